This is an optimization exercise on Yosys and OpenROAD, whose aim is small area, not a production implementation.
Function was checked by simulation only, so behaviour that the tests miss may differ from the original.
The runs stand in the order in which they began. Some may have run side by side, so a run need not build on the results above it, and the first need not be the original design.
Not every run is shown, and edits may drop behaviour that the tests do not exercise.
The clock port is modelled as an ideal driver; clocking choices that lean on that would not hold on a real chip.
Power figures rest on the tool's default switching activity, not on a simulated workload.

--- flow/config.mk ---
export PLATFORM = sky130hd
export DESIGN_NAME = cpu
export DESIGN_NICKNAME = cpu
export VERILOG_FILES = /design/flow/design.v
export SDC_FILE = /design/flow/constraint.sdc
export NUM_CORES = 4
export LEC_CHECK = 0
export CAP_MARGIN = 20
export CORE_MARGIN = 2
export CORE_UTILIZATION = 40
export SLEW_MARGIN = 20
--- flow/constraint.sdc ---
create_clock -name core_clock -period 10.0 [get_ports {clk}]
set_input_delay 2.0000 -clock core_clock [delete_from_list [all_inputs] [get_ports {clk}]]
set_output_delay 2.0000 -clock core_clock [all_outputs]
set_load 0.01 [all_outputs]
--- flow/design.v ---
module cpu(clk, reset, read_data, mem_addr, mem_cmd, out, N, V, Z, w);
    input clk, reset;
    input [15:0] read_data;
    output [8:0] mem_addr;
    output [1:0] mem_cmd;
    output [15:0] out;
    output N, V, Z, w;
    reg [127:0] rf;          
    reg [15:0] ob;           
    reg [8:0] pc;            
    reg [8:0] nx;            
    reg [2:0] cnt;           
    reg fn, fv, fz;          
    reg ac;                  
    reg pcr;                 
    reg mp;                  
    reg ph2;                 
    reg ld;                  
    reg hlt;
    wire [15:0] ir = read_data;
    wire [2:0] opc = ir[15:13];
    wire [1:0] op = ir[12:11];
    wire [2:0] rn = ir[10:8];
    wire [2:0] rd = ir[7:5];
    wire [2:0] rm = ir[2:0];
    wire [1:0] sh = ir[4:3];
    wire c0 = (cnt == 3'd0);
    wire c6 = (cnt == 3'd6);
    wire c7 = (cnt == 3'd7);
    wire f1 = ~ph2 & ~ld & ~hlt;
    wire i_movi = (opc == 3'b110) & (op == 2'b10);
    wire i_movr = (opc == 3'b110) & (op == 2'b00);
    wire i_alu  = (opc == 3'b101);
    wire i_cmp  = i_alu & (op == 2'b01);
    wire i_and  = i_alu & (op == 2'b10);
    wire i_mvn  = i_alu & (op == 2'b11);
    wire i_ldr  = (opc == 3'b011) & (op == 2'b00);
    wire i_str  = (opc == 3'b100) & (op == 2'b00);
    wire i_b    = (opc == 3'b001) & (op == 2'b00);
    wire i_bl   = (opc == 3'b010) & (op == 2'b11) & (rn == 3'b111);
    wire i_blx  = (opc == 3'b010) & (op == 2'b10) & (rn == 3'b111);
    wire i_bx   = (opc == 3'b010) & (op == 2'b00) & (rn == 3'b000);
    wire i_halt = ~(i_movi | i_movr | i_alu | i_ldr | i_str | i_b | i_bl | i_blx | i_bx);
    wire [2:0] bs = (i_str | i_bx | i_blx) ? rd : rm;
    wire [1:0] ndig = rf[{rn, 4'd0} +: 2];
    wire [1:0] bdig = rf[{bs, 4'd0} +: 2];
    wire bla = rf[{bs, 4'd2}];
    reg [1:0] pdig;
    always @(*)
        case (cnt)
            3'd0: pdig = pc[1:0];
            3'd1: pdig = pc[3:2];
            3'd2: pdig = pc[5:4];
            3'd3: pdig = pc[7:6];
            3'd4: pdig = {1'b0, pc[8]};
            default: pdig = 2'b00;
        endcase
    wire pci = c0 | pcr;
    wire pcm = pdig[0] & pci;
    wire [1:0] pinc = {(pdig[1] ^ pcm) & ~cnt[2], pdig[0] ^ pci};
    reg [1:0] im8d;
    always @(*)
        case (cnt)
            3'd0: im8d = ir[1:0];
            3'd1: im8d = ir[3:2];
            3'd2: im8d = ir[5:4];
            3'd3: im8d = ir[7:6];
            default: im8d = {2{ir[7]}};
        endcase
    wire [1:0] im5d = (cnt == 3'd0) ? ir[1:0] : (cnt == 3'd1) ? ir[3:2] : {2{ir[4]}};
    reg [1:0] shd;
    always @(*)
        case (sh)
            2'b00: shd = bdig;
            2'b01: shd = {bdig[0], mp & ~c0};
            2'b10: shd = {bla & ~c7, bdig[1]};
            default: shd = {c7 ? bdig[1] : bla, bdig[1]};
        endcase
    wire [1:0] bop = (i_movi | i_b | i_bl) ? im8d :
                     (i_ldr | i_str) ? im5d :
                     (i_bx | i_blx) ? bdig : shd;
    wire [1:0] aop = (i_b | i_bl) ? pdig :
                     (i_alu & ~i_mvn) | i_ldr | i_str ? ndig : 2'b00;
    wire invb = i_cmp | i_mvn;
    wire cin0 = i_cmp | i_b | i_bl;
    wire ci = c0 ? cin0 : ac;
    wire [1:0] bb = bop ^ {2{invb}};
    wire s0 = aop[0] ^ bb[0] ^ ci;
    wire c1 = (aop[0] & bb[0]) | (ci & (aop[0] ^ bb[0]));
    wire s1 = aop[1] ^ bb[1] ^ c1;
    wire co = (aop[1] & bb[1]) | (c1 & (aop[1] ^ bb[1]));
    wire [1:0] res = i_and ? (aop & bop) : {s1, s0};
    reg taken;
    always @(*)
        case (rn)
            3'd0: taken = 1'b1;
            3'd1: taken = ~fv & ~fn & fz;
            3'd2: taken = ~fz;
            3'd3: taken = (fv ^ fn) & ~fz;
            3'd4: taken = ((fv ^ fn) & ~fz) | (~fv & ~fn & fz);
            default: taken = 1'b0;
        endcase
    wire use_alu = (i_b & taken) | i_bl | i_ldr | i_str | i_bx | (i_blx & (rd != 3'd7));
    wire [1:0] sdig = (f1 & use_alu) ? res : pinc;
    wire wen = (f1 & (i_movi | i_movr | (i_alu & ~i_cmp) | i_bl | i_blx)) | ld & ph2;
    wire [2:0] wdst = (f1 & i_movi) ? rn : (f1 & (i_bl | i_blx)) ? 3'd7 : rd;
    wire [1:0] wdat = ph2 ? ob[1:0] : (i_bl | i_blx) ? pinc : res;
    integer i;
    always @(posedge clk)
        for (i = 0; i < 8; i = i + 1)
            rf[16*i +: 16] <= {(wen && wdst == i) ? wdat : rf[16*i +: 2], rf[16*i+2 +: 14]};
    wire enter2 = ~ph2 & (ld | (f1 & i_str));
    wire memw = c0 & ph2 & ~ld;
    wire sel_nx = (c7 & ~(ld & ~ph2)) | (c6 & f1 & i_ldr) | memw;
    assign mem_addr = sel_nx ? nx : pc;
    assign mem_cmd = {~memw, memw};
    assign out = ob;
    assign N = fn;
    assign V = fv;
    assign Z = fz;
    assign w = hlt;
    always @(posedge clk) begin
        ob <= (ld & ~ph2 & c7) ? read_data : {bdig, ob[15:2]};
        mp <= bdig[1];
        ac <= co;
        pcr <= pdig[1] & pcm;
        if (f1 & i_cmp) begin
            fz <= (c0 | fz) & ~(s1 | s0);
            if (c7) begin
                fn <= s1;
                fv <= c1 ^ co;
            end
        end
        if (c7 & ~enter2)
            pc <= nx;
        if (reset) begin
            cnt <= 3'd7;
            ph2 <= 1'b1;
            ld <= 1'b0;
            hlt <= 1'b0;
            nx <= 9'd0;
        end else begin
            cnt <= cnt + 3'd1;
            if (c7)
                ph2 <= enter2;
            if (f1 & c6 & i_ldr)
                ld <= 1'b1;
            else if (ph2 & c7)
                ld <= 1'b0;
            hlt <= hlt | (f1 & i_halt);
            case (cnt)
                3'd0: nx[1:0] <= sdig;
                3'd1: nx[3:2] <= sdig;
                3'd2: nx[5:4] <= sdig;
                3'd3: nx[7:6] <= sdig;
                3'd4: nx[8] <= sdig[0];
                default: ;
            endcase
        end
    end
endmodule
--- flow/run.sh ---
#!/bin/bash
# synth_recipe.tcl (not shown) runs the flow's synth.tcl, then flattens the netlist and writes it again
# the make line also repeats each setting of config.mk as NAME=value (left out here)
make -C /OpenROAD-flow-scripts/flow DESIGN_CONFIG=/design/flow/config.mk WORK_HOME=/design/flow/orfs CLKGATE_MAP_FILE= SYNTH_SCRIPT=/design/flow/synth_recipe.tcl finish
==> results of run 1 <==
## critical path, delay by kind of cell
kind,cells,cell delay [ps]
simple gates,4,1160
buf+inv,2,1130
mux,1,390
## cells in the mapped netlist (all sizes together), types with 10 or more instances
library cell    n  area (um2)
a21oi          23       122.6
nand2b         19       118.9
inv            18       67.56
a2111oi        11       96.34
a32oi          14       122.6
edfxtp         12       360.4
nand2          67       251.5
dfxtp         162        3243
o21ai          13       65.06
clkbuf         20       75.07
mux2           36       405.4
nor2           46       180.2
a211oi         10       75.07
## layout make-up
| class | count | area [um2] | area share [%] |
|---|---|---|---|
| Inverter | 18 | 67.56 | 0.9051 |
| Timing Repair Buffer | 50 | 495.5 | 6.638 |
| Clock buffer | 19 | 442.9 | 5.934 |
| Clock inverter | 13 | 141.4 | 1.894 |
| Sequential cell | 174 | 3603 | 48.27 |
| Tap cell | 211 | 264.0 | 3.537 |
| Multi-Input combinational cell | 353 | 2450 | 32.82 |
## registers in the layout (all words and copies together), names as in the netlist
name  count
mp        1
ph2       1
ob       16
pc        9
pcr       1
hlt       1
fz        1
ac        1
rf      128
cnt       3
ld        1
nx        9
fn        1
fv        1
## stage by stage
stage	setup slack (ps)	instance area (um2)	hold slack, ps
after floorplan	4309	6261	309.6
after global placement	3078	6880	309.6
after detailed placement	2979	6880	312.1
after CTS	3330	7465	321.1
after global routing	3132	7465	327.3
final	3325	7465	321.1
## per-layer routing
metal | vias to the layer above | wire, um | global-route usage (%)
li1 | 2124 | - | -
met1 | 2124 | 6585 | 23.44
met2 | 133 | 7185 | 30.31
met3 | 30 | 663 | 5.120
met4 | 0 | 335 | 7.097
met5 | - | 0 | 0
## cells by family (layout without fill, tap and decap cells)
| group | count (synthesis) | in the layout | share of synthesized area, % |
|---|---|---|---|
| simple gates | 184 | 184 | 14.49 |
| flops | 174 | 174 | 57.55 |
| compound gates | 109 | 109 | 12.51 |
| buf+inv | 47 | 100 | 3.317 |
| mux | 45 | 45 | 9.113 |
| fa+ha+maj | 12 | 12 | 2.598 |
| xor+xnor | 3 | 3 | 0.4197 |
## final timing paths
path,slack (ps),cells after the start,endpoint
max,3330,7,mem_addr[3]
min,320,0,rf[4]
max reg2reg,5990,14,rf[127]
min reg2reg,320,0,rf[4]
## report_power, final
part / internal (mW) / leakage, nW / switching (mW)
clock network: 0.361 / 0.291 / 0.293
registers: 0.724 / 1.43 / 0.0160
logic: 0.0593 / 1.09 / 0.0705
total: 1.14 / 2.81 / 0.379
==> out/qor_table.md, run 1 <==
| Step | Quantity | This run |
|:---|:---|:---|
| sta | TNS Setup | 0 ps |
| sta | Number of max-slew violations in the final report | 0 |
| finish | Proportion of layout cells with a drive suffix above 1 | 14.35% |
| placement | Dpl cells | 806 |
| worst setup path | Critical Path Start Type | input port |
| worst hold path | Beginning of the worst hold path | rf[6] |
| clock tree | Clock latency of the later-clocked register in the worst-skew pair | 440 ps |
| route | Total via count after detailed routing | 4411 |
| logic synthesis | Number of synthesized flops with an enable pin | 12 |
| finish | Final instance count without filler cells | 838 |
| worst hold path | Type of the worst min-delay path | reg -> reg |
| power and ir drop | Leakage component of the power | 2.807 nW |
| grt | Global-route wire length before repair | 23240 um |
| finish | Nets@finish | 643 |
| finish | Most common cell after layout, fill and taps aside | sky130_fd_sc_hd__dfxtp_1 |
| worst setup path | WP data arrival | 4670 ps |
| logic synthesis | Library cells used by synthesis | 63 |
| logic synthesis | Sequential share of the synthesized area | 57.55% |
| logic synthesis | Number of cells produced by synthesis | 574 |
| worst setup path | Highest fanout seen on the critical path | 12 |
| finish | Number of filler instances in the final layout | 1391 |
| floorplan | Die Height | 129.1 um |
| route | Number of design rule violations left after detail routing | 0 |
| worst setup path | Cell with the most instances on the worst path | sky130_fd_sc_hd__clkdlybuf4s50_1 |
| sta | Count of final hold-check violations | 0 |
| logic synthesis | Fraction of registers with async set or reset after synthesis | 0% |
| grt | Vias in the first global route | 4314 |
| placement | Detailed placer's ending HPWL | 10610 um |
| worst setup path | Element type at the critical path end | output pin |
| flow run | Max cap viols | 0 |
| power and ir drop | Worst supply voltage drop on vdd | 0.1703 mV |
| clock tree | Hold bufs inserted after CTS | 0 |
| power and ir drop | PD cells | 204.0 nW/um2 |
| sta | Final period utilization | 66.75% |
| logic synthesis | Post-Synthesis Net Count | 603 |
| worst setup path | Largest stage delay on the critical path | 650 ps |
| floorplan | Site Rows | 45 |
| grt | Total grt overflow | 0 |
| floorplan | Initial standard-cell utilization of the core | 41.03% |
| logic synthesis | Avg Cell Area, Syn | 10.91 um2 |
| worst setup path | Launching element of the worst setup path | read_data[12] |
| worst setup path | Cell Chain, Critical Path | clkdlybuf4s50_1, nor3_2, and3_1, nand2_1, nand3_1, mux2_2, clkdlybuf4s50_1 |
| route | Number of routed nets with antenna violations | 0 |
| sta | Unrepaired setup endpoints after global routing | false |
| clock tree | Setup fix buffers added after clock tree synthesis | 0 |
| clock tree | TritonCTS clock tree | built |
| sta | Worst slew slack as a fraction of its limit | 39.33% |
| sta | Min Tclk post-route | 6675 ps |
| route | Detailed Routing Iterations Pass 1 | 5 |
| grt | Pin count of the biggest net entering global routing | 30 |
| power and ir drop | Power Total | 1.523 mW |
| sta | Fmax | 149.8 MHz |
| placement | Count of buffers from port buffering | 48 |
| floorplan | Die ar. | 16670 um2 |
| grt | Aggregate global-route resource usage | 18.54% |
| worst setup path | Category of the critical setup timing path | in -> out |
| finish | Final antenna diode count | 0 |
| logic synthesis | Flop and latch count out of synthesis | 174 |
| worst setup path | Worst r2r src | cnt[0] |
| finish | Most frequent cells in the layout | sky130_fd_sc_hd__dfxtp_1 (162), sky130_fd_sc_hd__nand2_1 (67), sky130_fd_sc_hd__clkdlybuf4s50_1 (48) |
| clock tree | CTS Buffer Depth | 2 |
| clock tree | H-tree depth reported by CTS | 4 |
| logic synthesis | Synthesized cell area | 6261 um2 |
| placement | Final weighted congestion of routability-driven global placement | 0.8894 |
| finish | Synthesis-to-layout area growth | 19.22% |
| logic synthesis | Total number of yosys warnings | 1 |
| worst setup path | Worst Path Required | 8000 ps |
| clock tree | Clock Tree Root | sky130_fd_sc_hd__clkbuf_16 |
| route | Vias/cell | 5.264 |
| status | Status | finished clean |
| sta | Worst Skew | 21.13 ps |
| route | DR WL/cell | 17.62 um |
| clock tree | Cts bufs inserted | 17 |
| floorplan | Die Span X | 129.1 um |
| route | Wirelength, routed | 14770 um |
| route | Number of DRC markers after the initial detailed-route iteration | 279 |
| finish | Util after Layout | 48.92% |
| clock tree | Clock edge transition at the registers on the reported setup and hold paths | 60 ps |
| sta | Final count of negative-setup-slack endpoints | 0 |
| logic synthesis | Synth Flop Type | sky130_fd_sc_hd__dfxtp_1 |
| sta | Least-Margin Pin Slew | 907.1 ps |
| grt | Number of antenna violations at the first check in global routing | 0 |
| worst setup path | Slowest stage cell, crit path | sky130_fd_sc_hd__clkdlybuf4s50_1 |
| clock tree | Post-cts sizing count | 0 |
| clock tree | Number of clock sinks | 174 |
| floorplan | Number of top-level pins | 49 |
| floorplan | Area of the placeable core | 15260 um2 |
==> run 2: changes to the inputs <==
--- a/flow/design.v
+++ b/flow/design.v
@@ -42,9 +42,30 @@
     wire i_bx   = (opc == 3'b010) & (op == 2'b00) & (rn == 3'b000);
     wire i_halt = ~(i_movi | i_movr | i_alu | i_ldr | i_str | i_b | i_bl | i_blx | i_bx);
     wire [2:0] bs = (i_str | i_bx | i_blx) ? rd : rm;
-    wire [1:0] ndig = rf[{rn, 4'd0} +: 2];
-    wire [1:0] bdig = rf[{bs, 4'd0} +: 2];
-    wire bla = rf[{bs, 4'd2}];
+    reg [1:0] ndig, bdig;
+    reg bla;
+    always @(*) begin
+        case (rn)
+            3'd0: ndig = rf[1:0];
+            3'd1: ndig = rf[17:16];
+            3'd2: ndig = rf[33:32];
+            3'd3: ndig = rf[49:48];
+            3'd4: ndig = rf[65:64];
+            3'd5: ndig = rf[81:80];
+            3'd6: ndig = rf[97:96];
+            default: ndig = rf[113:112];
+        endcase
+        case (bs)
+            3'd0: {bla, bdig} = rf[2:0];
+            3'd1: {bla, bdig} = rf[18:16];
+            3'd2: {bla, bdig} = rf[34:32];
+            3'd3: {bla, bdig} = rf[50:48];
+            3'd4: {bla, bdig} = rf[66:64];
+            3'd5: {bla, bdig} = rf[82:80];
+            3'd6: {bla, bdig} = rf[98:96];
+            default: {bla, bdig} = rf[114:112];
+        endcase
+    end
     reg [1:0] pdig;
     always @(*)
         case (cnt)
==> flow/flow/run.sh (new file) <==
#!/bin/bash
# Own layout flow: the standard ORFS flow (standard.sh) with three changes
#  - synthesis maps logic with an area-oriented ABC script (flow/abc.script) and
#    leaves adders to ABC instead of the fa/ha cells; the registers are mapped
#    exactly as in the standard synthesis (that step is untouched);
#  - port buffers are sky130_fd_sc_hd__buf_1 (every port still gets one);
#  - CTS uses clkbuf_8 and inserts no dummy loads.
# Each tool's output goes to a log file in the work folder.
set -euo pipefail
cd "$(dirname "$0")/.."
W=$PWD
rm -rf "$W/scripts_abc"
cp -r "$FLOW_HOME/scripts" "$W/scripts_abc"
cp "$W/flow/abc.script" "$W/scripts_abc/abc_area.script"
export SCRIPTS_DIR="$W/scripts_abc"
export ADDER_MAP_FILE=
export BUFFER_PORTS_ARGS="-buffer_cell sky130_fd_sc_hd__buf_1"
export CTS_ARGS="-sink_clustering_enable -repair_clock_nets -dont_use_dummy_load -buf_list sky130_fd_sc_hd__clkbuf_8"
bash standard.sh synth > "$W/synth.log" 2>&1
bash standard.sh > "$W/layout.log" 2>&1
==> flow/flow/abc.script (new file) <==
strash
&get -n
&fraig -x
&put
scorr
dc2
strash
dch -f
amap
topo
strash
dch -f
amap
==> flow/standard.sh (new file) <==
#!/bin/bash
# synth_recipe.tcl (not shown) runs the flow's synth.tcl, then flattens the netlist and writes it again
# the make line also repeats each setting of config.mk as NAME=value (left out here)
make -C /OpenROAD-flow-scripts/flow DESIGN_CONFIG=/design/flow/config.mk WORK_HOME=/design/flow/orfs CLKGATE_MAP_FILE= SYNTH_SCRIPT=/design/flow/synth_recipe.tcl "${@:-finish}"
--- a/flow/config.mk
+++ b/flow/config.mk
@@ -5,7 +5,8 @@
 export SDC_FILE = /design/flow/constraint.sdc
 export NUM_CORES = 4
 export LEC_CHECK = 0
+export ABC_AREA = 1
 export CAP_MARGIN = 20
 export CORE_MARGIN = 2
-export CORE_UTILIZATION = 40
+export CORE_UTILIZATION = 60
 export SLEW_MARGIN = 20
removed: flow/run.sh
==> out/qor_table.md, run 2 <==
| Step | Quantity | This run | Change |
|:---|:---|:---|:---|
| power and ir drop | Switching power as a share of total power | 25.49% | +0.59 points |
| sta | Least-Margin Pin Slew | 936.4 ps | +29.26 ps |
| logic synthesis | Top cells by instance count after synthesis | sky130_fd_sc_hd__dfxtp_1 (162), sky130_fd_sc_hd__clkinv_1 (82), sky130_fd_sc_hd__nor2_1 (82), sky130_fd_sc_hd__a21oi_1 (50), sky130_fd_sc_hd__o22ai_1 (28) |  |
| placement | Detailed placer's ending HPWL | 9363 um | -12% |
| worst hold path | Worst hold stages | 0 | unchanged |
| logic synthesis | Number of cells produced by synthesis | 545 | -5.1% |
| sta | Worst Skew | 42.82 ps | +21.69 ps |
| sta | Worst slew slack as a fraction of its limit | 37.42% | -1.9 points |
| sta | Final period utilization | 84.15% | +17 points |
| route | DR WL/cell | 18.13 um | +2.9% |
| grt | Total grt overflow | 0 | unchanged |
| status | Status | finished clean |  |
| floorplan | Die Span X | 99.05 um | -23% |
| route | Wirelength, routed | 13070 um | -11% |
| grt | Vias in the first global route | 4015 | -6.9% |
| clock tree | Number of clock sinks | 174 | unchanged |
| route | Number of design rule violations left after detail routing | 0 | unchanged |
| finish | Number of filler instances in the final layout | 681 | -51% |
| finish | Most common cell after layout, fill and taps aside | sky130_fd_sc_hd__dfxtp_1 |  |
| logic synthesis | Synthesized cell area | 5420 um2 | -13% |
| worst setup path | Category of the critical setup timing path | in -> reg |  |
| sta | TNS Setup | 0 ps | unchanged |
| placement | Worst slack at placement | 1118 ps | -1861 ps |
| grt | Global-route wire length before repair | 20510 um | -12% |
| worst hold path | Beginning of the worst hold path | rf[10] |  |
| sta | Number of max-slew violations in the final report | 0 | unchanged |
| floorplan | Die ar. | 9810 um2 | -41% |
| logic synthesis | Fraction of registers with async set or reset after synthesis | 0% | unchanged |
| sta | Final hold slack | 312.3 ps | -8.756 ps |
| floorplan | Initial standard-cell utilization of the core | 62.15% | +21 points |
| placement | Final weighted congestion of routability-driven global placement | 0.9720 | +9.3% |
| logic synthesis | Synth Flop Type | sky130_fd_sc_hd__dfxtp_1 |  |
| finish | Nets@finish | 633 | -1.6% |
| power and ir drop | Sequential fraction of design power | 60.5% | +12 points |
| power and ir drop | Leakage component of the power | 2.222 nW | -21% |
| power and ir drop | PD cells | 209.2 nW/um2 | +2.5% |
| sta | Final count of negative-setup-slack endpoints | 0 | unchanged |
| finish | Synthesis-to-layout area growth | 10.57% |  |
| clock tree | Hold bufs inserted after CTS | 0 | unchanged |
| finish | Flip-flop count of the largest register, all copies and words added | 128 | unchanged |
| logic synthesis | Largest cells by area after synthesis | sky130_fd_sc_hd__dfxtp_1 (60%), sky130_fd_sc_hd__edfxtp_1 (6.6%), sky130_fd_sc_hd__clkinv_1 (5.7%), sky130_fd_sc_hd__nor2_1 (5.7%), sky130_fd_sc_hd__a21oi_1 (4.6%) |  |
| finish | Largest registers | rf (128), ob (16) |  |
| grt | Number of antenna violations at the first check in global routing | 0 | unchanged |
| sta | Fmax | 118.8 MHz | -21% |
| worst setup path | Register-to-register setup slack | 5500 ps | -490 ps |
| logic synthesis | Post-Synthesis Net Count | 563 | -6.6% |
| finish | Most frequent cells in the layout | sky130_fd_sc_hd__dfxtp_1 (162), sky130_fd_sc_hd__clkinv_1 (82), sky130_fd_sc_hd__nor2_1 (82) |  |
| logic synthesis | Flop and latch count out of synthesis | 174 | unchanged |
| clock tree | CTS Buffer Depth | 2 | unchanged |
| logic synthesis | Sequential share of the synthesized area | 66.48% | +8.9 points |
| worst setup path | Highest fanout seen on the critical path | 8 | -4 |
| finish | Final antenna diode count | 0 | unchanged |
| placement | Count of buffers from port buffering | 48 | unchanged |
| clock tree | H-tree depth reported by CTS | 4 | unchanged |
| route | Number of routed nets with antenna violations | 0 | unchanged |
| sta | Unrepaired setup endpoints after global routing | false |  |
| logic synthesis | Share of the synthesized area in the top cell type | 59.83% | +8.0 points |
| floorplan | Number of top-level pins | 49 | unchanged |
| worst setup path | Worst Path Required | 10290 ps | +2290 ps |
| logic synthesis | Avg Cell Area, Syn | 9.945 um2 | -8.8% |
| logic synthesis | Most area-hungry cell type in the Yosys netlist | sky130_fd_sc_hd__dfxtp_1 |  |
| clock tree | TritonCTS clock tree | built |  |
| power and ir drop | Net switching power of the design | 319.7 uW | -16% |
| floorplan | Site Rows | 34 | -24% |
| flow run | Max cap viols | 0 | unchanged |
| logic synthesis | Total number of yosys warnings | 1 | unchanged |
| worst setup path | Worst r2r src | cnt[0] |  |
| power and ir drop | Worst supply voltage drop on vdd | 0.1896 mV | +11% |
| power and ir drop | P_int | 934.1 uW | -18% |
| route | Vias/cell | 5.741 | +9.1% |
| worst hold path | Sink of the worst hold path | rf[8] |  |
| logic synthesis | Most common cell in the synthesized netlist | sky130_fd_sc_hd__dfxtp_1 |  |
| worst setup path | Largest stage delay on the critical path | 860 ps | +210 ps |
| clock tree | Setup fix buffers added after clock tree synthesis | 0 | unchanged |
| route | Detailed Routing Iterations Pass 1 | 5 | unchanged |
| logic synthesis | Number of synthesized flops with an enable pin | 12 | unchanged |
| clock tree | Clock latency of the later-clocked register in the worst-skew pair | 450 ps | about the same |
| worst setup path | Cell with the most instances on the worst path | sky130_fd_sc_hd__nor2_1 |  |
| route | Total via count after detailed routing | 4139 | -6.2% |
| worst setup path | Critical Path Start Type | input port |  |
| floorplan | Die Height | 99.05 um | -23% |
| clock tree | Clock Tree Root | sky130_fd_sc_hd__clkbuf_8 |  |
| clock tree | Cts bufs inserted | 17 | unchanged |
| worst setup path | Slowest stage cell, crit path | sky130_fd_sc_hd__a2111oi_1 |  |
| sta | Count of final hold-check violations | 0 | unchanged |
| worst setup path | Cell count of the worst reg-to-reg path | 22 | +8 |
| power and ir drop | Power share of the combinational group | 10.7% | +2.2 points |
| worst hold path | Type of the worst min-delay path | reg -> reg |  |
| power and ir drop | Power Total | 1.254 mW | -18% |
| sta | Min Tclk post-route | 8415 ps | +1741 ps |
| logic synthesis | Library cells used by synthesis | 35 | -44% |
| grt | Aggregate global-route resource usage | 27.82% | +9.3 points |
| finish | Most flop-heavy register | rf |  |
| clock tree | Post-cts sizing count | 0 | unchanged |
| finish | Proportion of layout cells with a drive suffix above 1 | 3.426% | -11 points |
| worst setup path | Terminus of the critical flop-to-flop path | rf[127] |  |
| worst setup path | WP data arrival | 8700 ps | +4030 ps |
| grt | Pin count of the biggest net entering global routing | 27 | -10% |
| clock tree | Clock edge transition at the registers on the reported setup and hold paths | 110 ps | +50 ps |
| route | Number of DRC markers after the initial detailed-route iteration | 312 | +12% |
| floorplan | Area of the placeable core | 8721 um2 | -43% |
| power and ir drop | Clock Power Share | 28.8% | -14 points |
| sta | Worst setup margin | 1585 ps | -1741 ps |
| worst setup path | Element type at the critical path end | register |  |
-- run 2: area by class of cell --
| class | count | area [um2] | area share, % |
|---|---|---|---|
| Sequential cell | 174 | 3603 | 60.13 |
| Timing Repair Buffer | 52 | 210.2 | 3.507 |
| Multi-Input combinational cell | 288 | 1503 | 25.07 |
| Clock buffer | 17 | 234.0 | 3.904 |
| Tap cell | 108 | 135.1 | 2.255 |
| Inverter | 82 | 307.8 | 5.136 |
-- run 2: how the worst max path moves through the flow --
stage	startpoint	to	slack, ps
floorplan	read_data[9]	rf[79]	3050
global placement	read_data[9]	rf[79]	1470
detailed placement	read_data[9]	rf[15]	1120
CTS	read_data[9]	rf[111]	1570
global route	read_data[8]	rf[111]	860
finish	read_data[9]	rf[127]	1580
-- run 2: cell families (layout without fill, tap and decap cells) --
logic type	after synthesis	in the layout	synth area share (%)
flip-flops	174	174	66.48
AND/OR/NAND/NOR	145	145	11.36
AO/OA/AOI/OAI	143	143	16.34
buffers and inverters	83	151	5.817
-- run 2: through the flow --
stage | area [um2] | util (%) | cells
after floorplan | 5420 | - | 545
after global placement | 5758 | 66.03 | 704
after detailed placement | 5758 | 66.03 | 704
after CTS | 5992 | 68.71 | 721
after global routing | 5993 | 68.72 | 721
final | 5993 | 68.72 | 721
-- run 2: power by group through the flow --
stage	sequential, mW	clock, mW	combinational, mW
after floorplan	0.773	0	0.0802
after global placement	0.772	0	0.130
after detailed placement	0.774	0	0.131
after CTS	0.759	0.367	0.132
after global routing	0.762	0.392	0.149
final	0.759	0.361	0.134
-- run 2: worst max-delay path, delay by kind of cell --
family / cells / cell delay [ps]
buf+inv: 6 / 1000
simple gates: 12 / 1980
compound gates: 13 / 3680
-- run 2: metal layers --
metal	up-vias	GRT usage (%)	share of wire [%]
li1	2006	-	-
met1	1941	33.83	41
met2	157	47.35	49
met3	35	7.376	6.9
met4	0	10.75	2.8
met5	-	0	0
==> run 3: changes to the inputs <==
--- a/flow/design.v
+++ b/flow/design.v
@@ -13,7 +13,6 @@
     reg fn, fv, fz;          
     reg ac;                  
     reg pcr;                 
-    reg mp;                  
     reg ph2;                 
     reg ld;                  
     reg hlt;
@@ -24,6 +23,7 @@
     wire [2:0] rd = ir[7:5];
     wire [2:0] rm = ir[2:0];
     wire [1:0] sh = ir[4:3];
+    wire mp = ob[15];
     wire c0 = (cnt == 3'd0);
     wire c6 = (cnt == 3'd6);
     wire c7 = (cnt == 3'd7);
@@ -142,7 +142,6 @@
     assign w = hlt;
     always @(posedge clk) begin
         ob <= (ld & ~ph2 & c7) ? read_data : {bdig, ob[15:2]};
-        mp <= bdig[1];
         ac <= co;
         pcr <= pdig[1] & pcm;
         if (f1 & i_cmp) begin
==> out/qor_table.md, run 3 <==
| Step | Quantity | This run | Change |
|:---|:---|:---|:---|
| placement | Count of buffers from port buffering | 48 | unchanged |
| sta | Worst setup margin | 1703 ps | +118.2 ps |
| grt | Vias in the first global route | 4154 | +3.5% |
| worst setup path | Highest fanout seen on the critical path | 8 | unchanged |
| floorplan | Die Height | 98.89 um | -0.16% |
| power and ir drop | PD cells | 209.2 nW/um2 | about the same |
| logic synthesis | Fraction of registers with async set or reset after synthesis | 0% | unchanged |
| clock tree | TritonCTS clock tree | built |  |
| worst setup path | Largest stage delay on the critical path | 930 ps | +70 ps |
| finish | Final antenna diode count | 0 | unchanged |
| sta | Final count of negative-setup-slack endpoints | 0 | unchanged |
| worst setup path | Element type at the critical path end | register |  |
| floorplan | Initial standard-cell utilization of the core | 61.95% | -0.20 points |
| finish | Flip-flop count of the largest register, all copies and words added | 128 | unchanged |
| finish | Largest registers | rf (128), ob (16) |  |
| route | Wirelength, routed | 14040 um | +7.4% |
| logic synthesis | Synth Flop Type | sky130_fd_sc_hd__dfxtp_1 |  |
| route | Number of DRC markers after the initial detailed-route iteration | 311 | -0.32% |
| worst setup path | Cell with the most instances on the worst path | sky130_fd_sc_hd__nor2_1 |  |
| clock tree | Number of clock sinks | 173 | -0.57% |
| route | Vias/cell | 5.946 | +3.6% |
| clock tree | CTS Buffer Depth | 2 | unchanged |
| placement | Detailed placer's ending HPWL | 10520 um | +12% |
| logic synthesis | Avg Cell Area, Syn | 9.950 um2 | about the same |
| floorplan | Number of top-level pins | 49 | unchanged |
| worst setup path | Launching element of the worst setup path | read_data[8] |  |
| finish | Most frequent cells in the layout | sky130_fd_sc_hd__dfxtp_1 (161), sky130_fd_sc_hd__nor2_1 (80), sky130_fd_sc_hd__clkinv_1 (79) |  |
| placement | Worst slack at placement | 1697 ps | +578.7 ps |
| worst hold path | Beginning of the worst hold path | rf[89] |  |
| power and ir drop | Leakage component of the power | 2.202 nW | -0.89% |
| clock tree | Clock Tree Root | sky130_fd_sc_hd__clkbuf_8 |  |
| finish | Proportion of layout cells with a drive suffix above 1 | 3.284% | -0.14 points |
| worst hold path | Type of the worst min-delay path | reg -> reg |  |
| clock tree | H-tree depth reported by CTS | 4 | unchanged |
| finish | Nets@finish | 629 | -0.63% |
| logic synthesis | Number of synthesized flops with an enable pin | 12 | unchanged |
| sta | Final period utilization | 82.97% | -1.2 points |
| logic synthesis | Synthesized cell area | 5403 um2 | -0.32% |
| sta | Least-Margin Pin Slew | 1173 ps | +236.7 ps |
| worst setup path | Category of the critical setup timing path | in -> reg |  |
| floorplan | Site Rows | 34 | unchanged |
| logic synthesis | Most area-hungry cell type in the Yosys netlist | sky130_fd_sc_hd__dfxtp_1 |  |
| power and ir drop | Worst supply voltage drop on vdd | 0.1833 mV | -3.3% |
| sta | Min Tclk post-route | 8297 ps | -118.2 ps |
| sta | Number of max-slew violations in the final report | 0 | unchanged |
| worst setup path | Crit path buffers/inverters | 6 | unchanged |
| logic synthesis | Total number of yosys warnings | 1 | unchanged |
| sta | Count of final hold-check violations | 0 | unchanged |
| floorplan | Die Span X | 98.89 um | -0.16% |
| route | Number of design rule violations left after detail routing | 0 | unchanged |
| clock tree | Clock latency of the later-clocked register in the worst-skew pair | 450 ps | about the same |
| grt | Aggregate global-route resource usage | 29.89% | +2.1 points |
| grt | Pin count of the biggest net entering global routing | 25 | -7.4% |
| sta | Worst slew slack as a fraction of its limit | 19.77% | -18 points |
| worst setup path | Family with the most delay on the worst path | compound AO/OA/AOI/OAI gates |  |
| worst setup path | WP data arrival | 8560 ps | -140 ps |
| logic synthesis | Library cells used by synthesis | 34 | -2.9% |
| worst setup path | Register-to-register setup slack | 5360 ps | -140 ps |
| logic synthesis | Post-Synthesis Net Count | 561 | -0.36% |
| logic synthesis | Number of cells produced by synthesis | 543 | -0.37% |
| placement | Final weighted congestion of routability-driven global placement | 1.052 | +8.3% |
| status | Status | finished clean |  |
| clock tree | Post-cts sizing count | 0 | unchanged |
| logic synthesis | Sequential share of the synthesized area | 66.33% | -0.15 points |
| route | DR WL/cell | 19.58 um | +8.0% |
| grt | Number of antenna violations at the first check in global routing | 0 | unchanged |
| clock tree | Hold bufs inserted after CTS | 0 | unchanged |
| route | Detailed Routing Iterations Pass 1 | 5 | unchanged |
| worst setup path | Worst Path Required | 10270 ps | -20 ps |
| clock tree | Clock edge transition at the registers on the reported setup and hold paths | 110 ps | about the same |
| logic synthesis | Top cells by instance count after synthesis | sky130_fd_sc_hd__dfxtp_1 (161), sky130_fd_sc_hd__nor2_1 (80), sky130_fd_sc_hd__clkinv_1 (79), sky130_fd_sc_hd__a21oi_1 (46), sky130_fd_sc_hd__o22ai_1 (32) |  |
| sta | Fmax | 120.5 MHz | +1.4% |
| logic synthesis | Flop and latch count out of synthesis | 173 | -0.57% |
| route | Total via count after detailed routing | 4263 | +3.0% |
| logic synthesis | Most common cell in the synthesized netlist | sky130_fd_sc_hd__dfxtp_1 |  |
| sta | TNS Setup | 0 ps | unchanged |
| route | Number of routed nets with antenna violations | 0 | unchanged |
| clock tree | Cts bufs inserted | 17 | unchanged |
| finish | Most flop-heavy register | rf |  |
| floorplan | Area of the placeable core | 8721 um2 | unchanged |
| grt | Total grt overflow | 0 | unchanged |
| finish | Synthesis-to-layout area growth | 10.31% |  |
| clock tree | Setup fix buffers added after clock tree synthesis | 0 | unchanged |
| logic synthesis | Share of the synthesized area in the top cell type | 59.66% | -0.18 points |
| finish | Most common cell after layout, fill and taps aside | sky130_fd_sc_hd__dfxtp_1 |  |
| grt | Global-route wire length before repair | 22020 um | +7.4% |
| logic synthesis | Largest cells by area after synthesis | sky130_fd_sc_hd__dfxtp_1 (60%), sky130_fd_sc_hd__edfxtp_1 (6.7%), sky130_fd_sc_hd__nor2_1 (5.6%), sky130_fd_sc_hd__clkinv_1 (5.5%), sky130_fd_sc_hd__a21oi_1 (4.3%) |  |
| worst setup path | Critical Path Start Type | input port |  |
| worst setup path | Slowest stage cell, crit path | sky130_fd_sc_hd__a2111oi_0 |  |
| floorplan | Die ar. | 9779 um2 | -0.31% |
| flow run | Max cap viols | 0 | unchanged |
| sta | Worst Skew | 49.87 ps | +7.048 ps |
| worst setup path | Worst r2r src | rf[64] |  |
| sta | Unrepaired setup endpoints after global routing | false |  |
[run 3: changes by cell type in the layout (fill, tap and decap cells not counted), sizes merged, moves of 3 or more]
cell,previous run,this run
a22oi,5,0
nand3,12,8
o221ai,4,1
a31oi,7,4
clkinv,82,79
o22ai,28,32
nor3,23,27
a21oi,50,46
o21ai,19,23
nand2,17,21
a2111oi,1,4
[run 3: path summary, 6_finish.rpt]
| kind | end | cells after the start |
|---|---|---|
| worst max-delay path | rf[47] | 30 |
| worst min-delay path | rf[87] | 0 |
| worst max register to register | rf[47] | 19 |
| worst min register to register | rf[87] | 0 |
[run 3: worst reg2reg max path: cells and delay by family, from the launching register on]
family / cells / cell delay, ps
AOI/OAI and AO/OA: 12 / 3350
and+or+nand+nor: 6 / 660
DFF: 1 / 360
buffers and inverters: 1 / 90
[run 3: cell type report]
class | instances | area (um2)
inverters | 79 | 296.5
multi-input cells | 289 | 1508
repair buffers | 51 | 202.7
well taps | 108 | 135.1
fillers | 682 | 2761
flip-flops and latches | 173 | 3583
clock buffers | 17 | 234.0
[run 3: where the power goes]
group / internal, mW / total, mW / switching, mW
sequential: 0.735 / 0.756 / 0.0212
clock: 0.150 / 0.354 / 0.203
combinational: 0.0443 / 0.137 / 0.0929
[run 3: routing by layer]
metal / GRT usage [%] / up-vias / share of wire [%]
li1: - / 1987 / -
met2: 49.01 / 212 / 49
met1: 37.35 / 2019 / 41
met3: 5.887 / 45 / 6.5
met5: 0 / - / 0
met4: 16.02 / 0 / 4.1
[run 3: metrics by stage]
stage	power, mW	cell area (um2)	hold slack [ps]	cells	util [%]
finish	1.247	5959	299.0	717	68.34
global route	1.296	5959	308.3	717	68.34
CTS	1.253	5959	306.7	717	68.34
detailed placement	0.9045	5725	312.1	700	65.65
global placement	0.9015	5725	310.4	700	65.65
floorplan	0.8518	5403	309.6	543	-
[run 3: kinds of logic after synthesis]
logic type	share of synthesized area (%)
AOI/OAI and AO/OA	16.49
buffers and inverters	5.766
DFF	66.33
and+or+nand+nor	11.42
==> run 4: changes to the inputs <==
--- a/flow/design.v
+++ b/flow/design.v
@@ -124,7 +124,7 @@
     wire use_alu = (i_b & taken) | i_bl | i_ldr | i_str | i_bx | (i_blx & (rd != 3'd7));
     wire [1:0] sdig = (f1 & use_alu) ? res : pinc;
     wire wen = (f1 & (i_movi | i_movr | (i_alu & ~i_cmp) | i_bl | i_blx)) | ld & ph2;
-    wire [2:0] wdst = (f1 & i_movi) ? rn : (f1 & (i_bl | i_blx)) ? 3'd7 : rd;
+    wire [2:0] wdst = (f1 & (i_movi | i_bl | i_blx)) ? rn : rd;    
     wire [1:0] wdat = ph2 ? ob[1:0] : (i_bl | i_blx) ? pinc : res;
     integer i;
     always @(posedge clk)
==> out/qor_table.md, run 4 <==
| Step | Quantity | This run | Change |
|:---|:---|:---|:---|
| status | Status | finished clean |  |
| worst hold path | Sink of the worst hold path | rf[6] |  |
| clock tree | Clock Tree Root | sky130_fd_sc_hd__clkbuf_8 |  |
| logic synthesis | Most area-hungry cell type in the Yosys netlist | sky130_fd_sc_hd__dfxtp_1 |  |
| worst setup path | Launching element of the worst setup path | read_data[10] |  |
| grt | Number of antenna violations at the first check in global routing | 0 | unchanged |
| logic synthesis | Post-Synthesis Net Count | 561 | unchanged |
| flow run | Max cap viols | 0 | unchanged |
| worst setup path | Worst Path Required | 10270 ps | about the same |
| clock tree | Cts bufs inserted | 17 | unchanged |
| finish | Number of filler instances in the final layout | 661 | -3.1% |
| finish | Synthesis-to-layout area growth | 10.01% |  |
| floorplan | Die Height | 98.97 um | about the same |
| route | Detailed Routing Iterations Pass 1 | 7 | +2 |
| finish | Most frequent cells in the layout | sky130_fd_sc_hd__dfxtp_1 (161), sky130_fd_sc_hd__nor2_1 (88), sky130_fd_sc_hd__clkinv_1 (79) |  |
| clock tree | TritonCTS clock tree | built |  |
| clock tree | Hold bufs inserted after CTS | 0 | unchanged |
| logic synthesis | Most common cell in the synthesized netlist | sky130_fd_sc_hd__dfxtp_1 |  |
| worst setup path | Element type at the critical path end | register |  |
| power and ir drop | PD cells | 210.0 nW/um2 | +0.36% |
| placement | Final weighted congestion of routability-driven global placement | 0.9871 | -6.2% |
| clock tree | Clock edge transition at the registers on the reported setup and hold paths | 90 ps | -20 ps |
| sta | Final count of negative-setup-slack endpoints | 0 | unchanged |
| clock tree | CTS Buffer Depth | 2 | unchanged |
| sta | Min Tclk post-route | 8350 ps | +52.53 ps |
| floorplan | Initial standard-cell utilization of the core | 62.05% | +0.10 points |
| sta | Least-Margin Pin Slew | 1026 ps | -147.3 ps |
| finish | Most flop-heavy register | rf |  |
| placement | Count of buffers from port buffering | 48 | unchanged |
| worst setup path | Category of the critical setup timing path | in -> reg |  |
| logic synthesis | Avg Cell Area, Syn | 9.966 um2 | +0.16% |
| floorplan | Die Span X | 98.97 um | about the same |
| sta | Worst slew slack as a fraction of its limit | 29.84% | +10 points |
| route | Wirelength, routed | 13250 um | -5.6% |
| floorplan | Number of top-level pins | 49 | unchanged |
| worst setup path | Cell count of the worst reg-to-reg path | 19 | unchanged |
| worst hold path | Beginning of the worst hold path | rf[8] |  |
| worst setup path | WP data arrival | 8620 ps | +60 ps |
| clock tree | H-tree depth reported by CTS | 4 | unchanged |
| finish | Flip-flop count of the largest register, all copies and words added | 128 | unchanged |
| logic synthesis | Flop and latch count out of synthesis | 173 | unchanged |
| power and ir drop | Worst supply voltage drop on vdd | 0.1556 mV | -15% |
| logic synthesis | Synth Flop Type | sky130_fd_sc_hd__dfxtp_1 |  |
| sta | Final period utilization | 83.50% | +0.53 points |
| logic synthesis | Share of the synthesized area in the top cell type | 59.56% | -0.097 points |
| sta | Fmax | 119.8 MHz | -0.63% |
| logic synthesis | Number of cells produced by synthesis | 543 | unchanged |
| placement | Detailed placer's ending HPWL | 9929 um | -5.6% |
| logic synthesis | Fraction of registers with async set or reset after synthesis | 0% | unchanged |
| logic synthesis | Largest cells by area after synthesis | sky130_fd_sc_hd__dfxtp_1 (60%), sky130_fd_sc_hd__edfxtp_1 (6.7%), sky130_fd_sc_hd__nor2_1 (6.1%), sky130_fd_sc_hd__clkinv_1 (5.5%), sky130_fd_sc_hd__o22ai_1 (3.8%) |  |
| clock tree | Post-cts sizing count | 0 | unchanged |
| floorplan | Area of the placeable core | 8721 um2 | unchanged |
| sta | Final hold slack | 295.4 ps | -3.607 ps |
| logic synthesis | Number of synthesized flops with an enable pin | 12 | unchanged |
| sta | Count of final hold-check violations | 0 | unchanged |
| route | Number of DRC markers after the initial detailed-route iteration | 357 | +15% |
| worst hold path | Type of the worst min-delay path | reg -> reg |  |
| placement | Instance area at placement | 5719 um2 | -0.11% |
| worst setup path | Highest fanout seen on the critical path | 8 | unchanged |
| sta | TNS Setup | 0 ps | unchanged |
| sta | Worst Skew | 37.66 ps | -12.21 ps |
| grt | Aggregate global-route resource usage | 27.93% | -2.0 points |
| logic synthesis | Top cells by instance count after synthesis | sky130_fd_sc_hd__dfxtp_1 (161), sky130_fd_sc_hd__nor2_1 (88), sky130_fd_sc_hd__clkinv_1 (79), sky130_fd_sc_hd__a21oi_1 (40), sky130_fd_sc_hd__o22ai_1 (33) |  |
| worst hold path | Worst hold stages | 0 | unchanged |
| sta | Number of max-slew violations in the final report | 0 | unchanged |
| grt | Pin count of the biggest net entering global routing | 28 | +12% |
| logic synthesis | Library cells used by synthesis | 37 | +8.8% |
| finish | Most common cell after layout, fill and taps aside | sky130_fd_sc_hd__dfxtp_1 |  |
| worst setup path | Worst r2r src | rf[16] |  |
| floorplan | Die ar. | 9795 um2 | +0.16% |
| route | Number of routed nets with antenna violations | 0 | unchanged |
| worst setup path | Terminus of the critical flop-to-flop path | rf[127] |  |
| route | Number of design rule violations left after detail routing | 0 | unchanged |
| finish | Cell area after layout | 5953 um2 | -0.11% |
| route | DR WL/cell | 18.53 um | -5.4% |
| finish | Largest registers | rf (128), ob (16) |  |
| finish | Nets@finish | 627 | -0.32% |
| sta | Unrepaired setup endpoints after global routing | false |  |
| grt | Vias in the first global route | 3912 | -5.8% |
| worst setup path | Register-to-register setup slack | 5410 ps | +50 ps |
| power and ir drop | Leakage component of the power | 2.203 nW | about the same |
| worst setup path | Critical Path Start Type | input port |  |
| logic synthesis | Sequential share of the synthesized area | 66.22% | -0.11 points |
| logic synthesis | Total number of yosys warnings | 1 | unchanged |
| route | Total via count after detailed routing | 4081 | -4.3% |
| clock tree | Setup fix buffers added after clock tree synthesis | 0 | unchanged |
| clock tree | Clock latency of the later-clocked register in the worst-skew pair | 440 ps | about the same |
| clock tree | Number of clock sinks | 173 | unchanged |
| logic synthesis | Synthesized cell area | 5411 um2 | +0.16% |
| finish | Proportion of layout cells with a drive suffix above 1 | 2.965% | -0.32 points |
| grt | Total grt overflow | 0 | unchanged |
| route | Vias/cell | 5.708 | -4.0% |
| finish | Final antenna diode count | 0 | unchanged |
| floorplan | Site Rows | 34 | unchanged |
| grt | Global-route wire length before repair | 20580 um | -6.5% |
run 4: worst max-delay path: stages:
cell,delay (ps)
sky130_fd_sc_hd__buf_1,230
sky130_fd_sc_hd__clkinv_1,200
sky130_fd_sc_hd__nor2_1,180
sky130_fd_sc_hd__clkinv_1,140
sky130_fd_sc_hd__nor3_1,540
sky130_fd_sc_hd__a21oi_1,250
sky130_fd_sc_hd__clkinv_1,120
sky130_fd_sc_hd__nor2_1,80
sky130_fd_sc_hd__o22ai_1,390
sky130_fd_sc_hd__clkinv_1,210
sky130_fd_sc_hd__and3_1,260
sky130_fd_sc_hd__a221o_1,340
sky130_fd_sc_hd__a2111oi_0,810
sky130_fd_sc_hd__o221ai_1,280
sky130_fd_sc_hd__a31oi_1,400
sky130_fd_sc_hd__nor2_1,90
sky130_fd_sc_hd__a21oi_1,180
sky130_fd_sc_hd__nor2_1,90
sky130_fd_sc_hd__a21o_1,180
sky130_fd_sc_hd__nor2_1,170
sky130_fd_sc_hd__nor2_1,90
sky130_fd_sc_hd__nand2_1,60
sky130_fd_sc_hd__o21ai_0,140
sky130_fd_sc_hd__a22o_1,260
sky130_fd_sc_hd__nor2_1,90
sky130_fd_sc_hd__nor3_1,60
sky130_fd_sc_hd__a21oi_1,620
sky130_fd_sc_hd__a21oi_1,170
run 4: power breakdown:
part	switching, mW	internal, mW	leakage, nW
Clock	0.204	0.151	0.122
Combinational	0.0929	0.0461	0.650
Sequential	0.0206	0.736	1.43
run 4: layout make-up:
cell class / instances / area, um2 / area share (%)
clock buffer: 17 / 234.0 / 3.930
tap: 108 / 135.1 / 2.270
multi-input combinational: 289 / 1516 / 25.47
sequential: 173 / 3583 / 60.19
inverter: 79 / 296.5 / 4.981
timing repair buffer: 49 / 187.7 / 3.153
run 4: kinds of logic (layout without fill, tap and decap cells):
family          Yosys count  count (layout)  synth area share, %
flops                   173             173                66.22
simple gates            156             156                12.32
buf+inv                  81             145                5.757
compound gates          133             133                15.70
run 4: routing by layer:
| metal | global-route usage [%] | wire length (um) | up-vias |
|---|---|---|---|
| met5 | 0 | 0 | - |
| met4 | 11.38 | 280 | 0 |
| met3 | 6.738 | 806 | 20 |
| met2 | 43.56 | 6204 | 164 |
| met1 | 37.60 | 5956 | 1912 |
| li1 | - | - | 1985 |
run 4: through the flow:
stage,instances,setup slack (ps),util [%],power (mW)
finish,715,1650,68.26,1.250
global placement,698,1673,65.58,0.9044
CTS,715,1884,68.26,1.255
floorplan,543,3208,-,0.8552
global route,715,947.2,68.26,1.299
detailed placement,698,1448,65.58,0.9076
run 4: worst max path at each step:
stage / slack (ps) / cells after the start / to
CTS: 1880 / 28 / rf[111]
global placement: 1670 / 28 / rf[31]
detailed placement: 1450 / 28 / rf[111]
global route: 950 / 28 / rf[111]
finish: 1650 / 28 / rf[127]
floorplan: 3210 / 27 / rf[127]
==> run 5: changes to the inputs <==
--- a/flow/flow/run.sh
+++ b/flow/flow/run.sh
@@ -4,7 +4,9 @@
 #    leaves adders to ABC instead of the fa/ha cells; the registers are mapped
 #    exactly as in the standard synthesis (that step is untouched);
 #  - port buffers are sky130_fd_sc_hd__buf_1 (every port still gets one);
-#  - CTS uses clkbuf_8 and inserts no dummy loads.
+#  - CTS builds leaves of at most 13 flip-flops (flow/pre_cts.tcl) with
+#    clkbuf_4, inserts no dummy loads, and upsizes to clkbuf_8 the buffers
+#    whose clock slew would be high (flow/post_cts.tcl).
 # Each tool's output goes to a log file in the work folder.
 set -euo pipefail
 cd "$(dirname "$0")/.."
@@ -15,6 +17,8 @@
 export SCRIPTS_DIR="$W/scripts_abc"
 export ADDER_MAP_FILE=
 export BUFFER_PORTS_ARGS="-buffer_cell sky130_fd_sc_hd__buf_1"
-export CTS_ARGS="-sink_clustering_enable -repair_clock_nets -dont_use_dummy_load -buf_list sky130_fd_sc_hd__clkbuf_8"
+export CTS_ARGS="-repair_clock_nets -dont_use_dummy_load -buf_list sky130_fd_sc_hd__clkbuf_4"
+export PRE_CTS_TCL="$W/flow/pre_cts.tcl"
+export POST_CTS_TCL="$W/flow/post_cts.tcl"
 bash standard.sh synth > "$W/synth.log" 2>&1
 bash standard.sh > "$W/layout.log" 2>&1
==> flow/flow/post_cts.tcl (new file) <==
# Upsize to clkbuf_8 each clkbuf_4 of the clock tree whose loads see a clock
# slew over 115 ps (placement estimate); the others stay clkbuf_4. Then
# legalize, and lift the fanout limit set for CTS.
estimate_parasitics -placement
set n 0
foreach inst [get_cells *] {
  if {[get_property $inst ref_name] ne "sky130_fd_sc_hd__clkbuf_4"} { continue }
  set out [get_pins -of_objects $inst -filter "direction==output"]
  set w 0
  foreach p [get_pins -of_objects [get_nets -of_objects $out] -filter "direction==input"] {
    set s [get_property $p slew_max]
    if {$s > $w} { set w $s }
  }
  puts "clock buffer [get_property $inst name]: load slew $w"
  if {$w > 0.115} {
    replace_cell $inst sky130_fd_sc_hd__clkbuf_8
    incr n
  }
}
puts "clock buffers upsized: $n"
detailed_placement
set_max_fanout 10000 [current_design]
==> flow/flow/pre_cts.tcl (new file) <==
# Leaf clusters of at most 13 flip-flops, so that clkbuf_4 leaves can drive them.
set_max_fanout 13 [current_design]
==> out/qor_table.md, run 5 <==
| Step | Quantity | This run | Change |
|:---|:---|:---|:---|
| floorplan | Number of top-level pins | 49 | unchanged |
| sta | TNS Setup | 0 ps | unchanged |
| placement | Final weighted congestion of routability-driven global placement | 0.9871 | unchanged |
| logic synthesis | Total number of yosys warnings | 1 | unchanged |
| finish | Sequential Area | 3583 um2 | unchanged |
| worst hold path | Type of the worst min-delay path | reg -> reg |  |
| worst hold path | Sink of the worst hold path | rf[118] |  |
| logic synthesis | Most area-hungry cell type in the Yosys netlist | sky130_fd_sc_hd__dfxtp_1 |  |
| finish | Synthesis-to-layout area growth | 8.509% |  |
| logic synthesis | Sequential share of the synthesized area | 66.22% | unchanged |
| finish | Largest registers | rf (128), ob (16) |  |
| clock tree | Number of clock sinks | 173 | unchanged |
| sta | Count of final hold-check violations | 0 | unchanged |
| power and ir drop | Net switching power of the design | 306.1 uW | -3.7% |
| worst setup path | Worst Path Required | 10270 ps | about the same |
| floorplan | Die ar. | 9795 um2 | unchanged |
| power and ir drop | Worst supply voltage drop on vdd | 0.1537 mV | -1.2% |
| logic synthesis | Flop and latch count out of synthesis | 173 | unchanged |
| route | Vias/cell | 5.752 | +0.78% |
| sta | Fmax | 120.9 MHz | +0.98% |
| logic synthesis | Synthesized cell area | 5411 um2 | unchanged |
| power and ir drop | Leakage component of the power | 2.169 nW | -1.5% |
| power and ir drop | P_int | 878.2 uW | -5.8% |
| logic synthesis | Avg Cell Area, Syn | 9.966 um2 | unchanged |
| finish | Cell area after layout | 5872 um2 | -1.4% |
| finish | Most frequent cells in the layout | sky130_fd_sc_hd__dfxtp_1 (161), sky130_fd_sc_hd__nor2_1 (88), sky130_fd_sc_hd__clkinv_1 (79) |  |
| grt | Global-route wire length before repair | 20290 um | -1.4% |
| clock tree | Clock edge transition at the registers on the reported setup and hold paths | 110 ps | +20 ps |
| sta | Final period utilization | 82.69% | -0.81 points |
| worst setup path | Register-to-register setup slack | 5450 ps | +40 ps |
| route | Number of DRC markers after the initial detailed-route iteration | 387 | +8.4% |
| finish | Area used by multi-input combinational logic | 1516 um2 | unchanged |
| logic synthesis | Share of synthesized area spent on multiplexers | 0% | unchanged |
| floorplan | Area of the placeable core | 8721 um2 | unchanged |
| flow run | Max cap viols | 0 | unchanged |
| sta | Unrepaired setup endpoints after global routing | false |  |
| sta | Worst slew slack as a fraction of its limit | 33.36% | +3.5 points |
| finish | Proportion of layout cells with a drive suffix above 1 | 2.965% | unchanged |
| worst setup path | Terminus of the critical flop-to-flop path | rf[111] |  |
| sta | Final count of negative-setup-slack endpoints | 0 | unchanged |
| worst setup path | Worst r2r src | rf[32] |  |
| worst setup path | WP data arrival | 8540 ps | -80 ps |
| status | Status | finished clean |  |
| finish | Most common cell after layout, fill and taps aside | sky130_fd_sc_hd__dfxtp_1 |  |
| worst setup path | Family with the most delay on the worst path | compound AO/OA/AOI/OAI gates |  |
| floorplan | Initial standard-cell utilization of the core | 62.05% | unchanged |
| finish | Most flop-heavy register | rf |  |
| power and ir drop | PD cells | 201.7 nW/um2 | -4.0% |
| worst setup path | Highest fanout seen on the critical path | 8 | unchanged |
| logic synthesis | Top cells by instance count after synthesis | sky130_fd_sc_hd__dfxtp_1 (161), sky130_fd_sc_hd__nor2_1 (88), sky130_fd_sc_hd__clkinv_1 (79), sky130_fd_sc_hd__a21oi_1 (40), sky130_fd_sc_hd__o22ai_1 (33) |  |
| logic synthesis | Post-Synthesis Net Count | 561 | unchanged |
| route | Total via count after detailed routing | 4113 | +0.78% |
| route | Number of routed nets with antenna violations | 0 | unchanged |
| clock tree | TritonCTS clock tree | built |  |
| placement | Count of buffers from port buffering | 48 | unchanged |
| logic synthesis | Area fraction in compound gates after synthesis | 15.70% | unchanged |
| placement | Dpl cells | 698 | unchanged |
| logic synthesis | Library cells used by synthesis | 37 | unchanged |
| power and ir drop | Power share of the combinational group | 11.7% | +0.6 points |
| worst setup path | Category of the critical setup timing path | in -> reg |  |
| floorplan | Die Span X | 98.97 um | unchanged |
| power and ir drop | Power Total | 1.184 mW | -5.3% |
| sta | Min Tclk post-route | 8269 ps | -80.63 ps |
| logic synthesis | Share of the synthesized area in the top cell type | 59.56% | unchanged |
| worst setup path | Slowest stage cell, crit path | sky130_fd_sc_hd__a2111oi_0 |  |
| finish | Number of filler instances in the final layout | 683 | +3.3% |
| worst setup path | Crit path buffers/inverters | 5 | unchanged |
| clock tree | Clock latency of the later-clocked register in the worst-skew pair | 410 ps | -30 ps |
| logic synthesis | Fraction of registers with async set or reset after synthesis | 0% | unchanged |
| route | Wirelength, routed | 13110 um | -1.1% |
| logic synthesis | Number of cells produced by synthesis | 543 | unchanged |
| floorplan | Site Rows | 34 | unchanged |
| grt | Total grt overflow | 0 | unchanged |
| sta | Least-Margin Pin Slew | 974.4 ps | -51.36 ps |
| power and ir drop | Clock Power Share | 24.5% | -3.9 points |
| power and ir drop | Switching power as a share of total power | 25.84% | +0.43 points |
| placement | Instance area at placement | 5719 um2 | unchanged |
| logic synthesis | Arithmetic-cell share of the synthesized area counting full adders, half adders and majority gates | 0% | unchanged |
| grt | Pin count of the biggest net entering global routing | 28 | unchanged |
| logic synthesis | Dominant combinational cell family by area after synthesis | compound AO/OA/AOI/OAI gates |  |
| grt | Vias in the first global route | 3877 | -0.89% |
| grt | Number of antenna violations at the first check in global routing | 0 | unchanged |
| worst setup path | Cell with the most instances on the worst path | sky130_fd_sc_hd__nor2_1 |  |
| route | Number of design rule violations left after detail routing | 0 | unchanged |
| finish | Final antenna diode count | 0 | unchanged |
| finish | Nets@finish | 627 | unchanged |
| worst setup path | Element type at the critical path end | register |  |
| logic synthesis | Most common cell in the synthesized netlist | sky130_fd_sc_hd__dfxtp_1 |  |
| sta | Worst Skew | 37.77 ps | +0.1166 ps |
| logic synthesis | Fraction of the mapped netlist area in simple logic gates | 12.32% | unchanged |
| route | DR WL/cell | 18.33 um | -1.1% |
| floorplan | Die Height | 98.97 um | unchanged |
| logic synthesis | Number of synthesized flops with an enable pin | 12 | unchanged |
| worst setup path | Largest stage delay on the critical path | 770 ps | -40 ps |
| logic synthesis | Synth Flop Type | sky130_fd_sc_hd__dfxtp_1 |  |
| worst hold path | Beginning of the worst hold path | rf[120] |  |
| worst setup path | Cell count of the worst reg-to-reg path | 19 | unchanged |
| sta | Number of max-slew violations in the final report | 0 | unchanged |
| worst setup path | Critical Path Start Type | input port |  |
| finish | Flip-flop count of the largest register, all copies and words added | 128 | unchanged |
| logic synthesis | Synthesized-area fraction occupied by xor and xnor cells | 0% | unchanged |
| placement | Detailed placer's ending HPWL | 9929 um | unchanged |
| power and ir drop | Sequential fraction of design power | 63.9% | +3.4 points |
| finish | Final instance count without filler cells | 715 | unchanged |
| logic synthesis | Largest cells by area after synthesis | sky130_fd_sc_hd__dfxtp_1 (60%), sky130_fd_sc_hd__edfxtp_1 (6.7%), sky130_fd_sc_hd__nor2_1 (6.1%), sky130_fd_sc_hd__clkinv_1 (5.5%), sky130_fd_sc_hd__o22ai_1 (3.8%) |  |
| grt | Aggregate global-route resource usage | 27.60% | -0.33 points |
| route | Detailed Routing Iterations Pass 1 | 6 | -1 |
| worst hold path | Worst hold stages | 0 | unchanged |
-- run 5: area by class of cell --
cell class	instances	area share (%)
Sequential cell	173	61.03
Clock buffer	17	2.600
Inverter	79	5.050
Timing Repair Buffer	49	3.196
Tap cell	108	2.301
Multi-Input combinational cell	289	25.83
-- run 5: power by group through the flow --
stage                     clock network [mW]  logic [mW]  registers (mW)
after floorplan                            0      0.0856           0.770
after global placement                     0       0.135           0.770
after detailed placement                   0       0.136           0.772
after global routing                   0.322       0.153           0.760
final                                  0.290       0.138           0.756
-- run 5: metrics by stage --
step,hold WS (ps),utilization [%],worst slack [ps]
finish,291.4,67.33,1731
global route,294.2,67.33,969.1
detailed placement,312.1,65.58,1448
global placement,309.5,65.58,1673
floorplan,309.6,-,3208
-- run 5: routing by layer --
metal | wire (um) | track usage [%]
met2 | 5995 | 43.24
met3 | 881 | 6.667
met5 | 0 | 0
met4 | 404 | 10.01
met1 | 5824 | 37.51
-- run 5: how the worst max path moves through the flow --
stage	slack (ps)	depth (start not counted)	startpoint	to
2_1_floorplan	3210	27	read_data[10]	rf[127]
3_3_place_gp	1670	28	read_data[10]	rf[31]
3_5_place_dp	1450	28	read_data[10]	rf[111]
5_1_grt	970	28	read_data[10]	rf[111]
6_report	1730	28	read_data[10]	rf[111]
-- run 5: cell families (layout without fill, tap and decap cells) --
kind of cell,Yosys count,count (layout)
simple gates,156,156
flops,173,173
buf+inv,81,145
compound gates,133,133
==> run 6: changes to the inputs <==
--- a/flow/flow/run.sh
+++ b/flow/flow/run.sh
@@ -1,6 +1,7 @@
 #!/bin/bash
 # Own layout flow: the standard ORFS flow (standard.sh) with three changes
-#  - synthesis maps logic with an area-oriented ABC script (flow/abc.script) and
+#  - synthesis maps logic with an area-oriented ABC script (flow/abc.script,
+#    which restructures the logic with &deepsyn for 30 s) and
 #    leaves adders to ABC instead of the fa/ha cells; the registers are mapped
 #    exactly as in the standard synthesis (that step is untouched);
 #  - port buffers are sky130_fd_sc_hd__buf_1 (every port still gets one);
==> flow/flow/abc.script (replaced) <==
strash
scorr
dc2
strash
&get -n
&deepsyn -T 30
&put
dch -f
amap
--- a/flow/flow/post_cts.tcl
+++ b/flow/flow/post_cts.tcl
@@ -1,5 +1,5 @@
 # Upsize to clkbuf_8 each clkbuf_4 of the clock tree whose loads see a clock
-# slew over 115 ps (placement estimate); the others stay clkbuf_4. Then
+# slew over 110 ps (placement estimate); the others stay clkbuf_4. Then
 # legalize, and lift the fanout limit set for CTS.
 estimate_parasitics -placement
 set n 0
@@ -12,7 +12,7 @@
     if {$s > $w} { set w $s }
   }
   puts "clock buffer [get_property $inst name]: load slew $w"
-  if {$w > 0.115} {
+  if {$w > 0.110} {
     replace_cell $inst sky130_fd_sc_hd__clkbuf_8
     incr n
   }
==> out/qor_table.md, run 6 <==
| Step | Quantity | This run | Change |
|:---|:---|:---|:---|
| sta | TNS Setup | 0 ps | unchanged |
| route | Total via count after detailed routing | 4093 | -0.49% |
| floorplan | Die Height | 98.75 um | -0.22% |
| power and ir drop | Switching power as a share of total power | 25.51% | -0.33 points |
| power and ir drop | Leakage component of the power | 2.214 nW | +2.1% |
| grt | Number of antenna violations at the first check in global routing | 0 | unchanged |
| placement | Detailed placer's ending HPWL | 10260 um | +3.4% |
| finish | Most flop-heavy register | rf |  |
| floorplan | Number of top-level pins | 49 | unchanged |
| logic synthesis | Number of synthesized flops with an enable pin | 12 | unchanged |
| grt | Pin count of the biggest net entering global routing | 30 | +7.1% |
| logic synthesis | Number of cells produced by synthesis | 534 | -1.7% |
| logic synthesis | Most area-hungry cell type in the Yosys netlist | sky130_fd_sc_hd__dfxtp_1 |  |
| route | Number of design rule violations left after detail routing | 0 | unchanged |
| grt | Aggregate global-route resource usage | 28.62% | +1.0 points |
| finish | Number of filler instances in the final layout | 653 | -4.4% |
| floorplan | Area of the placeable core | 8721 um2 | unchanged |
| flow run | Max cap viols | 0 | unchanged |
| worst hold path | Type of the worst min-delay path | reg -> reg |  |
| worst setup path | Element type at the critical path end | register |  |
| sta | Final hold slack | 292.4 ps | +1.049 ps |
| power and ir drop | P_int | 876.2 uW | -0.23% |
| floorplan | Site Rows | 34 | unchanged |
| sta | Count of final hold-check violations | 0 | unchanged |
| finish | Largest registers | rf (128), ob (16) |  |
| sta | Worst setup margin | 2930 ps | +1199 ps |
| logic synthesis | Most common cell in the synthesized netlist | sky130_fd_sc_hd__dfxtp_1 |  |
| logic synthesis | Flop and latch count out of synthesis | 173 | unchanged |
| route | Number of routed nets with antenna violations | 0 | unchanged |
| grt | Global-route wire length before repair | 21110 um | +4.0% |
| logic synthesis | Sequential share of the synthesized area | 66.53% | +0.31 points |
| finish | Synthesis-to-layout area growth | 9.408% |  |
| logic synthesis | Fraction of registers with async set or reset after synthesis | 0% | unchanged |
| sta | Number of max-slew violations in the final report | 0 | unchanged |
| placement | Worst slack at placement | 2650 ps | +1202 ps |
| sta | Final period utilization | 70.70% | -12 points |
| logic synthesis | Synth Flop Type | sky130_fd_sc_hd__dfxtp_1 |  |
| power and ir drop | Sequential fraction of design power | 63.4% | -0.5 points |
| route | Detailed Routing Iterations Pass 1 | 5 | -1 |
| finish | Flip-flop count of the largest register, all copies and words added | 128 | unchanged |
| clock tree | Number of clock sinks | 173 | unchanged |
| sta | Min Tclk post-route | 7070 ps | -1199 ps |
| route | DR WL/cell | 19.10 um | +4.2% |
| floorplan | Die ar. | 9752 um2 | -0.44% |
| power and ir drop | Power share of the combinational group | 9.8% | -1.9 points |
| route | Number of DRC markers after the initial detailed-route iteration | 292 | -25% |
| floorplan | Die Span X | 98.75 um | -0.22% |
| placement | Count of buffers from port buffering | 48 | unchanged |
| logic synthesis | Synthesized cell area | 5386 um2 | -0.46% |
| finish | Cell area after layout | 5893 um2 | +0.36% |
| finish | Most common cell after layout, fill and taps aside | sky130_fd_sc_hd__dfxtp_1 |  |
| sta | Fmax | 141.4 MHz | +17% |
| logic synthesis | Top cells by instance count after synthesis | sky130_fd_sc_hd__dfxtp_1 (161), sky130_fd_sc_hd__clkinv_1 (75), sky130_fd_sc_hd__nor2_1 (73), sky130_fd_sc_hd__nand2_1 (44) |  |
| logic synthesis | Avg Cell Area, Syn | 10.09 um2 | +1.2% |
| worst setup path | Worst Path Required | 10340 ps | +70 ps |
| grt | Vias in the first global route | 3923 | +1.2% |
| route | Vias/cell | 5.781 | +0.50% |
| logic synthesis | Total number of yosys warnings | 1 | unchanged |
| sta | Final count of negative-setup-slack endpoints | 0 | unchanged |
| worst setup path | Critical Path Start Type | input port |  |
| finish | Nets@finish | 620 | -1.1% |
| clock tree | Clock edge transition at the registers on the reported setup and hold paths | 110 ps | about the same |
| floorplan | Initial standard-cell utilization of the core | 61.76% | -0.29 points |
| power and ir drop | Worst supply voltage drop on vdd | 0.1505 mV | -2.1% |
| sta | Worst Skew | 37.62 ps | -0.1511 ps |
| logic synthesis | Library cells used by synthesis | 37 | unchanged |
| worst setup path | Highest fanout seen on the critical path | 8 | unchanged |
| sta | Unrepaired setup endpoints after global routing | false |  |
| route | Wirelength, routed | 13520 um | +3.2% |
| grt | Total grt overflow | 0 | unchanged |
| power and ir drop | Clock Power Share | 26.8% | +2.3 points |
| clock tree | Clock latency of the later-clocked register in the worst-skew pair | 440 ps | +30 ps |
| power and ir drop | Net switching power of the design | 300.1 uW | -2.0% |
| logic synthesis | Largest cells by area after synthesis | sky130_fd_sc_hd__dfxtp_1 (60%), sky130_fd_sc_hd__edfxtp_1 (6.7%), sky130_fd_sc_hd__clkinv_1 (5.2%), sky130_fd_sc_hd__nor2_1 (5.1%), sky130_fd_sc_hd__o22ai_1 (3.5%) |  |
| placement | Instance area at placement | 5709 um2 | -0.18% |
| finish | Most frequent cells in the layout | sky130_fd_sc_hd__dfxtp_1 (161), sky130_fd_sc_hd__clkinv_1 (75), sky130_fd_sc_hd__nor2_1 (73) |  |
| logic synthesis | Post-Synthesis Net Count | 552 | -1.6% |
| clock tree | TritonCTS clock tree | built |  |
| status | Status | finished clean |  |
| sta | Worst slew slack as a fraction of its limit | 54.12% | +21 points |
| finish | Final antenna diode count | 0 | unchanged |
| finish | Proportion of layout cells with a drive suffix above 1 | 3.500% | +0.53 points |
| worst setup path | Category of the critical setup timing path | in -> reg |  |
| placement | Final weighted congestion of routability-driven global placement | 0.9550 | -3.3% |
| power and ir drop | PD cells | 199.6 nW/um2 | -1.0% |
| worst setup path | WP data arrival | 7410 ps | -1130 ps |
| sta | Least-Margin Pin Slew | 670.8 ps | -303.6 ps |
| logic synthesis | Share of the synthesized area in the top cell type | 59.84% | +0.28 points |
run 6: worst max-delay path, cell delays in order:
cell and delay, ps:
sky130_fd_sc_hd__buf_1 150, sky130_fd_sc_hd__nor2_1 440, sky130_fd_sc_hd__clkinv_1 200, sky130_fd_sc_hd__nor4_1 370, sky130_fd_sc_hd__o21bai_1 250, sky130_fd_sc_hd__nor2_1 160
sky130_fd_sc_hd__o22ai_1 360, sky130_fd_sc_hd__clkinv_1 220, sky130_fd_sc_hd__nand2_1 170, sky130_fd_sc_hd__nor2_1 60, sky130_fd_sc_hd__o41ai_1 660, sky130_fd_sc_hd__nor2_1 110
sky130_fd_sc_hd__o41ai_1 520, sky130_fd_sc_hd__nor2_1 70, sky130_fd_sc_hd__a21oi_1 160, sky130_fd_sc_hd__and2_0 220, sky130_fd_sc_hd__nor2_1 70, sky130_fd_sc_hd__nor2_1 90
sky130_fd_sc_hd__a21oi_1 80, sky130_fd_sc_hd__o22ai_1 260, sky130_fd_sc_hd__nor3_1 70, sky130_fd_sc_hd__a221o_1 440, sky130_fd_sc_hd__o22a_1 270
run 6: cells by family (layout without fill, tap and decap cells):
| kind of cell | Yosys count | in the layout | share of synthesized area (%) |
|---|---|---|---|
| flip-flops | 173 | 173 | 66.53 |
| AND/OR/NAND/NOR | 149 | 149 | 11.45 |
| AO/OA/AOI/OAI | 135 | 135 | 16.52 |
| buffers and inverters | 77 | 143 | 5.505 |
run 6: worst paths after layout:
kind | start | end | slack [ps] | cells past startpoint
worst max-delay path | read_data[9] | rf[63] | 2930 | 23
worst min-delay path | rf[38] | rf[36] | 290 | 0
worst max register to register | cnt[0] | rf[111] | 5980 | 18
worst min register to register | rf[38] | rf[36] | 290 | 0
run 6: layout make-up:
type | instances | area, um2 | share of cell area (%)
flip-flops and latches | 173 | 3583 | 60.81
multi-input cells | 284 | 1513 | 25.67
inverters | 75 | 281.5 | 4.777
repair buffers | 51 | 202.7 | 3.439
clock buffers | 17 | 177.7 | 3.015
well taps | 108 | 135.1 | 2.293
run 6: through the flow:
stage	util, %	instances	power, mW
final	67.58	708	1.176
after detailed placement	65.47	691	0.8740
after global placement	65.47	691	0.8703
after floorplan	-	534	0.8275
after global routing	67.58	708	1.222
run 6: per-layer routing:
metal,global-route usage [%],up-vias,wire length (um)
li1,-,1977,-
met1,36.72,1891,5703
met2,47.51,178,6537
met3,6.170,47,819
met4,11.28,0,461
met5,0,-,0
run 6: power by group through the flow:
stage | Sequential (mW) | Combinational, mW | Clock, mW
final | 0.746 | 0.115 | 0.315
after floorplan | 0.759 | 0.0685 | 0
after global placement | 0.760 | 0.111 | 0
after detailed placement | 0.761 | 0.113 | 0
after global routing | 0.748 | 0.127 | 0.347
==> run 7: changes to the inputs <==
--- a/flow/flow/post_cts.tcl
+++ b/flow/flow/post_cts.tcl
@@ -1,5 +1,5 @@
 # Upsize to clkbuf_8 each clkbuf_4 of the clock tree whose loads see a clock
-# slew over 110 ps (placement estimate); the others stay clkbuf_4. Then
+# slew over 115 ps (placement estimate); the others stay clkbuf_4. Then
 # legalize, and lift the fanout limit set for CTS.
 estimate_parasitics -placement
 set n 0
@@ -12,7 +12,7 @@
     if {$s > $w} { set w $s }
   }
   puts "clock buffer [get_property $inst name]: load slew $w"
-  if {$w > 0.110} {
+  if {$w > 0.115} {
     replace_cell $inst sky130_fd_sc_hd__clkbuf_8
     incr n
   }
==> out/qor_table.md, run 7 <==
| Step | Quantity | This run | Change |
|:---|:---|:---|:---|
| placement | Detailed placer's ending HPWL | 10260 um | unchanged |
| grt | Pin count of the biggest net entering global routing | 30 | unchanged |
| sta | Final count of negative-setup-slack endpoints | 0 | unchanged |
| power and ir drop | Sequential fraction of design power | 64.0% | +0.6 points |
| route | Vias/cell | 5.785 | about the same |
| grt | Met3 track demand over resource in global routing | 6.454% | +0.28 points |
| grt | Aggregate global-route resource usage | 28.58% | -0.045 points |
| power and ir drop | Leakage component of the power | 2.209 nW | -0.23% |
| sta | Final period utilization | 71.11% | +0.41 points |
| clock tree | Clock latency of the later-clocked register in the worst-skew pair | 430 ps | about the same |
| worst hold path | Worst hold stages | 0 | unchanged |
| clock tree | TritonCTS clock tree | built |  |
| logic synthesis | Synthesized-area fraction occupied by xor and xnor cells | 0% | unchanged |
| worst setup path | Cell with the most instances on the worst path | sky130_fd_sc_hd__nor2_1 |  |
| grt | Met1 Use GR | 36.63% | -0.093 points |
| logic synthesis | Avg Cell Area, Syn | 10.09 um2 | unchanged |
| logic synthesis | Arithmetic-cell share of the synthesized area counting full adders, half adders and majority gates | 0% | unchanged |
| grt | GR peak layer | met2 |  |
| grt | Met2 Resource Use GR | 47.45% | -0.052 points |
| status | Status | finished clean |  |
| worst setup path | Largest stage delay on the critical path | 670 ps | about the same |
| worst hold path | Type of the worst min-delay path | reg -> reg |  |
| logic synthesis | Dominant combinational cell family by area after synthesis | compound AO/OA/AOI/OAI gates |  |
| finish | Proportion of layout cells with a drive suffix above 1 | 3.500% | unchanged |
| placement | Dpl cells | 691 | unchanged |
| sta | Count of final hold-check violations | 0 | unchanged |
| worst setup path | Cell Chain, Critical Path | buf_1, nor2_1, clkinv_1, nor4_1, o21bai_1, nor2_1, o22ai_1, clkinv_1, nand2_1, nor2_1, o41ai_1, nor2_1, o41ai_1, nor2_1, a21oi_1, and2_0, nor2_1, nor2_1, a21oi_1, o22ai_1, nor3_1, a221o_1, o22a_1 |  |
| sta | TNS Setup | 0 ps | unchanged |
| logic synthesis | Share of synthesized area spent on multiplexers | 0% | unchanged |
| logic synthesis | Synthesized cell area | 5386 um2 | unchanged |
| route | Wirelength, routed | 13520 um | unchanged |
| logic synthesis | Total number of yosys warnings | 1 | unchanged |
| finish | Most common cell after layout, fill and taps aside | sky130_fd_sc_hd__dfxtp_1 |  |
| worst setup path | Cell count of the worst reg-to-reg path | 18 | unchanged |
| placement | Final weighted congestion of routability-driven global placement | 0.9550 | unchanged |
| power and ir drop | Power share of the combinational group | 9.9% | about the same |
| logic synthesis | Most common cell in the synthesized netlist | sky130_fd_sc_hd__dfxtp_1 |  |
| route | Number of routed nets with antenna violations | 0 | unchanged |
| sta | Final hold slack | 314.2 ps | +21.79 ps |
| logic synthesis | Sequential share of the synthesized area | 66.53% | unchanged |
| worst setup path | WP data arrival | 7440 ps | +30 ps |
| worst setup path | Highest fanout seen on the critical path | 8 | unchanged |
| floorplan | Initial standard-cell utilization of the core | 61.76% | unchanged |
| logic synthesis | Library cells used by synthesis | 37 | unchanged |
| power and ir drop | Switching power as a share of total power | 25.58% | +0.070 points |
| logic synthesis | Number of cells produced by synthesis | 534 | unchanged |
| finish | Most flop-heavy register | rf |  |
| finish | Most frequent cells in the layout | sky130_fd_sc_hd__dfxtp_1 (161), sky130_fd_sc_hd__clkinv_1 (75), sky130_fd_sc_hd__nor2_1 (73) |  |
| flow run | Max cap viols | 0 | unchanged |
| grt | Number of antenna violations at the first check in global routing | 0 | unchanged |
| finish | Largest registers | rf (128), ob (16) |  |
| grt | Global-route wire length before repair | 21050 um | -0.29% |
| route | Number of DRC markers after the initial detailed-route iteration | 300 | +2.7% |
| finish | Nets@finish | 620 | unchanged |
| sta | Worst slew slack as a fraction of its limit | 49.84% | -4.3 points |
| route | Total via count after detailed routing | 4096 | +0.073% |
| power and ir drop | Worst supply voltage drop on vdd | 0.1376 mV | -8.6% |
| logic synthesis | Synth Flop Type | sky130_fd_sc_hd__dfxtp_1 |  |
| logic synthesis | Post-Synthesis Net Count | 552 | unchanged |
| sta | Number of max-slew violations in the final report | 0 | unchanged |
| finish | Flip-flop count of the largest register, all copies and words added | 128 | unchanged |
| finish | Final antenna diode count | 0 | unchanged |
| grt | Vias in the first global route | 3936 | +0.33% |
| route | Number of design rule violations left after detail routing | 0 | unchanged |
| placement | Count of buffers from port buffering | 48 | unchanged |
| clock tree | Clock edge transition at the registers on the reported setup and hold paths | 100 ps | about the same |
| logic synthesis | Share of the synthesized area in the top cell type | 59.84% | unchanged |
| worst setup path | Element type at the critical path end | register |  |
| sta | Unrepaired setup endpoints after global routing | false |  |
| grt | Total grt overflow | 0 | unchanged |
| logic synthesis | Most area-hungry cell type in the Yosys netlist | sky130_fd_sc_hd__dfxtp_1 |  |
| power and ir drop | PD cells | 198.3 nW/um2 | -0.65% |
| route | DR WL/cell | 19.10 um | unchanged |
| logic synthesis | Fraction of the mapped netlist area in simple logic gates | 11.45% | unchanged |
| power and ir drop | P_int | 867.9 uW | -0.95% |
| worst setup path | Critical Path Start Type | input port |  |
| logic synthesis | Flop and latch count out of synthesis | 173 | unchanged |
| worst setup path | Worst Path Required | 10320 ps | -20 ps |
| floorplan | Die Span X | 98.75 um | unchanged |
| worst setup path | Slowest stage cell, crit path | sky130_fd_sc_hd__o41ai_1 |  |
| worst setup path | Category of the critical setup timing path | in -> reg |  |
| logic synthesis | Largest cells by area after synthesis | sky130_fd_sc_hd__dfxtp_1 (60%), sky130_fd_sc_hd__edfxtp_1 (6.7%), sky130_fd_sc_hd__clkinv_1 (5.2%), sky130_fd_sc_hd__nor2_1 (5.1%), sky130_fd_sc_hd__o22ai_1 (3.5%) |  |
| clock tree | Number of clock sinks | 173 | unchanged |
| logic synthesis | Area fraction in compound gates after synthesis | 16.52% | unchanged |
| finish | Synthesis-to-layout area growth | 9.175% |  |
| floorplan | Die Height | 98.75 um | unchanged |
| sta | Worst Skew | 38.40 ps | +0.7797 ps |
| finish | Util after Layout | 67.43% | -0.14 points |
| power and ir drop | Clock Power Share | 26.2% | -0.6 points |
| floorplan | Site Rows | 34 | unchanged |
| power and ir drop | Net switching power of the design | 298.3 uW | -0.59% |
| floorplan | Number of top-level pins | 49 | unchanged |
| finish | Final instance count without filler cells | 708 | unchanged |
| route | Detailed Routing Iterations Pass 1 | 5 | unchanged |
| sta | Fmax | 140.6 MHz | -0.58% |
| logic synthesis | Top cells by instance count after synthesis | sky130_fd_sc_hd__dfxtp_1 (161), sky130_fd_sc_hd__clkinv_1 (75), sky130_fd_sc_hd__nor2_1 (73), sky130_fd_sc_hd__nand2_1 (44) |  |
| sta | Min Tclk post-route | 7111 ps | +41.11 ps |
| sta | Least-Margin Pin Slew | 733.4 ps | +62.57 ps |
| floorplan | Die ar. | 9752 um2 | unchanged |
| logic synthesis | Number of synthesized flops with an enable pin | 12 | unchanged |
| logic synthesis | Fraction of registers with async set or reset after synthesis | 0% | unchanged |
| floorplan | Area of the placeable core | 8721 um2 | unchanged |
## run 7: changes by cell type in the layout (fill, tap and decap cells not counted)
cell,before,now
sky130_fd_sc_hd__clkbuf_8,8,6
sky130_fd_sc_hd__clkbuf_4,9,11
## run 7: through the flow
step	power [mW]	setup WS (ps)	area (um2)
6_report	1.166	2889	5881
5_1_grt	1.212	2307	5881
3_5_place_dp	0.8740	2650	5709
3_3_place_gp	0.8703	2973	5709
2_1_floorplan	0.8275	3867	5386
## run 7: final timing paths
path                startpoint  endpoint  slack, ps
setup reg to reg        cnt[0]   rf[111]       5960
hold / removal         rf[111]   rf[109]        310
setup / recovery  read_data[9]    rf[63]       2890
hold reg to reg        rf[111]   rf[109]        310
## run 7: cell families (layout without fill, tap and decap cells)
kind of cell / after synthesis / count (layout)
flip-flops: 173 / 173
AND/OR/NAND/NOR: 149 / 149
AO/OA/AOI/OAI: 135 / 135
buffers and inverters: 77 / 143
## run 7: critical path, delay by kind of cell
kind	cells	cell delay [ps]
AO/OA/AOI/OAI	9	3010
AND/OR/NAND/NOR	11	1840
buffers and inverters	3	570
## run 7: power by group through the flow
stage / logic (mW) / clock network (mW) / registers [mW]
3_3_place_gp: 0.111 / 0 / 0.760
3_5_place_dp: 0.113 / 0 / 0.761
6_report: 0.115 / 0.305 / 0.746
2_1_floorplan: 0.0685 / 0 / 0.759
5_1_grt: 0.127 / 0.337 / 0.749
## run 7: final cells by class
class | instances | area [um2]
Tap cell | 108 | 135.1
Sequential cell | 173 | 3583
Inverter | 75 | 281.5
Clock buffer | 17 | 165.2
Timing Repair Buffer | 51 | 202.7
Multi-Input combinational cell | 284 | 1513
Fill cell | 656 | 2840
## run 7: metal layers
| metal | vias to the layer above | wire length (um) |
|---|---|---|
| met5 | - | 0 |
| met4 | 0 | 341 |
| met3 | 33 | 854 |
| met2 | 187 | 6646 |
| met1 | 1900 | 5680 |
| li1 | 1976 | - |

[port drivers added, routing unchanged]
How much do the figures lean on ideal ports? The routed layouts below were timed once more, with nothing changed but the port constraints. Step 1: set_driving_cell puts a clkbuf_16 on clk and a buf_2 on each other input, an assumption about the parent block. Step 2 times the ports against the registers' clock, not the clock port: input delays grow and output delays shrink by t, the midpoint of the rising clock arrivals with the driver on. a / b / c = ideal ports / drivers / drivers and shift; a / b = the first two.
run	t, ns	setup slack, ns	hold slack, ns	worst setup path after step 2
run 1	0.465	3.325 / 3.304 / 2.935	0.321 / 0.321 / 0.321	input to register
run 2	0.461	1.585 / 1.596 / 1.135	0.312 / 0.312 / 0.312	input to register
run 3	0.461	1.703 / 1.714 / 1.254	0.299 / 0.299 / 0.299	input to register
run 4	0.455	1.650 / 1.647 / 1.193	0.295 / 0.295 / 0.295	input to register
run 5	0.427	1.731 / 1.728 / 1.301	0.291 / 0.291 / 0.291	input to register
run 6	0.452	2.930 / 2.943 / 2.491	0.292 / 0.292 / 0.292	input to register
run 7	0.445	2.889 / 2.902 / 2.457	0.314 / 0.314 / 0.314	input to register
After both steps every run listed still meets setup and hold. The setup slack of run 4, which loses most, moves by -0.003 ns with the drivers and by -0.457 ns with both steps.
